This is an optimization exercise on Yosys and OpenROAD, whose aim is small area, not a production implementation. In this exercise RTL edits were held to simulation tests only and were not proved equivalent to the original. Runs are listed by start time; runs that overlapped did not see each other's results, and the first one shown may already differ from the original design. Some runs may be left out. An edit can pass the tests and still lose a function that they never use. Power and IR drop assume default switching activity.

## flow/config.mk

```make
export PLATFORM = sky130hd
export DESIGN_NAME = Gshare_branch_predictor
export DESIGN_NICKNAME = Gshare_branch_predictor
export VERILOG_FILES = /design/flow/design.v
export SDC_FILE = /design/flow/constraint.sdc
export NUM_CORES = 4
export LEC_CHECK = 0
export CAP_MARGIN = 20
export CORE_MARGIN = 2
export CORE_UTILIZATION = 40
export SLEW_MARGIN = 20
```

## flow/constraint.sdc

```tcl
create_clock -name core_clock -period 7.0 [get_ports {clk}]
set_input_delay 1.4000 -clock core_clock [delete_from_list [all_inputs] [get_ports {clk}]]
set_output_delay 1.4000 -clock core_clock [all_outputs]
set_load 0.01 [all_outputs]
```

## flow/design.v

```verilog
`timescale 1ns/1ps
module Gshare_branch_predictor(
    input clk,
    input rst_n,
    input  predict_valid,
    input  [6:0] predict_pc,
    output predict_taken,
    output [6:0] predict_history,
    input train_valid,
    input train_taken,
    input train_mispredicted,
    input [6:0] train_history,
    input [6:0] train_pc
);
    reg [6:0] GHR;
    reg [1:0] PHT [0:127];
    integer i;
    wire [6:0] predict_index;
    wire [6:0] train_index;
    assign predict_index = predict_pc ^ predict_history;
    assign train_index =  train_pc ^  train_history;
    always@(posedge clk or negedge rst_n) begin
        if(!rst_n) begin
            GHR <= 7'b0;
            for(i=0; i<128; i=i+1) PHT[i] <= 2'b01;
        end else begin
            if(train_valid && train_mispredicted) begin
                GHR <= { train_history[5:0], train_taken};   													  
            end else if(predict_valid) begin
                GHR <= { predict_history[5:0], predict_taken}; 
            end  
            if(train_valid) begin
                if(train_taken) begin
                    PHT[train_index] <= (PHT[train_index]==2'b11) ? 2'b11 : (PHT[train_index]+1'b1);
                end else begin
                    PHT[train_index] <= (PHT[train_index]==2'b00) ? 2'b00 : (PHT[train_index]-1'b1);
                end
            end
        end
    end
assign predict_taken = PHT[predict_index][1];  
assign predict_history  = GHR;
endmodule
```

## flow/run.sh

```bash
#!/bin/bash
# synth_recipe.tcl (not shown) runs the flow's synth.tcl, then flattens the netlist and writes it again
# the make line also repeats each setting of config.mk as NAME=value (left out here)
make -C /OpenROAD-flow-scripts/flow DESIGN_CONFIG=/design/flow/config.mk WORK_HOME=/design/flow/orfs CLKGATE_MAP_FILE= SYNTH_SCRIPT=/design/flow/synth_recipe.tcl finish
```

==> results of run 1 <==
## area by class of cell
cell class / count / area, µm² / share of cell area
inverters: 5 / 18.8 / 0.000994
flip-flops and latches: 263 / 6740 / 0.357
clock buffers: 48 / 908 / 0.0481
multi-input cells: 1419 / 8830 / 0.467
well taps: 525 / 657 / 0.0348
repair buffers: 185 / 1580 / 0.0836
clock inverters: 8 / 150 / 0.00795
## worst min path at each step
stage                             from                       to  slack, ps  cells past startpoint
2_1_floorplan   PHT[70][0]$_DFFE_PN1P_   PHT[70][0]$_DFFE_PN1P_        460                      2
3_3_place_gp    PHT[70][0]$_DFFE_PN1P_   PHT[70][0]$_DFFE_PN1P_        460                      2
3_5_place_dp    PHT[70][0]$_DFFE_PN1P_   PHT[70][0]$_DFFE_PN1P_        470                      2
4_1_cts         PHT[70][0]$_DFFE_PN1P_   PHT[70][0]$_DFFE_PN1P_        490                      2
5_1_grt        PHT[104][0]$_DFFE_PN1P_  PHT[104][0]$_DFFE_PN1P_        510                      2
6_report        PHT[70][0]$_DFFE_PN1P_   PHT[70][0]$_DFFE_PN1P_        490                      2
## Yosys cell counts, types with 3 or more instances
cell type  instances  area share
clkbuf_1         147       0.034
a21oi_1          175       0.054
nor3_1            41       0.013
nor2_1           146       0.034
xor2_2             3      0.0030
a31oi_1           89       0.035
dfrtp_1          135        0.21
mux2i_1           29       0.018
o2111ai_1          7      0.0038
inv_1              5      0.0012
o21ai_0          179       0.056
and3_1            12      0.0047
a31o_2             3      0.0016
a32o_1             5      0.0031
a22oi_1           45       0.021
a2111oi_0         21       0.011
or4_1              7      0.0033
xor2_1            11      0.0060
buf_2             29      0.0090
a32oi_1           25       0.014
nand2_1          119       0.028
nand4_1           48       0.019
buf_6              4      0.0028
a222oi_1           3      0.0019
a211oi_1          28       0.013
a311oi_1           4      0.0022
xnor2_1           18      0.0098
o32ai_1           15      0.0082
a22o_1            12      0.0065
nor4_1            36       0.014
and2_1             9      0.0035
buf_1             34      0.0079
o211ai_1           5      0.0023
o31ai_1          128       0.060
a221oi_1           3      0.0016
nand3_1          122       0.038
o22ai_1           27       0.010
a211o_1            4      0.0022
o32a_1             3      0.0019
dfstp_2          128        0.21
mux2_2            16       0.011
## per-stage QoR
step	instance area (µm²)	cells	total power, mW
floorplan	16100	1902	3.39
global placement	17800	2397	4.49
detailed placement	17800	2397	4.50
CTS	18900	2453	6.19
global route	18900	2453	6.48
finish	18900	2453	6.26
## power breakdown
| part | internal [mW] | leakage (nW) | switching (mW) | total (mW) |
|---|---|---|---|---|
| clock | 1.03 | 0.518 | 0.663 | 1.69 |
| combinational | 0.716 | 3.09 | 1.48 | 2.20 |
| sequential | 1.95 | 3.11 | 0.421 | 2.37 |
| total | 3.70 | 6.72 | 2.57 | 6.26 |
## cells by family after synthesis
group,count (synthesis)
compound gates,794
buf+inv,220
mux,46
simple gates,544
fa+ha+maj,2
xor+xnor,33
flops,263
## worst max-delay path, cell delays in order
cell,delay (ps)
clkdlybuf4s50_1,510
xnor2_2,440
buf_4,310
mux4_2,590
a32oi_1,230
o311ai_0,240
nor4_1,250
nand3_1,130
mux2_2,330
clkdlybuf4s50_1,480
## per-layer routing
layer,track usage,vias up,share of wire
li1,-,7340,-
met1,0.519,8580,0.40
met2,0.590,1179,0.44
met3,0.0686,271,0.095
met4,0.177,2,0.056
met5,0,-,0.000087
## sequential cells by signal, indices dropped and copies added (netlist names)
register	flops
PHT	256
GHR	7
## placed cells by master (no fill, tap or decap), types with 5 or more instances in the layout
cell type and instances:
a2111oi_0 21, dfstp_2 128, a22o_1 12, xnor2_1 5, o32ai_1 15, a22oi_1 45
xnor2_2 11, xor2_4 5, o21ai_0 179, a31oi_1 89, a21oi_1 175, nor3_1 37
or4_1 7, a32o_1 5, and2_1 9, nand3_1 122, and3_1 12, xor2_2 6
clkbuf_8 9, o211ai_1 5, o22ai_1 27, o2111ai_1 7, nor2_1 146, clkbuf_16 30
nor4_1 26, nand2_1 119, mux2_2 16, o31ai_1 128, dfrtp_1 135, buf_12 8
clkbuf_1 9, nor4_2 10, buf_4 143, mux2i_1 29, inv_1 5, a32oi_1 25
a211oi_1 28, nand4_1 48, clkdlybuf4s50_1 33
==> reports/results.ini, run 1 <==
[sta]
rsz0062_at_grt = false
hold_slack_ps = 488
drv_slew = 0
worst_slew_pin_slew_ps = 1110
min_period_ps = 6340
relSlewSlack = 0.253
setup_ws_ps = 656
setup_tns_ps = 0
hold_viol = 0
fin_crit_sh = 0.906
fin_skew_ps = 25.8
fmax_ghz = 0.158
setup_viol = 0

[cts]
cts_tree = done
clockBufferDepth = 3
post_cts_buffers = 0
cts_made_buffers = 30
numClockSinks = 263
cts_resized = 0
cts_max_level = 1
clk_pin_slew_ps = 60
cts-root-buf = clkbuf_16
clk_latency_ps = 590
cts_hold_buffers = 0

[place]
port_buffers = 34
pre_cts_ws_ps = 719
hpwl_um = 56100
gp_congestion = 1.04

[final_layout]
n_antenna_cell = 0
finalNetCount = 1931
drive_gt1_frac = 0.201
fillerInstances = 3842
area_growth_syn_to_layout_pct = 17.1
finish.utilization = 0.475

[hold_path]
hp-class = flop to flop

[setup_path]
reg2reg_to = PHT[86][0]$_DFFE_PN1P_
rr_worst_depth = 9
endpoint_kind = primary output
crit_arrival_ps = 4940
cp.required_ps = 5600
critical_path_class = input port to primary output
reg2reg_from = PHT[124][0]$_DFFE_PN1P_
critPathLaunch = predict_pc[0]
critPathLaunchType = input port
path_max_fanout = 9
reg2reg_slack_ps = 3360
cp-endpoint = predict_taken

[synth]
synth_compound_area_frac = 0.316
synth_top_family_by_area = compound AO/OA/AOI/OAI gates
synth_fp_nets = 1929
synth_edf_count = 0
syn_area_mm2 = 0.0161
synth-seq-cells = 263
synth_xor_area_frac = 0.0198
synth.distinct_cells = 57
yosys_warnings = 2
syn_inst = 1902
synthMuxAreaShare = 0.0306
async_flop_share = 1.00
synth_fa_ha_area_frac = 0.00124
seq_area_frac_synth = 0.418
yosys.area_share.simple = 0.159
syn_area_per_cell_um2 = 8.47
synth_ff_type = dfrtp_1

[drt]
drt_first_iter_violations = 2715
post-route-drc-count = 0
drt_pass1_iterations = 9
vias_per_cell = 7.08
routed_wl_um = 80200
vias = 17400
avgRoutedWirePerCell_um = 32.7
ant_nets = 0

[global_routing]
grt_pass1_vias = 16100
grt_max_degree = 115
antenna_found_initial = 2
grt_usage = 0.381
grt_overflow = 0
grt_first_pass_wirelength_um = 117000

[floorplanning]
die_area_mm2 = 0.0419
start_util = 0.406
die_y_um = 205
coreArea_mm2 = 0.0397
placementRows = 73
die_width_um = 205
num_io_pins = 35

[power_and_ir_drop]
p_per_area_mw_per_mm2 = 332
p_leak_nw = 6.72
vdd_ir_drop_max_mv = 0.209

[status]
outcome = finished clean

[job]
drv_cap = 0

==> inputs of run 2 (changes only) <==
==> flow/design.v (replaced) <==
`timescale 1ns/1ps
module Gshare_branch_predictor(
    input clk,
    input rst_n,
    input  predict_valid,
    input  [6:0] predict_pc,
    output predict_taken,
    output [6:0] predict_history,
    input train_valid,
    input train_taken,
    input train_mispredicted,
    input [6:0] train_history,
    input [6:0] train_pc
);
    reg [6:0] GHR;
    reg [127:0] p;    
    reg [127:0] qn;   
    wire [6:0] predict_index = predict_pc ^ GHR;
    wire [6:0] train_index   = train_pc ^ train_history;
    assign predict_taken   = p[predict_index];
    assign predict_history = GHR;
    always @(posedge clk or negedge rst_n) begin
        if (!rst_n)
            GHR <= 7'b0;
        else if (train_valid && train_mispredicted)
            GHR <= {train_history[5:0], train_taken};
        else if (predict_valid)
            GHR <= {GHR[5:0], predict_taken};
    end
    wire [7:0]  row = {8{train_valid}} & (8'd1 << train_index[6:4]);
    wire [15:0] col = 16'd1 << train_index[3:0];
    wire train_p  = p[train_index];
    wire train_qn = ~(train_p ^ train_taken);
    genvar k;
    generate
        for (k = 0; k < 128; k = k + 1) begin : g_pht
            wire en = ~(row[k/16] & col[k%16]);    
            wire x  = ~((en | qn[k]) & p[k]);
            wire p_d  = ~((en | qn[k] | ~train_taken) & x);
            wire qn_d = ~((en | ~train_qn) & ~(en & qn[k]));
            always @(posedge clk or negedge rst_n) begin
                if (!rst_n) begin
                    p[k]  <= 1'b0;
                    qn[k] <= 1'b0;
                end else begin
                    p[k]  <= p_d;
                    qn[k] <= qn_d;
                end
            end
        end
    endgenerate
endmodule
==> flow/flow/run.sh (new file) <==
#!/bin/bash
# Own layout flow: the standard ORFS flow (standard.sh), with
#  - synthesis mapped by an area-oriented ABC script (flow/area.abc) instead of
#    ORFS's speed script; everything else in the synthesis is the standard flow's script,
#  - ports buffered with the smallest buffer,
#  - a clock tree built from smaller clock buffers without dummy loads.
# Each tool's output goes to a log file in this folder (and ORFS's own logs
# under orfs/logs).
set -euo pipefail
W=$(pwd)
export AREA_ABC_SCRIPT=$W/flow/area.abc

# The standard flow's synthesis script with ABC's -script argument replaced
{
  head -n 1 synth_recipe.tcl
  cat <<'TCL'
proc abc {args} {
  set i [lsearch -exact $args -script]
  if { $i >= 0 } { set args [lreplace $args $i [expr { $i + 1 }] -script $::env(AREA_ABC_SCRIPT)] }
  yosys abc {*}$args
}
TCL
  tail -n +2 synth_recipe.tcl
} > area_synth.tcl
sed "s|synth_recipe.tcl|area_synth.tcl|g" standard.sh > area_standard.sh

bash area_standard.sh \
  "BUFFER_PORTS_ARGS=-buffer_cell sky130_fd_sc_hd__buf_1" \
  "CTS_ARGS=-sink_clustering_enable -repair_clock_nets -dont_use_dummy_load -buf_list sky130_fd_sc_hd__clkbuf_8 -sink_clustering_size 24" \
  finish > make.log 2>&1
==> flow/flow/area.abc (new file) <==
strash
&get -n
&st
&synch2
&put
dch -f
amap
==> flow/standard.sh (new file) <==
#!/bin/bash
# synth_recipe.tcl (not shown) runs the flow's synth.tcl, then flattens the netlist and writes it again
# the make line also repeats each setting of config.mk as NAME=value (left out here)
make -C /OpenROAD-flow-scripts/flow DESIGN_CONFIG=/design/flow/config.mk WORK_HOME=/design/flow/orfs CLKGATE_MAP_FILE= SYNTH_SCRIPT=/design/flow/synth_recipe.tcl "${@:-finish}"
removed: flow/run.sh
==> run 2 against run 1 <==
Compared with the run above: combinational power down 63%; worst setup slack better by 450 ps; largest power group unchanged; clock skew up 0.61 ps; worst hold slack improved by 37 ps; synthesized cell count down 29%; final cell count down 24%.
==> reports/results.ini, run 2 <==
[status]
outcome = finished clean

[cts]
cts_tree = done
cts-root-buf = clkbuf_8
cts_max_level = 2
clockBufferDepth = 3
numClockSinks = 263
clk_pin_slew_ps = 50
clk_latency_ps = 550
cts_made_buffers = 46
cts_hold_buffers = 0
cts_resized = 0
post_cts_buffers = 0

[synth]
netlist.top_cell.by_area = dfrtp_1
synth_ff_type = dfrtp_1
synth_xor_area_frac = 0
syn_inst = 1359
syn_area_per_cell_um2 = 8.84
synth_commonest_cells = nor2_1, a21oi_1, dfrtp_1
yosys.area_share.simple = 0.233
synth_compound_area_frac = 0.215
yosys_warnings = 1
synthMuxAreaShare = 0
synth.distinct_cells = 15
synth_top_family_by_area = simple AND/OR/NAND/NOR gates
synth_area_leaders = dfrtp_1, nor2_1, a21oi_1
synth.top_cell.area_share = 0.548
synth_edf_count = 0
seq_area_frac_synth = 0.548
synth-seq-cells = 263
synth.most_common_cell = nor2_1
synth_fp_nets = 1386
syn_area_mm2 = 0.0120
async_flop_share = 1.00
synth_fa_ha_area_frac = 0

[final_layout]
final_common_cell = nor2_1
stdcell_count = 1855
finalNetCount = 1494
drive_gt1_frac = 0.0532
fillerInstances = 2929
final_area_mm2 = 0.0135
area_growth_syn_to_layout_pct = 12.5
final_cell_mix = nor2_1, a21oi_1, dfrtp_1
finish.utilization = 0.456
n_antenna_cell = 0

[setup_path]
cpPeakStageDelay_ps = 640
critPathLaunchType = input port
crit_slowest_cell = nor4_1
endpoint_kind = primary output
cp.required_ps = 5600
path_max_fanout = 13
critical_path_class = input port to primary output
path_cells = buf_1 > nor2_1 > a21oi_1 > clkinv_1 > nand2_1 > a221oi_1 > nor4_1 > nor3_1 > or4_1 > o21ai_0 > a21oi_1 > nor2_1 > buf_1
crit_arrival_ps = 4490

[sta]
rsz0062_at_grt = false
min_period_ps = 5890
setup_viol = 0
hold_slack_ps = 525
drv_slew = 0
fin_crit_sh = 0.842
setup_tns_ps = 0
relSlewSlack = 0.366
setup_ws_ps = 1110
hold_viol = 0
fin_skew_ps = 26.4
fmax_ghz = 0.170
worst_slew_pin_slew_ps = 950

[global_routing]
grt_usage = 0.236
grt_max_degree = 152
antenna_found_initial = 0
grt_overflow = 0
grt_pass1_vias = 9937
grt_first_pass_wirelength_um = 57400

[job]
drv_cap = 0

[floorplanning]
num_io_pins = 35
placementRows = 63
die_y_um = 177
coreArea_mm2 = 0.0296
die_width_um = 177
start_util = 0.406
die_area_mm2 = 0.0314

[drt]
routed_wl_um = 36600
vias = 10900
ant_nets = 0
drt_pass1_iterations = 6
vias_per_cell = 5.89
drt_first_iter_violations = 1144
avgRoutedWirePerCell_um = 19.7
post-route-drc-count = 0

[power_and_ir_drop]
totalPowerFinal_mw = 4.00
switching_share = 0.330
p_leak_nw = 5.56
p_per_area_mw_per_mm2 = 296
p_seq_frac = 0.514
p_comb_frac = 0.202
switchingPower_mw = 1.32
power.internal_mw = 2.68
vdd_ir_drop_max_mv = 0.110
clockPowerShare = 0.284

[place]
place_inst = 1809
port_buffers = 34
gp_congestion = 0.871
pre_cts_ws_ps = 1110
dpl_cell_area_mm2 = 0.0129
hpwl_um = 23200

[hold_path]
hp-class = flop to flop

-- run 2: cell count changes after synthesis, moves of 48 or more --
cell | previous run | this run
dfstp_2 | 128 | 0
o31ai_1 | 128 | 0
dfrtp_1 | 135 | 263
nor3_1 | 41 | 146
nor2_1 | 146 | 421
nand2_1 | 119 | 33
nand3_1 | 122 | 0
a31oi_1 | 89 | 6
a221oi_1 | 3 | 113
nand4_1 | 48 | 0
a21oi_1 | 175 | 273
clkbuf_1 | 147 | 0
o21ai_0 | 179 | 11
-- run 2: per-layer routing --
layer	share of wire	vias up	wire, µm	track usage
met4	0.029	0	1060	0.0840
met2	0.44	414	16000	0.351
met1	0.46	5166	17000	0.344
li1	-	5269	-	-
met3	0.068	83	2500	0.0416
met5	0	-	0	0
-- run 2: layout make-up --
| class | count | area, µm² | share of cell area |
|---|---|---|---|
| flip-flops and latches | 263 | 6580 | 0.487 |
| well taps | 390 | 488 | 0.0361 |
| inverters | 14 | 60.1 | 0.00444 |
| clock buffers | 46 | 633 | 0.0468 |
| repair buffers | 60 | 339 | 0.0251 |
| multi-input cells | 1082 | 5420 | 0.401 |
-- run 2: worst max-delay path: cells and delay by family --
kind,cells,cell delay (ps)
simple gates,6,2080
compound gates,4,600
buf+inv,3,420
-- run 2: power groups by stage --
stage	Sequential, mW	Clock, mW	Combinational [mW]
3_3_place_gp	2.06	0	0.782
2_1_floorplan	1.98	0	0.541
4_1_cts	2.05	1.16	0.806
5_1_grt	2.09	1.23	0.905
3_5_place_dp	2.07	0	0.804
6_report	2.05	1.14	0.808
-- run 2: logic make-up after synthesis --
family,Yosys count
AOI/OAI and AO/OA,423
buffers and inverters,14
DFF,263
and+or+nand+nor,659
-- run 2: worst paths after layout --
path,slack [ps],start,endpoint,depth (start not counted)
min in group asynchronous,1010,rst_n,async pin,1
hold reg to reg,520,flop,flop,2
max in group asynchronous,4650,rst_n,async pin,2
setup reg to reg,3420,GHR[0]$_DFFE_PN0P_,GHR[0]$_DFFE_PN0P_,13
hold / removal,520,flop,flop,2
setup / recovery,1110,predict_pc[3],predict_taken,13
==> inputs of run 3 (changes only) <==
==> flow/run.sh (new file) <==
#!/bin/bash
# synth_recipe.tcl (not shown) runs the flow's synth.tcl, then flattens the netlist and writes it again
# the make line also repeats each setting of config.mk as NAME=value (left out here)
make -C /OpenROAD-flow-scripts/flow DESIGN_CONFIG=/design/flow/config.mk WORK_HOME=/design/flow/orfs CLKGATE_MAP_FILE= SYNTH_SCRIPT=/design/flow/synth_recipe.tcl finish
--- a/flow/config.mk
+++ b/flow/config.mk
@@ -8,4 +8,4 @@
 export CAP_MARGIN = 20
 export CORE_MARGIN = 2
-export CORE_UTILIZATION = 40
+export CORE_UTILIZATION = 70
 export SLEW_MARGIN = 20
removed: flow/flow/run.sh
removed: flow/flow/area.abc
removed: flow/standard.sh
==> run 3 against run 2 <==
Compared with the run above: still clean; non-clock buffer count fell by 3; synthesized cell count fell by 12%; first-iteration DRC count fell by 20%; register-to-register slack improved by 610 ps; utilization rose by 35 points; sequential power fell by 3%; clock-buffer cell count fell by 9; maximum frequency rose by 0.11%; worst hold slack got worse by 48 ps; global-route usage rose by 13 points; area after synthesis rose by 8.7%; largest cell class unchanged; highest routed layer unchanged.
==> reports/results.ini, run 3 <==
[status]
outcome = finished clean

[synth]
synth_area_leaders = dfrtp_1, mux2_2, mux4_2
synth_edf_count = 0
netlist.top_cell.by_area = dfrtp_1
synth_fp_nets = 1218
synth-seq-cells = 263
synth_commonest_cells = nand2_1, dfrtp_1, nor2_1
async_flop_share = 1.00
synth.distinct_cells = 31
syn_inst = 1191
syn_area_mm2 = 0.0131
seq_area_frac_synth = 0.504
synth_ff_type = dfrtp_1
synth.most_common_cell = nand2_1
yosys_warnings = 1
syn_area_per_cell_um2 = 11.0
synth.top_cell.area_share = 0.504

[global_routing]
antenna_found_initial = 0
grt_overflow = 0
grt_max_degree = 141
grt_usage = 0.362
grt_pass1_vias = 9586
grt_first_pass_wirelength_um = 54300

[setup_path]
cpPeakStageDelay_ps = 580
rr_worst_depth = 8
path_common_cell = clkdlybuf4s50_1
path_cells = clkdlybuf4s50_1 > xor2_4 > buf_4 > mux4_2 > mux2i_1 > a22oi_1 > a21oi_1 > a31oi_1 > and2_1 > clkdlybuf4s50_1
critical_path_class = input port to primary output
critPathLaunch = predict_pc[0]
path_max_fanout = 32
reg2reg_slack_ps = 4030
crit_arrival_ps = 4480
endpoint_kind = primary output
cp.required_ps = 5600
critPathLaunchType = input port
crit_slowest_cell = mux4_2

[final_layout]
area_growth_syn_to_layout_pct = 11.4
final_area_mm2 = 0.0146
n_antenna_cell = 0
regArea_mm2 = 0.00658
stdcell_count = 1474
finish.utilization = 0.802
finalNetCount = 1252
final_cell_mix = nand2_1, dfrtp_1, nor2_1
fillerInstances = 1100
final_common_cell = nand2_1
multi_input_area_mm2 = 0.00627
drive_gt1_frac = 0.251

[cts]
post_cts_buffers = 0
cts_hold_buffers = 0
cts_resized = 0
clockBufferDepth = 3
cts-root-buf = clkbuf_16
clk_latency_ps = 530
cts_max_level = 1
cts_tree = done
clk_pin_slew_ps = 60
numClockSinks = 263
cts_made_buffers = 27

[sta]
fin_skew_ps = 17.2
hold_viol = 0
min_period_ps = 5880
relSlewSlack = 0.194
rsz0062_at_grt = false
hold_slack_ps = 477
setup_viol = 0
fmax_ghz = 0.170
setup_tns_ps = 0
fin_crit_sh = 0.841
drv_slew = 0
worst_slew_pin_slew_ps = 1210
setup_ws_ps = 1120

[place]
place_inst = 1425
pre_cts_ws_ps = 1100
dpl_cell_area_mm2 = 0.0137
hpwl_um = 22300
port_buffers = 34
gp_congestion = 0.957

[drt]
drt_first_iter_violations = 916
drt_pass1_iterations = 5
vias = 9619
post-route-drc-count = 0
vias_per_cell = 6.53
avgRoutedWirePerCell_um = 23.4
routed_wl_um = 34400
ant_nets = 0

[power_and_ir_drop]
p_per_area_mw_per_mm2 = 296
totalPowerFinal_mw = 4.31
vdd_ir_drop_max_mv = 0.254
p_leak_nw = 6.69

[hold_path]
hp-class = flop to flop
min_path_cells = 2

[floorplanning]
num_io_pins = 35
placementRows = 49
coreArea_mm2 = 0.0181
die_width_um = 141
die_area_mm2 = 0.0198
start_util = 0.720
die_y_um = 141

[job]
drv_cap = 0

==> run 3: cell count changes after synthesis, moves of 29 or more <==
cell      previous run  this run
mux4_2               0        62
a21oi_1            273         2
clkbuf_1             0        29
mux2_2               0       130
nand2_1             33       290
a221oi_1           113         3
o21ai_1              0        76
o21ai_2              0        40
nor2_1             421       168
nor4_1              33         0
nor3_1             146         2
==> run 3: how the worst max path moves through the flow <==
| stage | depth (start not counted) | slack (ps) | endpoint |
|---|---|---|---|
| 2_1_floorplan | 8 | 2400 | predict_taken |
| 3_3_place_gp | 10 | 1120 | predict_taken |
| 3_5_place_dp | 10 | 1100 | predict_taken |
| 4_1_cts | 10 | 1100 | predict_taken |
| 5_1_grt | 10 | 920 | predict_taken |
| 6_report | 10 | 1120 | predict_taken |
==> run 3: area by class of cell <==
cell class / count / area share
tap: 229 / 0.0197
sequential: 263 / 0.452
clock inverter: 12 / 0.00748
timing repair buffer: 57 / 0.0363
inverter: 1 / 0.000258
clock buffer: 37 / 0.0531
multi-input combinational: 875 / 0.431
==> run 3: worst max-delay path, delay by kind of cell <==
kind            cells  cell delay (ps)
simple gates        1              200
mux                 2              800
xor+xnor            1              140
buf+inv             3             1570
compound gates      3              360
==> run 3: kinds of logic (layout without fill, tap and decap cells) <==
| family | Yosys count | count (layout) | share of synthesized area |
|---|---|---|---|
| and+or+nand+nor | 474 | 474 | 0.139 |
| AOI/OAI and AO/OA | 160 | 160 | 0.0773 |
| xor gates and xnor gates | 24 | 24 | 0.0167 |
| DFF | 263 | 263 | 0.504 |
| muxes | 217 | 217 | 0.239 |
| buffers and inverters | 53 | 107 | 0.0240 |
==> run 3: where the power goes <==
part	switching [mW]	leakage, nW	internal, mW
Sequential	0.210	3.57	1.77
Combinational	0.498	2.70	0.416
Clock	0.603	0.420	0.814
Total	1.31	6.69	3.00
==> run 3: layer usage <==
layer | vias up | share of wire | routed length, µm | GRT usage
li1 | 4226 | - | - | -
met1 | 4817 | 0.39 | 13500 | 0.511
met2 | 468 | 0.47 | 16300 | 0.575
met3 | 108 | 0.089 | 3070 | 0.0679
met4 | 0 | 0.045 | 1560 | 0.137
met5 | - | 0 | 0 | 0
==> inputs of run 4 (changes only) <==
==> flow/design.v (replaced) <==
`timescale 1ns/1ps
module gshare_pht_next(
    input  row,
    input  col,
    input  p,
    input  qn,
    input  train_tn,    
    input  train_dn,    
    output p_d,
    output qn_d
);
    wire en  = ~(row & col);
    wire sel = ~(en | qn);                  
    assign p_d  = ~((train_tn & sel) | ~(p | sel));
    assign qn_d = ~((en | train_dn) & ~(en & qn));
endmodule
module gshare_aoi222(input a1, input a2, input b1, input b2, input c1, input c2, output y);
    assign y = ~((a1 & a2) | (b1 & b2) | (c1 & c2));
endmodule
module gshare_aoi22(input a1, input a2, input b1, input b2, output y);
    assign y = ~((a1 & a2) | (b1 & b2));
endmodule
module gshare_nand2(input a, input b, output y);
    assign y = ~(a & b);
endmodule
module gshare_nand3(input a, input b, input c, output y);
    assign y = ~(a & b & c);
endmodule
module gshare_and3(input a, input b, input c, output y);
    assign y = a & b & c;
endmodule
module gshare_nand4(input a, input b, input c, input d, output y);
    assign y = ~(a & b & c & d);
endmodule
module gshare_sel16(
    input  [15:0] d,
    input  [15:0] s,
    output y
);
    wire [5:0] g;
    wire h;
    genvar i;
    generate
        for (i = 0; i < 5; i = i + 1) begin : g_aoi
            gshare_aoi222 u (.a1(d[3*i]), .a2(s[3*i]), .b1(d[3*i+1]), .b2(s[3*i+1]),
                             .c1(d[3*i+2]), .c2(s[3*i+2]), .y(g[i]));
        end
    endgenerate
    gshare_nand2 u_last (.a(d[15]), .b(s[15]), .y(g[5]));
    gshare_and3  u_and  (.a(g[0]), .b(g[1]), .c(g[2]), .y(h));
    gshare_nand4 u_or   (.a(h), .b(g[3]), .c(g[4]), .d(g[5]), .y(y));
endmodule
module gshare_sel8(
    input  [7:0] d,
    input  [7:0] s,
    output y
);
    wire [2:0] g;
    gshare_aoi222 u_a (.a1(d[0]), .a2(s[0]), .b1(d[1]), .b2(s[1]), .c1(d[2]), .c2(s[2]), .y(g[0]));
    gshare_aoi222 u_b (.a1(d[3]), .a2(s[3]), .b1(d[4]), .b2(s[4]), .c1(d[5]), .c2(s[5]), .y(g[1]));
    gshare_aoi22  u_c (.a1(d[6]), .a2(s[6]), .b1(d[7]), .b2(s[7]), .y(g[2]));
    gshare_nand3  u_or (.a(g[0]), .b(g[1]), .c(g[2]), .y(y));
endmodule
module Gshare_branch_predictor(
    input clk,
    input rst_n,
    input  predict_valid,
    input  [6:0] predict_pc,
    output predict_taken,
    output [6:0] predict_history,
    input train_valid,
    input train_taken,
    input train_mispredicted,
    input [6:0] train_history,
    input [6:0] train_pc
);
    reg [6:0] GHR;
    reg [127:0] p;    
    reg [127:0] qn;   
    wire [6:0] predict_index = predict_pc ^ GHR;
    wire [6:0] train_index   = train_pc ^ train_history;
    wire [15:0] predict_col = 16'd1 << predict_index[3:0];
    wire [7:0]  predict_rows;
    genvar r;
    generate
        for (r = 0; r < 8; r = r + 1) begin : g_predict_row
            gshare_sel16 u (.d(p[16*r+15:16*r]), .s(predict_col), .y(predict_rows[r]));
        end
    endgenerate
    assign predict_taken = predict_rows[predict_index[6:4]];
    assign predict_history = GHR;
    always @(posedge clk or negedge rst_n) begin
        if (!rst_n)
            GHR <= 7'b0;
        else if (train_valid && train_mispredicted)
            GHR <= {train_history[5:0], train_taken};
        else if (predict_valid)
            GHR <= {GHR[5:0], predict_taken};
    end
    wire [7:0]  row = {8{train_valid}} & (8'd1 << train_index[6:4]);
    wire [15:0] col = 16'd1 << train_index[3:0];
    wire train_p;
    wire [7:0] train_rows;
    generate
        for (r = 0; r < 8; r = r + 1) begin : g_train_row
            gshare_sel16 u (.d(p[16*r+15:16*r]), .s(col), .y(train_rows[r]));
        end
    endgenerate
    gshare_sel8 u_train_read (.d(train_rows), .s(row), .y(train_p));
    wire train_dn = train_p ^ train_taken;
    wire [127:0] p_d, qn_d;
    genvar k;
    generate
        for (k = 0; k < 128; k = k + 1) begin : g_pht
            gshare_pht_next u_next (
                .row(row[k/16]), .col(col[k%16]), .p(p[k]), .qn(qn[k]),
                .train_tn(~train_taken), .train_dn(train_dn),
                .p_d(p_d[k]), .qn_d(qn_d[k])
            );
        end
    endgenerate
    always @(posedge clk or negedge rst_n) begin
        if (!rst_n) begin
            p  <= 128'b0;
            qn <= 128'b0;
        end else begin
            p  <= p_d;
            qn <= qn_d;
        end
    end
endmodule
==> flow/flow/run.sh (new file) <==
#!/bin/bash
# Own layout flow: the standard ORFS flow (standard.sh), with
#  - synthesis mapped by an area-oriented ABC script (flow/area.abc) instead of
#    ORFS's speed script; everything else in the synthesis is the standard flow's script,
#  - ports buffered with the smallest buffer,
#  - a clock tree built from smaller clock buffers without dummy loads.
# Each tool's output goes to a log file in this folder (and ORFS's own logs
# under orfs/logs).
set -euo pipefail
W=$(pwd)
export AREA_ABC_SCRIPT=$W/flow/area.abc

# The standard flow's synthesis script with ABC's -script argument replaced
{
  head -n 1 synth_recipe.tcl
  cat <<'TCL'
proc abc {args} {
  set i [lsearch -exact $args -script]
  if { $i >= 0 } { set args [lreplace $args $i [expr { $i + 1 }] -script $::env(AREA_ABC_SCRIPT)] }
  yosys abc {*}$args
}
TCL
  tail -n +2 synth_recipe.tcl
} > area_synth.tcl
sed "s|synth_recipe.tcl|area_synth.tcl|g" standard.sh > area_standard.sh

bash area_standard.sh \
  "BUFFER_PORTS_ARGS=-buffer_cell sky130_fd_sc_hd__buf_1" \
  "CTS_ARGS=-sink_clustering_enable -repair_clock_nets -dont_use_dummy_load -buf_list sky130_fd_sc_hd__clkbuf_8 -sink_clustering_size 16 -sink_clustering_max_diameter 80" \
  finish > make.log 2>&1
==> flow/flow/area.abc (new file) <==
strash
&get -n
&st
&synch2
&put
dch -f
amap
==> flow/standard.sh (new file) <==
#!/bin/bash
# synth_recipe.tcl (not shown) runs the flow's synth.tcl, then flattens the netlist and writes it again
# the make line also repeats each setting of config.mk as NAME=value (left out here)
make -C /OpenROAD-flow-scripts/flow DESIGN_CONFIG=/design/flow/config.mk WORK_HOME=/design/flow/orfs CLKGATE_MAP_FILE= SYNTH_SCRIPT=/design/flow/synth_recipe.tcl "${@:-finish}"
--- a/flow/config.mk
+++ b/flow/config.mk
@@ -6,6 +6,8 @@
 export NUM_CORES = 4
 export LEC_CHECK = 0
-export CAP_MARGIN = 20
+export CAP_MARGIN = 5
 export CORE_MARGIN = 2
 export CORE_UTILIZATION = 70
-export SLEW_MARGIN = 20
+export SLEW_MARGIN = 5
+export SYNTH_HIERARCHICAL = 1
+export SYNTH_MINIMUM_KEEP_SIZE = 0
removed: flow/run.sh
==> run 4 against run 3 <==
Compared with the run above: area after synthesis is 12% lower; sequential power hardly changed; total power is 25% lower; global-route usage is 2.5 points higher; critical endpoint unchanged; die area is 12% lower; critical path type unchanged; final cell count is 8.3% higher; clock-buffer cell count is 17 lower; largest power group unchanged.
==> reports/results.ini, run 4 <==
[status]
outcome = finished clean

[floorplanning]
die_width_um = 132
num_io_pins = 35
start_util = 0.721
die_area_mm2 = 0.0175
placementRows = 46
die_y_um = 132
coreArea_mm2 = 0.0159

[cts]
clk_pin_slew_ps = 50
cts_max_level = 1
cts_resized = 0
cts_hold_buffers = 0
clk_latency_ps = 550
clockBufferDepth = 3
cts_tree = done
cts-root-buf = clkbuf_8
numClockSinks = 263
cts_made_buffers = 20
post_cts_buffers = 0

[synth]
synth_fa_ha_area_frac = 0
synth_fp_nets = 1335
synth.top_cell.area_share = 0.572
synth_commonest_cells = nor2_1, nand2_1, dfrtp_1
synthMuxAreaShare = 0
yosys.area_share.simple = 0.226
netlist.top_cell.by_area = dfrtp_1
synth_xor_area_frac = 0
syn_area_mm2 = 0.0115
synth_edf_count = 0
synth-seq-cells = 263
seq_area_frac_synth = 0.572
synth_ff_type = dfrtp_1
synth_compound_area_frac = 0.198
synth.distinct_cells = 17
yosys_warnings = 7
synth.most_common_cell = nor2_1
syn_area_per_cell_um2 = 8.79
syn_inst = 1308
synth_top_family_by_area = simple AND/OR/NAND/NOR gates
synth_area_leaders = dfrtp_1, nor2_1, nand2_1
async_flop_share = 1.00

[final_layout]
largestRegisters = p x128, qn x128, GHR x7
multi_input_area_mm2 = 0.00488
final_common_cell = nor2_1
drive_gt1_frac = 0.0297
area_growth_syn_to_layout_pct = 7.40
final_cell_mix = nor2_1, nand2_1, dfrtp_1
n_antenna_cell = 0
fillerInstances = 1083
regArea_mm2 = 0.00658
finalNetCount = 1409

[drt]
avgRoutedWirePerCell_um = 20.8
routed_wl_um = 33200
ant_nets = 0
vias = 10500
drt_first_iter_violations = 1763
vias_per_cell = 6.60
drt_pass1_iterations = 15
post-route-drc-count = 0

[sta]
hold_viol = 0
fmax_ghz = 0.181
min_period_ps = 5510
fin_crit_sh = 0.787
worst_slew_pin_slew_ps = 1350
drv_slew = 0
rsz0062_at_grt = false
relSlewSlack = 0.0951
setup_tns_ps = 0
setup_viol = 0
fin_skew_ps = 62.4

[power_and_ir_drop]
vdd_ir_drop_max_mv = 0.232
p_per_area_mw_per_mm2 = 260
p_comb_frac = 0.159
p_seq_frac = 0.617
switching_share = 0.320
clockPowerShare = 0.224
power.internal_mw = 2.18
switchingPower_mw = 1.03
totalPowerFinal_mw = 3.21
p_leak_nw = 5.57

[setup_path]
crit_slowest_cell = nor4_1
endpoint_kind = primary output
critical_path_class = input port to primary output
reg2reg_slack_ps = 3780
path_max_fanout = 8
reg2reg_to = GHR[0]$_DFFE_PN0P_
cpPeakStageDelay_ps = 570
cp_num_buf_inv = 2
path_cells = buf_1 > nor2_1 > a21oi_1 > nand2_1 > nor2_1 > a222oi_1 > and3_1 > nand4_1 > a221oi_1 > nor4_1 > buf_1
crit_arrival_ps = 4110
rr_worst_depth = 11
critPathTopFamily = simple AND/OR/NAND/NOR gates
critPathLaunchType = input port
cp.required_ps = 5600
reg2reg_from = GHR[0]$_DFFE_PN0P_

[place]
port_buffers = 34
gp_congestion = 0.966
hpwl_um = 22100

[global_routing]
grt_max_degree = 146
grt_first_pass_wirelength_um = 53200
grt_pass1_vias = 10300
grt_overflow = 0
grt_usage = 0.387
antenna_found_initial = 1

[hold_path]
hp-class = flop to flop
hp-start = qn[57]$_DFF_PN0_
min_to = qn[57]$_DFF_PN0_
min_path_cells = 2

[job]
drv_cap = 0

run 4: cell type report:
type | instances | share of cell area
inverter | 13 | 0.00415
sequential | 263 | 0.533
tap | 216 | 0.0219
clock buffer | 20 | 0.0223
multi-input combinational | 1032 | 0.395
timing repair buffer | 52 | 0.0236
run 4: per-layer routing:
| layer | track usage | wire [µm] | part of all wire |
|---|---|---|---|
| met1 | 0.511 | 12500 | 0.38 |
| met2 | 0.624 | 15700 | 0.47 |
| met3 | 0.0719 | 3270 | 0.099 |
| met4 | 0.188 | 1720 | 0.052 |
| met5 | 0 | 0 | 0 |
run 4: worst max-delay path by stage:
stage,from,slack [ps],to,depth (start not counted)
final,predict_pc[0],1490,predict_taken,11
after global routing,predict_pc[0],1350,predict_taken,11
after CTS,predict_pc[0],1640,predict_taken,11
after detailed placement,predict_pc[0],1660,predict_taken,11
after global placement,predict_pc[0],1710,predict_taken,11
after floorplan,train_history[2],1400,qn[0]$_DFF_PN0_,13
run 4: cells by family after synthesis:
family                 after synthesis
and+or+nand+nor                    666
AOI/OAI and AO/OA                  366
DFF                                263
buffers and inverters               13
run 4: modules after synthesis (local to each module, per instance), a selection:
| module | cells inside | times used |
|---|---|---|
| Gshare_branch_predictor | 408 | 1 |
| gshare_pht_next | 6 | 128 |
| gshare_aoi222 | 1 | 82 |
| gshare_aoi22 | 1 | 1 |
| gshare_and3 | 1 | 16 |
| gshare_nand4 | 1 | 16 |
| gshare_nand3 | 1 | 1 |
| gshare_nand2 | 1 | 16 |
run 4: stage by stage:
stage	instance area, µm²	hold slack (ps)	instances	worst slack [ps]	utilization
2_1_floorplan	11500	451	1308	1400	-
3_3_place_gp	12100	462	1576	1710	0.757
3_5_place_dp	12100	471	1576	1660	0.757
4_1_cts	12300	484	1596	1640	0.775
5_1_grt	12300	506	1596	1350	0.775
6_report	12300	476	1596	1490	0.775
run 4: worst reg2reg max path, delay by kind of cell, from the launching register on:
kind / cells / cell delay, ps
and+or+nand+nor: 6 / 1740
AOI/OAI and AO/OA: 5 / 970
DFF: 1 / 440
run 4: power groups by stage:
stage / registers, mW / logic, mW / clock network [mW]
2_1_floorplan: 1.91 / 0.329 / 0
3_3_place_gp: 2.00 / 0.469 / 0
3_5_place_dp: 2.00 / 0.499 / 0
4_1_cts: 1.97 / 0.504 / 0.726
5_1_grt: 2.00 / 0.574 / 0.786
6_report: 1.98 / 0.511 / 0.720
==> inputs of run 5 (changes only) <==
--- a/flow/config.mk
+++ b/flow/config.mk
@@ -6,8 +6,8 @@
 export NUM_CORES = 4
 export LEC_CHECK = 0
-export CAP_MARGIN = 5
+export CAP_MARGIN = 20
 export CORE_MARGIN = 2
-export CORE_UTILIZATION = 70
-export SLEW_MARGIN = 5
+export CORE_UTILIZATION = 60
+export SLEW_MARGIN = 20
 export SYNTH_HIERARCHICAL = 1
 export SYNTH_MINIMUM_KEEP_SIZE = 0
==> run 5 against run 4 <==
Compared with the run above: critical path depth unchanged; total power decreased by 0.86%; largest cell class unchanged; register-to-register slack got worse by 270 ps; sequential cell count unchanged; clock power increased by 0.6%; non-clock buffer count increased by 7; highest routed layer unchanged; via count decreased by 5.8%; still clean on timing, DRC and antenna; area after synthesis unchanged; maximum frequency decreased by 3.2%; final cell count increased by 1.6%; die area increased by 16%.
==> reports/results.ini, run 5 <==
[sta]
worst_slew_pin_slew_ps = 867
min_period_ps = 5690
setup_ws_ps = 1310
fin_crit_sh = 0.813
drv_slew = 0
rsz0062_at_grt = false
relSlewSlack = 0.422
hold_viol = 0
fin_skew_ps = 45.9
setup_viol = 0
fmax_ghz = 0.176
setup_tns_ps = 0

[cts]
cts_tree = done
cts_resized = 0
cts_hold_buffers = 0
numClockSinks = 263
cts-root-buf = clkbuf_8
clk_latency_ps = 560
cts_made_buffers = 20
post_cts_buffers = 0
cts_max_level = 1
clk_pin_slew_ps = 60
clockBufferDepth = 3

[global_routing]
grt_usage = 0.328
grt_pass1_vias = 9355
grt_first_pass_wirelength_um = 51200
grt_overflow = 0
antenna_found_initial = 0
grt_max_degree = 158

[floorplanning]
num_io_pins = 35
die_area_mm2 = 0.0203
die_y_um = 142
coreArea_mm2 = 0.0188
die_width_um = 142
placementRows = 50
start_util = 0.613

[synth]
synth_fa_ha_area_frac = 0
yosys.area_share.simple = 0.226
synth_area_leaders = dfrtp_1, nor2_1, nand2_1
syn_inst = 1308
synth_compound_area_frac = 0.198
async_flop_share = 1.00
syn_area_mm2 = 0.0115
synth_top_family_by_area = simple AND/OR/NAND/NOR gates
synth-seq-cells = 263
synthMuxAreaShare = 0
synth_ff_type = dfrtp_1
synth_commonest_cells = nor2_1, nand2_1, dfrtp_1
seq_area_frac_synth = 0.572
syn_area_per_cell_um2 = 8.79
synth.top_cell.area_share = 0.572
synth.distinct_cells = 17
synth_fp_nets = 1335
yosys_warnings = 7
synth_edf_count = 0
synth_xor_area_frac = 0
synth.most_common_cell = nor2_1
netlist.top_cell.by_area = dfrtp_1

[final_layout]
final_common_cell = nor2_1
drive_gt1_frac = 0.0368
area_growth_syn_to_layout_pct = 8.15
final_cell_mix = nor2_1, nand2_1, dfrtp_1
largestRegisters = p x128, qn x128, GHR x7
n_antenna_cell = 0
finalNetCount = 1416

[setup_path]
cpPeakStageDelay_ps = 660
reg2reg_to = qn[48]$_DFF_PN0_
cp_num_buf_inv = 2
critPathTopFamily = simple AND/OR/NAND/NOR gates
path_max_fanout = 8
rr_worst_depth = 8
crit_arrival_ps = 4290
crit_slowest_cell = nor4_1
critPathLaunchType = input port
cp.required_ps = 5600
path_cells = buf_1 > nor2_1 > a21oi_1 > nand2_1 > nor2_1 > a222oi_1 > and3_1 > nand4_1 > a221oi_1 > nor4_1 > buf_1
reg2reg_slack_ps = 3510
endpoint_kind = primary output
reg2reg_from = p[34]$_DFF_PN0_
critical_path_class = input port to primary output

[place]
hpwl_um = 21100
pre_cts_ws_ps = 1450
port_buffers = 34
gp_congestion = 0.899

[power_and_ir_drop]
p_leak_nw = 5.61
totalPowerFinal_mw = 3.19
p_per_area_mw_per_mm2 = 256
vdd_ir_drop_max_mv = 0.216

[drt]
avgRoutedWirePerCell_um = 19.9
drt_first_iter_violations = 1251
post-route-drc-count = 0
ant_nets = 0
vias_per_cell = 6.12
drt_pass1_iterations = 11
routed_wl_um = 32300
vias = 9920

[hold_path]
hp-start = qn[74]$_DFF_PN0_
min_to = qn[74]$_DFF_PN0_
hp-class = flop to flop
min_path_cells = 2

[job]
drv_cap = 0

[status]
outcome = finished clean

[run 5: modules after synthesis, one instance, submodules excluded, a selection]
| module | area, µm² | flip-flops and latches |
|---|---|---|
| gshare_and3 | 6.26 | 0 |
| Gshare_branch_predictor | 7200 | 263 |
| gshare_pht_next | 25.0 | 0 |
| gshare_aoi22 | 7.51 | 0 |
| gshare_nand2 | 3.75 | 0 |
| gshare_aoi222 | 10.0 | 0 |
| gshare_nand4 | 6.26 | 0 |
| gshare_nand3 | 5.00 | 0 |
[run 5: routing by layer]
metal	up-vias	global-route usage	routed length (µm)
li1	4793	-	-
met1	4674	0.468	13900
met2	387	0.524	15000
met3	66	0.0569	2420
met4	0	0.0917	971
met5	-	0	0
[run 5: where the power goes]
group	switching, mW	internal [mW]	total (mW)
sequential	0.194	1.75	1.95
clock	0.466	0.258	0.724
combinational	0.339	0.176	0.515
[run 5: logic make-up (layout without fill, tap and decap cells)]
kind of cell	count (synthesis)	after routing
AOI/OAI and AO/OA	366	366
and+or+nand+nor	666	666
DFF	263	263
buffers and inverters	13	92
[run 5: worst max-delay path by stage]
stage                                 from               to  depth (start not counted)
after detailed placement     predict_pc[0]    predict_taken                         11
after global placement       predict_pc[0]    predict_taken                         11
after CTS                    predict_pc[0]    predict_taken                         11
final                        predict_pc[0]    predict_taken                         11
after floorplan           train_history[2]  qn[0]$_DFF_PN0_                         13
after global routing         predict_pc[0]    predict_taken                         11
[run 5: worst min-delay path, stage by stage (launching register included)]
cell,delay (ps)
dfrtp_1,340
nand2_1,40
o21ai_0,60
[run 5: layout make-up]
cell class	count	area, µm²
multi-input cells	1032	4890
well taps	234	293
clock buffers	20	275
flip-flops and latches	263	6580
repair buffers	59	348
inverters	13	51.3
fillers	1575	6330
[run 5: metrics by stage]
stage               area [µm²]   util  hold WS (ps)  instances
floorplan                11500      -           451       1308
global placement         12100  0.646           462       1599
detailed placement       12200  0.648           470       1601
CTS                      12400  0.662           488       1621
global route             12400  0.663           510       1621
finish                   12400  0.663           482       1621
==> inputs of run 6 (changes only) <==
--- a/flow/design.v
+++ b/flow/design.v
@@ -3,4 +3,5 @@
     input  row,
     input  col,
+    input  valid,
     input  p,
     input  qn,
@@ -10,8 +11,11 @@
     output qn_d
 );
-    wire en  = ~(row & col);
-    wire sel = ~(en | qn);                  
-    assign p_d  = ~((train_tn & sel) | ~(p | sel));
-    assign qn_d = ~((en | train_dn) & ~(en & qn));
+    wire en, sel, x, y;
+    gshare_nand2 u_en  (.a(row), .b(col), .y(en));
+    gshare_a21oi u_sel (.a1(valid), .a2(qn), .b1(en), .y(sel));
+    gshare_a21oi u_x   (.a1(valid), .a2(p), .b1(sel), .y(x));
+    gshare_a21oi u_p   (.a1(train_tn), .a2(sel), .b1(x), .y(p_d));
+    gshare_nand3 u_y   (.a(en), .b(valid), .c(qn), .y(y));
+    gshare_o21ai u_qn  (.a1(en), .a2(train_dn), .b1(y), .y(qn_d));
 endmodule
 module gshare_aoi222(input a1, input a2, input b1, input b2, input c1, input c2, output y);
@@ -20,4 +24,10 @@
 module gshare_aoi22(input a1, input a2, input b1, input b2, output y);
     assign y = ~((a1 & a2) | (b1 & b2));
+endmodule
+module gshare_a21oi(input a1, input a2, input b1, output y);
+    assign y = ~((a1 & a2) | b1);
+endmodule
+module gshare_o21ai(input a1, input a2, input b1, output y);
+    assign y = ~((a1 | a2) & b1);
 endmodule
 module gshare_nand2(input a, input b, output y);
@@ -32,4 +42,7 @@
 module gshare_nand4(input a, input b, input c, input d, output y);
     assign y = ~(a & b & c & d);
+endmodule
+module gshare_nor2(input a, input b, output y);
+    assign y = ~(a | b);
 endmodule
 module gshare_sel16(
@@ -78,4 +91,11 @@
     reg [127:0] p;    
     reg [127:0] qn;   
+    reg pht_valid;    
+    always @(posedge clk or negedge rst_n) begin
+        if (!rst_n)
+            pht_valid <= 1'b0;
+        else
+            pht_valid <= 1'b1;
+    end
     wire [6:0] predict_index = predict_pc ^ GHR;
     wire [6:0] train_index   = train_pc ^ train_history;
@@ -88,5 +108,5 @@
         end
     endgenerate
-    assign predict_taken = predict_rows[predict_index[6:4]];
+    assign predict_taken = pht_valid & predict_rows[predict_index[6:4]];
     assign predict_history = GHR;
     always @(posedge clk or negedge rst_n) begin
@@ -98,15 +118,30 @@
             GHR <= {GHR[5:0], predict_taken};
     end
-    wire [7:0]  row = {8{train_valid}} & (8'd1 << train_index[6:4]);
-    wire [15:0] col = 16'd1 << train_index[3:0];
+    wire [3:0] col_lo_n  = ~(4'd1 << train_index[1:0]);
+    wire [3:0] col_hi_n  = ~(4'd1 << train_index[3:2]);
+    wire [3:0] row_lo_n  = ~(4'd1 << train_index[5:4]);
+    wire [1:0] row_hi_n  = ~({2{train_valid}} & (2'd1 << train_index[6]));
+    wire [15:0] col_a, col_b;    
+    wire [7:0]  row_a, row_b;    
+    genvar c;
+    generate
+        for (c = 0; c < 16; c = c + 1) begin : g_col
+            gshare_nor2 u_a (.a(col_lo_n[c%4]), .b(col_hi_n[c/4]), .y(col_a[c]));
+            gshare_nor2 u_b (.a(col_lo_n[c%4]), .b(col_hi_n[c/4]), .y(col_b[c]));
+        end
+        for (c = 0; c < 8; c = c + 1) begin : g_row
+            gshare_nor2 u_a (.a(row_lo_n[c%4]), .b(row_hi_n[c/4]), .y(row_a[c]));
+            gshare_nor2 u_b (.a(row_lo_n[c%4]), .b(row_hi_n[c/4]), .y(row_b[c]));
+        end
+    endgenerate
     wire train_p;
     wire [7:0] train_rows;
     generate
         for (r = 0; r < 8; r = r + 1) begin : g_train_row
-            gshare_sel16 u (.d(p[16*r+15:16*r]), .s(col), .y(train_rows[r]));
+            gshare_sel16 u (.d(p[16*r+15:16*r]), .s(r < 4 ? col_a : col_b), .y(train_rows[r]));
         end
     endgenerate
-    gshare_sel8 u_train_read (.d(train_rows), .s(row), .y(train_p));
-    wire train_dn = train_p ^ train_taken;
+    gshare_sel8 u_train_read (.d(train_rows), .s(row_a), .y(train_p));
+    wire train_dn = (pht_valid & train_p) ^ train_taken;
     wire [127:0] p_d, qn_d;
     genvar k;
@@ -114,5 +149,6 @@
         for (k = 0; k < 128; k = k + 1) begin : g_pht
             gshare_pht_next u_next (
-                .row(row[k/16]), .col(col[k%16]), .p(p[k]), .qn(qn[k]),
+                .row(k%16 < 8 ? row_a[k/16] : row_b[k/16]),
+                .col(k/16 < 4 ? col_a[k%16] : col_b[k%16]), .valid(pht_valid), .p(p[k]), .qn(qn[k]),
                 .train_tn(~train_taken), .train_dn(train_dn),
                 .p_d(p_d[k]), .qn_d(qn_d[k])
@@ -120,12 +156,7 @@
         end
     endgenerate
-    always @(posedge clk or negedge rst_n) begin
-        if (!rst_n) begin
-            p  <= 128'b0;
-            qn <= 128'b0;
-        end else begin
-            p  <= p_d;
-            qn <= qn_d;
-        end
+    always @(posedge clk) begin
+        p  <= p_d;
+        qn <= qn_d;
     end
 endmodule
--- a/flow/config.mk
+++ b/flow/config.mk
@@ -6,8 +6,8 @@
 export NUM_CORES = 4
 export LEC_CHECK = 0
-export CAP_MARGIN = 20
+export CAP_MARGIN = 5
 export CORE_MARGIN = 2
 export CORE_UTILIZATION = 60
-export SLEW_MARGIN = 20
+export SLEW_MARGIN = 5
 export SYNTH_HIERARCHICAL = 1
 export SYNTH_MINIMUM_KEEP_SIZE = 0
==> run 6 against run 5 <==
Compared with the run above: clock skew shrank 4.7 ps; die area shrank 5.7%; combinational power shrank 59%; non-clock buffer count is 20 lower; sequential power decreased by 21%; sequential share of layout area fell by 6.9 points; critical path type unchanged; critical endpoint unchanged; largest cell class is now multi-input gates; largest power group unchanged.
==> reports/results.ini, run 6 <==
[status]
outcome = finished clean

[global_routing]
grt_max_degree = 233
grt_first_pass_wirelength_um = 48900
grt_overflow = 0
grt_usage = 0.310
antenna_found_initial = 0
grt_pass1_vias = 9171

[setup_path]
path_cells = buf_1 > nor2_1 > a21oi_1 > clkinv_1 > or2_0 > nor2_1 > a222oi_1 > and3_1 > nand4_1 > a221oi_1 > nor4_1 > and2_0 > buf_1
critical_path_class = input port to primary output
rr_worst_depth = 13
crit_arrival_ps = 4320
cpPeakStageDelay_ps = 590
endpoint_kind = primary output
cp.required_ps = 5600
path_max_fanout = 8
critPathLaunchType = input port
crit_slowest_cell = nor4_1

[power_and_ir_drop]
p_seq_frac = 0.623
p_leak_nw = 3.93
p_comb_frac = 0.086
clockPowerShare = 0.291
vdd_ir_drop_max_mv = 0.183
p_per_area_mw_per_mm2 = 214
switching_share = 0.268
switchingPower_mw = 0.664
power.internal_mw = 1.82
totalPowerFinal_mw = 2.48

[sta]
fmax_ghz = 0.175
drv_slew = 0
min_period_ps = 5720
relSlewSlack = 0.292
hold_slack_ps = 485
setup_ws_ps = 1280
worst_slew_pin_slew_ps = 1060
fin_skew_ps = 41.2
setup_viol = 0
hold_viol = 0
rsz0062_at_grt = false
fin_crit_sh = 0.817
setup_tns_ps = 0

[synth]
synth.top_cell.area_share = 0.474
synth_edf_count = 0
netlist.top_cell.by_area = dfxtp_1
synth.most_common_cell = a21oi_1
syn_area_mm2 = 0.0108
synth_fp_nets = 1361
synth-seq-cells = 264
seq_area_frac_synth = 0.492
syn_area_per_cell_um2 = 8.11
synth.distinct_cells = 22
synth_ff_type = dfxtp_1
syn_inst = 1334
synth_area_leaders = dfxtp_1, a21oi_1, a222oi_1
synth_commonest_cells = a21oi_1, dfxtp_1, nand2_1
yosys_warnings = 7
async_flop_share = 0.0303

[drt]
post-route-drc-count = 0
vias_per_cell = 6.48
ant_nets = 0
routed_wl_um = 30800
drt_pass1_iterations = 11
vias = 10500
drt_first_iter_violations = 1582
avgRoutedWirePerCell_um = 19.0

[place]
pre_cts_ws_ps = 1450
hpwl_um = 20400
dpl_cell_area_mm2 = 0.0113
gp_congestion = 1.01
port_buffers = 34

[floorplanning]
num_io_pins = 35
coreArea_mm2 = 0.0178
start_util = 0.606
die_area_mm2 = 0.0191
placementRows = 49
die_width_um = 138
die_y_um = 138

[final_layout]
final_common_cell = a21oi_1
area_growth_syn_to_layout_pct = 6.98
drive_gt1_frac = 0.0201
largestRegisters = p x128, qn x128, GHR x7
final_area_mm2 = 0.0116
n_antenna_cell = 0
regArea_mm2 = 0.00533
finalNetCount = 1422
multi_input_area_mm2 = 0.00545
fillerInstances = 1594
final_cell_mix = a21oi_1, dfxtp_1, nand2_1

[cts]
cts_hold_buffers = 0
cts_tree = done
numClockSinks = 264
clockBufferDepth = 3
cts_resized = 0
clk_latency_ps = 550
cts_made_buffers = 20
cts_max_level = 1
cts-root-buf = clkbuf_8
clk_pin_slew_ps = 60
post_cts_buffers = 0

[job]
drv_cap = 0

[hold_path]
min_path_cells = 2
hp-class = flop to flop

==> run 6: stage by stage <==
stage | instances | utilization
after global routing | 1622 | 0.649
after global placement | 1602 | 0.633
after floorplan | 1334 | -
final | 1622 | 0.649
after detailed placement | 1602 | 0.633
after CTS | 1622 | 0.649
==> run 6: layout make-up <==
cell class | count | area share
Timing Repair Buffer | 39 | 0.0153
Tap cell | 229 | 0.0248
Sequential cell | 264 | 0.460
Multi-Input combinational cell | 1055 | 0.471
Clock buffer | 20 | 0.0238
Inverter | 15 | 0.00497
==> run 6: cells by family after synthesis <==
family,share of synthesized area
compound gates,0.329
buf+inv,0.00520
flops,0.492
other cells,0.000347
simple gates,0.173
==> run 6: critical path, delay by kind of cell <==
family / cells / cell delay (ps)
simple gates: 7 / 1990
compound gates: 3 / 560
buf+inv: 3 / 370
==> run 6: final timing paths <==
path,startpoint,endpoint,slack [ps]
max in group asynchronous,rst_n,pht_valid$_DFF_PN0_,5730
hold reg to reg,qn[125]$_DFF_P_,qn[125]$_DFF_P_,490
min in group asynchronous,rst_n,GHR[4]$_DFFE_PN0P_,820
setup / recovery,predict_pc[3],predict_taken,1280
setup reg to reg,GHR[3]$_DFFE_PN0P_,GHR[0]$_DFFE_PN0P_,3580
hold / removal,qn[125]$_DFF_P_,qn[125]$_DFF_P_,490
==> run 6: layer usage <==
layer,global-route usage,share of wire,up-vias
met2,0.472,0.44,449
li1,-,-,5237
met5,0,0,-
met4,0.0967,0.028,0
met1,0.460,0.45,4758
met3,0.0419,0.086,70
==> run 6: modules after synthesis (local to each module, per instance), a selection <==
module,cell area (µm²),flip-flops and latches,cells,copies in the design
Gshare_branch_predictor,5860,264,386,1
gshare_aoi222,10.0,0,1,82
gshare_aoi22,7.51,0,1,1
gshare_nand2,3.75,0,1,144
gshare_a21oi,5.00,0,1,384
gshare_o21ai,5.00,0,1,128
gshare_nor2,3.75,0,1,48
gshare_nand3,5.00,0,1,129
gshare_and3,6.26,0,1,16
gshare_nand4,6.26,0,1,16
==> run 6: power groups by stage <==
stage	combinational [mW]	sequential, mW	clock, mW
after floorplan	0.107	1.59	0
after global placement	0.205	1.58	0
after detailed placement	0.207	1.58	0
after CTS	0.208	1.54	0.736
after global routing	0.232	1.55	0.787
final	0.213	1.54	0.723
==> inputs of run 7 (changes only) <==
--- a/flow/flow/run.sh
+++ b/flow/flow/run.sh
@@ -27,4 +27,4 @@
 bash area_standard.sh \
   "BUFFER_PORTS_ARGS=-buffer_cell sky130_fd_sc_hd__buf_1" \
-  "CTS_ARGS=-sink_clustering_enable -repair_clock_nets -dont_use_dummy_load -buf_list sky130_fd_sc_hd__clkbuf_8 -sink_clustering_size 16 -sink_clustering_max_diameter 80" \
+  "CTS_ARGS=-sink_clustering_enable -repair_clock_nets -dont_use_dummy_load -buf_list sky130_fd_sc_hd__clkbuf_8 -sink_clustering_size 18 -sink_clustering_max_diameter 70" \
   finish > make.log 2>&1
--- a/flow/config.mk
+++ b/flow/config.mk
@@ -8,5 +8,5 @@
 export CAP_MARGIN = 5
 export CORE_MARGIN = 2
-export CORE_UTILIZATION = 60
+export CORE_UTILIZATION = 68
 export SLEW_MARGIN = 5
 export SYNTH_HIERARCHICAL = 1
==> run 7 against run 6 <==
Compared with the run above: utilization increased by 8.6 points; clock power decreased by 4.8%; critical path type unchanged; non-clock buffer count increased by 1; critical path depth unchanged; worst setup slack improved by 2.0 ps; largest cell class unchanged.
==> reports/results.ini, run 7 <==
[setup_path]
crit_arrival_ps = 4320
critPathTopFamily = simple AND/OR/NAND/NOR gates
path_max_fanout = 8
cp_num_buf_inv = 3
critPathLaunchType = input port
critical_path_class = input port to primary output
cp.required_ps = 5600
crit_slowest_cell = nor4_1
path_cells = buf_1 > nor2_1 > a21oi_1 > clkinv_1 > or2_0 > nor2_1 > a222oi_1 > and3_1 > nand4_1 > a221oi_1 > nor4_1 > and2_0 > buf_1
cpPeakStageDelay_ps = 560
endpoint_kind = primary output

[cts]
numClockSinks = 264
cts_hold_buffers = 0
cts-root-buf = clkbuf_8
cts_resized = 0
clk_pin_slew_ps = 70
clockBufferDepth = 3
clk_latency_ps = 530
cts_tree = done
cts_made_buffers = 18
cts_max_level = 1
post_cts_buffers = 0

[drt]
drt_first_iter_violations = 1678
avgRoutedWirePerCell_um = 19.2
post-route-drc-count = 0
vias_per_cell = 6.73
vias = 10800
drt_pass1_iterations = 10
ant_nets = 0
routed_wl_um = 30800

[global_routing]
grt_overflow = 0
grt_use_met2 = 0.548
grt_first_pass_wirelength_um = 47800
grt_usage = 0.352
antenna_found_initial = 0
grt_max_degree = 108
top_usage_layer = met2
use_met3 = 0.0570
grt_pass1_vias = 9380
grt_use_met1 = 0.504

[job]
drv_cap = 0

[synth]
synth.distinct_cells = 22
netlist.top_cell.by_area = dfxtp_1
synth_edf_count = 0
syn_area_per_cell_um2 = 8.11
syn_inst = 1334
synth_ff_type = dfxtp_1
synth-seq-cells = 264
synth_fp_nets = 1361
seq_area_frac_synth = 0.492
synth_commonest_cells = a21oi_1, dfxtp_1, nand2_1
yosys_warnings = 7
synth.top_cell.area_share = 0.474
synth.most_common_cell = a21oi_1
syn_area_mm2 = 0.0108
synth_area_leaders = dfxtp_1, a21oi_1, a222oi_1
async_flop_share = 0.0303

[place]
gp_congestion = 0.928
port_buffers = 34
hpwl_um = 20600
place_inst = 1590

[final_layout]
n_antenna_cell = 0
stdcell_count = 1608
finalNetCount = 1421
finish.utilization = 0.734
area_growth_syn_to_layout_pct = 6.65
fillerInstances = 1310
final_common_cell = a21oi_1
final_cell_mix = a21oi_1, dfxtp_1, nand2_1
largestRegisters = p x128, qn x128, GHR x7
drive_gt1_frac = 0.0194

[hold_path]
hp-class = flop to flop

[sta]
hold_viol = 0
worst_slew_pin_slew_ps = 1110
hold_slack_ps = 487
setup_viol = 0
rsz0062_at_grt = false
fin_skew_ps = 38.2
fmax_ghz = 0.175
min_period_ps = 5720
fin_crit_sh = 0.817
drv_slew = 0
relSlewSlack = 0.258
setup_tns_ps = 0

[power_and_ir_drop]
p_leak_nw = 3.92
p_comb_frac = 0.089
p_per_area_mw_per_mm2 = 212
switchingPower_mw = 0.654
switching_share = 0.267
p_seq_frac = 0.630
clockPowerShare = 0.281
power.internal_mw = 1.79
vdd_ir_drop_max_mv = 0.188

[floorplanning]
die_width_um = 130
num_io_pins = 35
die_area_mm2 = 0.0169
die_y_um = 130
coreArea_mm2 = 0.0157
placementRows = 46
start_util = 0.689

[status]
outcome = finished clean

-- run 7: cell counts after synthesis --
Identical to the previous run, type by type.
-- run 7: power groups by stage --
stage                     logic, mW  registers, mW  clock network [mW]
after floorplan               0.107           1.59                   0
after global placement        0.206           1.58                   0
after detailed placement      0.208           1.58                   0
after CTS                     0.209           1.54               0.697
after global routing          0.234           1.55               0.742
final                         0.217           1.54               0.688
-- run 7: area by class of cell --
class | instances | area, µm² | share of cell area
multi-input combinational | 1055 | 5450 | 0.472
timing repair buffer | 40 | 185 | 0.0160
inverter | 15 | 57.6 | 0.00499
sequential | 264 | 5330 | 0.462
clock buffer | 18 | 248 | 0.0215
tap | 216 | 270 | 0.0234
-- run 7: through the flow --
stage	cell area, µm²	setup WS [ps]	power [mW]
6_report	11500	1280	2.45
5_1_grt	11500	1160	2.52
4_1_cts	11500	1400	2.45
3_5_place_dp	11300	1420	1.78
3_3_place_gp	11300	1480	1.78
2_1_floorplan	10800	885	1.70
-- run 7: logic make-up (layout without fill, tap and decap cells) --
| group | Yosys count | count (layout) | synth area share |
|---|---|---|---|
| AOI/OAI and AO/OA | 623 | 623 | 0.329 |
| and+or+nand+nor | 431 | 431 | 0.173 |
| DFF | 264 | 264 | 0.492 |
| buffers and inverters | 15 | 73 | 0.00520 |
| other | 1 | 1 | 0.000347 |
-- run 7: metal layers --
layer	vias up	part of all wire	routed length, µm
li1	5227	-	-
met1	4989	0.42	13000
met2	531	0.45	13800
met3	72	0.099	3060
met4	0	0.029	887
met5	-	0	0
-- run 7: final timing paths --
kind | startpoint | endpoint | slack, ps | cells past startpoint
max in group asynchronous | rst_n | pht_valid$_DFF_PN0_ | 5650 | 1
setup / recovery | predict_pc[3] | predict_taken | 1280 | 13
setup reg to reg | GHR[3]$_DFFE_PN0P_ | GHR[0]$_DFFE_PN0P_ | 3520 | 13
hold reg to reg | qn[107]$_DFF_P_ | qn[107]$_DFF_P_ | 490 | 2
hold / removal | qn[107]$_DFF_P_ | qn[107]$_DFF_P_ | 490 | 2
min in group asynchronous | rst_n | GHR[4]$_DFFE_PN0P_ | 860 | 1
-- run 7: worst min-delay path: cells and delay by family (launching register included) --
family,cells,cell delay [ps]
and+or+nand+nor,1,70
AOI/OAI and AO/OA,1,60
DFF,1,330
-- run 7: per-module statistics from Yosys, one instance, submodules excluded, a selection --
module                   cells inside  cell area [µm²]
Gshare_branch_predictor           386             5860
gshare_a21oi                        1             5.00
gshare_and3                         1             6.26
gshare_aoi22                        1             7.51
gshare_aoi222                       1             10.0
gshare_nand2                        1             3.75
gshare_nand3                        1             5.00
gshare_nand4                        1             6.26
gshare_nor2                         1             3.75
gshare_o21ai                        1             5.00
==> inputs of run 8 (changes only) <==
--- a/flow/design.v
+++ b/flow/design.v
@@ -3,5 +3,4 @@
     input  row,
     input  col,
-    input  valid,
     input  p,
     input  qn,
@@ -11,11 +10,8 @@
     output qn_d
 );
-    wire en, sel, x, y;
-    gshare_nand2 u_en  (.a(row), .b(col), .y(en));
-    gshare_a21oi u_sel (.a1(valid), .a2(qn), .b1(en), .y(sel));
-    gshare_a21oi u_x   (.a1(valid), .a2(p), .b1(sel), .y(x));
-    gshare_a21oi u_p   (.a1(train_tn), .a2(sel), .b1(x), .y(p_d));
-    gshare_nand3 u_y   (.a(en), .b(valid), .c(qn), .y(y));
-    gshare_o21ai u_qn  (.a1(en), .a2(train_dn), .b1(y), .y(qn_d));
+    wire en  = ~(row & col);
+    wire sel = ~(en | qn);                  
+    assign p_d  = ~((train_tn & sel) | ~(p | sel));
+    assign qn_d = ~((en | train_dn) & ~(en & qn));
 endmodule
 module gshare_aoi222(input a1, input a2, input b1, input b2, input c1, input c2, output y);
@@ -24,10 +20,4 @@
 module gshare_aoi22(input a1, input a2, input b1, input b2, output y);
     assign y = ~((a1 & a2) | (b1 & b2));
-endmodule
-module gshare_a21oi(input a1, input a2, input b1, output y);
-    assign y = ~((a1 & a2) | b1);
-endmodule
-module gshare_o21ai(input a1, input a2, input b1, output y);
-    assign y = ~((a1 | a2) & b1);
 endmodule
 module gshare_nand2(input a, input b, output y);
@@ -91,11 +81,4 @@
     reg [127:0] p;    
     reg [127:0] qn;   
-    reg pht_valid;    
-    always @(posedge clk or negedge rst_n) begin
-        if (!rst_n)
-            pht_valid <= 1'b0;
-        else
-            pht_valid <= 1'b1;
-    end
     wire [6:0] predict_index = predict_pc ^ GHR;
     wire [6:0] train_index   = train_pc ^ train_history;
@@ -108,5 +91,5 @@
         end
     endgenerate
-    assign predict_taken = pht_valid & predict_rows[predict_index[6:4]];
+    assign predict_taken = predict_rows[predict_index[6:4]];
     assign predict_history = GHR;
     always @(posedge clk or negedge rst_n) begin
@@ -143,5 +126,5 @@
     endgenerate
     gshare_sel8 u_train_read (.d(train_rows), .s(row_a), .y(train_p));
-    wire train_dn = (pht_valid & train_p) ^ train_taken;
+    wire train_dn = train_p ^ train_taken;
     wire [127:0] p_d, qn_d;
     genvar k;
@@ -150,5 +133,5 @@
             gshare_pht_next u_next (
                 .row(k%16 < 8 ? row_a[k/16] : row_b[k/16]),
-                .col(k/16 < 4 ? col_a[k%16] : col_b[k%16]), .valid(pht_valid), .p(p[k]), .qn(qn[k]),
+                .col(k/16 < 4 ? col_a[k%16] : col_b[k%16]), .p(p[k]), .qn(qn[k]),
                 .train_tn(~train_taken), .train_dn(train_dn),
                 .p_d(p_d[k]), .qn_d(qn_d[k])
@@ -156,7 +139,12 @@
         end
     endgenerate
-    always @(posedge clk) begin
-        p  <= p_d;
-        qn <= qn_d;
+    always @(posedge clk or negedge rst_n) begin
+        if (!rst_n) begin
+            p  <= 128'b0;
+            qn <= 128'b0;
+        end else begin
+            p  <= p_d;
+            qn <= qn_d;
+        end
     end
 endmodule
--- a/flow/flow/run.sh
+++ b/flow/flow/run.sh
@@ -27,4 +27,4 @@
 bash area_standard.sh \
   "BUFFER_PORTS_ARGS=-buffer_cell sky130_fd_sc_hd__buf_1" \
-  "CTS_ARGS=-sink_clustering_enable -repair_clock_nets -dont_use_dummy_load -buf_list sky130_fd_sc_hd__clkbuf_8 -sink_clustering_size 18 -sink_clustering_max_diameter 70" \
+  "CTS_ARGS=-sink_clustering_enable -repair_clock_nets -dont_use_dummy_load -buf_list sky130_fd_sc_hd__clkbuf_8 -sink_clustering_size 16 -sink_clustering_max_diameter 80" \
   finish > make.log 2>&1
--- a/flow/config.mk
+++ b/flow/config.mk
@@ -8,5 +8,5 @@
 export CAP_MARGIN = 5
 export CORE_MARGIN = 2
-export CORE_UTILIZATION = 68
+export CORE_UTILIZATION = 60
 export SLEW_MARGIN = 5
 export SYNTH_HIERARCHICAL = 1
==> run 8 against run 7 <==
Compared with the run above: global-route usage is 3.1 points lower; maximum frequency grew 3.0%; non-clock buffer count fell by 1; wire length is 2.7% higher; sequential share of layout area up 7.0 points; sequential power grew 28%; clock power is 6.2% higher; first-iteration DRC count up 1.8%; register-to-register slack better by 60 ps; design area up 7.2%; largest power group unchanged.
==> reports/results.ini, run 8 <==
[status]
outcome = finished clean

[drt]
vias = 10000
ant_nets = 0
avgRoutedWirePerCell_um = 19.2
drt_pass1_iterations = 10
post-route-drc-count = 0
drt_first_iter_violations = 1709
vias_per_cell = 6.07
routed_wl_um = 31600

[sta]
hold_viol = 0
fin_skew_ps = 44.1
hold_slack_ps = 485
setup_viol = 0
rsz0062_at_grt = false
worst_slew_pin_slew_ps = 1030
setup_ws_ps = 1450
drv_slew = 0
fmax_ghz = 0.180
setup_tns_ps = 0
relSlewSlack = 0.311
min_period_ps = 5550
fin_crit_sh = 0.793

[floorplanning]
placementRows = 50
die_area_mm2 = 0.0204
die_width_um = 143
start_util = 0.614
coreArea_mm2 = 0.0188
die_y_um = 143
num_io_pins = 35

[synth]
synth_fa_ha_area_frac = 0
async_flop_share = 1.00
yosys_warnings = 7
synth-seq-cells = 263
seq_area_frac_synth = 0.569
syn_inst = 1329
synth_ff_type = dfrtp_1
synth.top_cell.area_share = 0.569
synth_top_family_by_area = simple AND/OR/NAND/NOR gates
netlist.top_cell.by_area = dfrtp_1
synth_area_leaders = dfrtp_1, nor2_1, nand2_1
synth_commonest_cells = nor2_1, nand2_1, dfrtp_1
synth_fp_nets = 1356
synth.most_common_cell = nor2_1
synth_edf_count = 0
synth_xor_area_frac = 0
synth_compound_area_frac = 0.196
syn_area_per_cell_um2 = 8.71
yosys.area_share.simple = 0.230
synth.distinct_cells = 17
syn_area_mm2 = 0.0116
synthMuxAreaShare = 0

[power_and_ir_drop]
clockPowerShare = 0.228
p_leak_nw = 5.53
p_comb_frac = 0.156
p_per_area_mw_per_mm2 = 259
totalPowerFinal_mw = 3.20
p_seq_frac = 0.615
switchingPower_mw = 1.02
power.internal_mw = 2.18
vdd_ir_drop_max_mv = 0.197
switching_share = 0.319

[final_layout]
area_growth_syn_to_layout_pct = 6.87
final_cell_mix = nor2_1, nand2_1, dfrtp_1
largestRegisters = p x128, qn x128, GHR x7
finalNetCount = 1417
n_antenna_cell = 0
final_common_cell = nor2_1
drive_gt1_frac = 0.0202
finish.utilization = 0.657

[global_routing]
grt_first_pass_wirelength_um = 51200
grt_use_met1 = 0.480
grt_use_met2 = 0.490
top_usage_layer = met2
grt_overflow = 0
grt_max_degree = 172
grt_usage = 0.322
grt_pass1_vias = 9419
use_met3 = 0.0513
antenna_found_initial = 0

[cts]
cts_hold_buffers = 0
clk_latency_ps = 560
cts_max_level = 1
post_cts_buffers = 0
numClockSinks = 263
cts_tree = done
clk_pin_slew_ps = 50
cts_made_buffers = 20
cts_resized = 0
cts-root-buf = clkbuf_8
clockBufferDepth = 3

[setup_path]
path_max_fanout = 8
cp.required_ps = 5600
critical_path_class = input port to primary output
crit_arrival_ps = 4150
critPathLaunchType = input port
endpoint_kind = primary output

[place]
port_buffers = 34
gp_congestion = 0.924
pre_cts_ws_ps = 1470
hpwl_um = 21300

[hold_path]
hp-class = flop to flop

[job]
drv_cap = 0

[run 8: cell types whose count changed after synthesis, moves of 128 or more]
cell     previous run  this run
nor2_1             84       341
a21oi_1           399       143
dfxtp_1           256         0
dfrtp_1             8       263
nand3_1           130         1
nand2_1           180       308
[run 8: kinds of logic (layout without fill, tap and decap cells)]
kind of cell           Yosys count  count (layout)
AND/OR/NAND/NOR                686             686
AO/OA/AOI/OAI                  366             366
buffers and inverters           14              73
flip-flops                     263             263
[run 8: per-stage QoR]
stage,std cells,area [µm²]
2_1_floorplan,1329,11600
3_3_place_gp,1628,12100
3_5_place_dp,1628,12100
4_1_cts,1648,12400
5_1_grt,1648,12400
6_report,1648,12400
[run 8: per-module statistics from Yosys, one instance, submodules excluded, a selection]
| module | area [µm²] | cells |
|---|---|---|
| gshare_pht_next | 25.0 | 6 |
| gshare_nor2 | 3.75 | 1 |
| gshare_aoi222 | 10.0 | 1 |
| gshare_aoi22 | 7.51 | 1 |
| gshare_and3 | 6.26 | 1 |
| gshare_nand4 | 6.26 | 1 |
| Gshare_branch_predictor | 7090 | 381 |
| gshare_nand3 | 5.00 | 1 |
| gshare_nand2 | 3.75 | 1 |
[run 8: power by group through the flow]
stage / sequential, mW / clock (mW) / combinational (mW)
global placement: 1.99 / 0 / 0.474
detailed placement: 1.99 / 0 / 0.494
floorplan: 1.91 / 0 / 0.333
CTS: 1.96 / 0.749 / 0.495
global route: 1.99 / 0.802 / 0.573
finish: 1.97 / 0.731 / 0.500
[run 8: area by class of cell]
type,instances,area (µm²)
sequential,263,6580
fill,1547,6460
multi-input combinational,1052,4950
tap,260,325
clock buffer,20,275
timing repair buffer,39,181
inverter,14,53.8
[run 8: final timing paths]
check	from	endpoint	slack (ps)	depth (start not counted)
setup / recovery	predict_pc[3]	predict_taken	1450	12
hold / removal	qn[126]$_DFF_PN0_	qn[126]$_DFF_PN0_	490	2
setup reg to reg	p[40]$_DFF_PN0_	qn[32]$_DFF_PN0_	3580	8
hold reg to reg	qn[126]$_DFF_PN0_	qn[126]$_DFF_PN0_	490	2
max in group asynchronous	rst_n	qn[110]$_DFF_PN0_	4860	2
min in group asynchronous	rst_n	qn[66]$_DFF_PN0_	800	1
[run 8: per-layer routing]
metal	part of all wire	wire, µm
met3	0.086	2740
met5	0	0
met1	0.43	13700
met4	0.027	863
met2	0.45	14300
[run 8: worst max-delay path: stages]
cell	delay (ps)
buf_1	130
nor2_1	50
a21oi_1	210
clkinv_1	110
or2_0	290
nor2_1	500
a222oi_1	210
and3_1	240
nand4_1	90
a221oi_1	100
nor4_1	600
buf_1	210

port drivers added, routing unchanged:
In the flow no input, the clock included, has a driving cell. The finished layouts below were timed again as built, in two steps.
Step 1: set_driving_cell puts a clkbuf_16 on clk and a buf_2 on each other input, an assumption about the parent block.
Step 2 adds t to the input delays and takes it off the output delays; t is the mean of the earliest and latest rising clock arrival at the registers after step 1. Input paths then give back, and output paths get back, about the clock's delay inside the block.
Slacks: ideal / step 1 / step 2; pairs: ideal / step 1.
| run | t (ns) | setup WS [ns] | worst hold slack (ns) | cell pins on the clock port's net |
|---|---|---|---|---|
| run 1 | 0.635 | 0.656 / 0.631 / 0.631 | 0.488 / 0.488 / 0.488 | 1 |
| run 2 | 0.585 | 1.109 / 1.077 / 0.978 | 0.525 / 0.525 / 0.525 | 1 |
| run 3 | 0.571 | 1.116 / 1.092 / 1.092 | 0.477 / 0.477 / 0.477 | 1 |
| run 4 | 0.559 | 1.490 / 1.465 / 1.465 | 0.476 / 0.476 / 0.476 | 1 |
| run 5 | 0.578 | 1.308 / 1.285 / 1.285 | 0.482 / 0.482 / 0.482 | 1 |
| run 6 | 0.568 | 1.281 / 1.257 / 1.257 | 0.485 / 0.485 / 0.485 | 1 |
| run 7 | 0.553 | 1.283 / 1.260 / 1.260 | 0.487 / 0.487 / 0.487 | 1 |
| run 8 | 0.583 | 1.452 / 1.427 / 1.313 | 0.485 / 0.485 / 0.485 | 1 |
After both steps setup and hold are still met in every run listed. The setup slack of run 8, which loses most, moves by -0.025 ns with the drivers and by -0.139 ns with both steps.
